Context: an optimization exercise on an open-source flow, tuned for small area. The choices shown serve that exercise and are no tape-out recipe. RTL that was checked went through simulation tests only; none was proved equivalent to the original. Runs are listed by start time; runs that overlapped did not see each other's results, and the first one shown may already differ from the original design. Some runs may be left out. An edit can pass the tests and still lose a function that they never use. Function not checked in runs 1, 2 and 4: the RTL went through the layout flow alone. Power and IR drop assume default switching activity.

[design/flow/config.mk]
export PLATFORM = sky130hd
export DESIGN_NAME = calc_5
export DESIGN_NICKNAME = calc_5
export VERILOG_FILES = /design/flow/design.v
export SDC_FILE = /design/flow/constraint.sdc
export NUM_CORES = 4
export LEC_CHECK = 0
export CAP_MARGIN = 20
export CORE_MARGIN = 2
export CORE_UTILIZATION = 40
export SLEW_MARGIN = 20
[design/flow/constraint.sdc]
create_clock -name core_clock -period 10.0 [get_ports {clk16M}]
set_input_delay 2.0000 -clock core_clock [delete_from_list [all_inputs] [get_ports {clk16M}]]
set_output_delay 2.0000 -clock core_clock [all_outputs]
set_load 0.01 [all_outputs]
[design/flow/design.v]
`timescale 1ns / 1ps
module DFF(
    input d,
    input rst,
    input clk,
    output reg q
    );
always @ (posedge clk)
begin
    if(rst)
        q <= 0;
    else
        q <= d;
end
endmodule
`timescale 1ns / 1ps
module add #(parameter N=8)(
    input [N-1:0] a,
    input [N-1:0] b,
    output [2*N-1:0] out
    );
assign out = a + b;
endmodule
`timescale 1ns / 1ps
module sub #(parameter N=8)(
    input [N-1:0] a,
    input [N-1:0] b,
    output err,
    output [2*N-1:0] out
    );
assign out = a - b;
assign err = a < b ? 1 : 0;
endmodule
`timescale 1ns / 1ps
module mul #(parameter N=8)(
    input [N-1:0] a,
    input [N-1:0] b,
    output [2*N-1:0] out
    );
assign out = a * b;
endmodule
`timescale 1ns / 1ps
module cmp #(parameter N = 8)(
    input [N-1:0] a,
    input [N-1:0] b,
    output a_lt_b
    );
assign a_lt_b = (a < b);
endmodule
`timescale 1ns / 1ps
module sub_div #(parameter N = 8)(
    input [N-1:0] a,
    input [N-1:0] b,
    output [N-1:0] a_sub_b
    );
assign a_sub_b = a - b;
endmodule
`timescale 1ns / 1ps
module cnt #(parameter N = 8)(
    input en,
    output tc,
    input clk,
    output reg [N-1:0] q,
    input rst
    );
always @(posedge clk)
begin
	if(rst)
		q <= 0;
	else if(en)
		q <= q + 1;
end
assign tc = (q == (255));
endmodule
`timescale 1ns / 1ps
module reg12 #(parameter N = 8)(
    input [N-1:0] in,
    input clk,
    output [N-1:0] out,
    input rst
    );
reg [N-1:0] outreg;
always @(posedge clk)
	if(rst)
		outreg <= 0;
	else
		outreg <= in;
assign out = outreg;
endmodule
`timescale 1ns / 1ps
module reg3 #(parameter N=8)(
    input [N-1:0] i0,
    input [N-1:0] i1,
    input ldi0,
    input ldi1,
    output [N-1:0] q,
    input rst,
    input clk
    );
reg [N-1:0] outreg;
always @(posedge clk)
    if(rst)
        outreg <= 0;
    else if(ldi1)
        outreg <= i1;
    else if(ldi0)
        outreg <= i0;
    else;
assign q = outreg;
endmodule
`timescale 1ns / 1ps
module reg4 #(parameter N=8)(
    input [N-1:0] D,
    output [N-1:0] q,
    input init,
    input rst,
    input clk
    );
reg [N-1:0] outreg;
always @(posedge clk)
    if(rst)
        outreg <= 1;
    else if (init)
        outreg <= D;
assign q = outreg;		  
endmodule
`timescale 1ns / 1ps
module reg56 #(parameter N = 8)(
    input [N-1:0] d,
    output [N-1:0] q,
    input ld,
    input rst,
	 input clk
    );
reg [N-1:0] outreg;
always @(posedge clk)
begin
	if(rst)
		outreg <= 0;
	else if (ld)
		outreg <= d;
end
assign q = outreg;
endmodule
`timescale 1ns / 1ps
module reg7(
    input d0,
    input d1,
    output q0,
    output q1,
    input clk
    );
reg out0, out1;
always @(posedge clk)
begin
	out0 <= d0;
	out1 <= d1;
end
assign q0 = out0;
assign q1 = out1;
endmodule
`timescale 1ns / 1ps
module FSM(
    input start,
    input clk,
    input rst,
    output ini,
    output upd,
    input altb,
    input zero_b,
    output rdy,
    output err
    );
localparam IDLE = 1'b0, WORK = 1'b1;
reg state, next_state;
always@(posedge clk)
    if(rst) 
        state <= IDLE;
    else 
        state <= next_state;
always@(*)
    case(state)
        IDLE: if(start && !zero_b) next_state <= WORK;
                else next_state <= IDLE;
        WORK: if(!altb) next_state <= WORK;
                else next_state <= IDLE;
    endcase
assign ini = (state == IDLE)& start & ~zero_b;
assign upd = (state == WORK)& ~altb;
assign rdy = (state == WORK)& altb | (state == IDLE) & start & zero_b;
assign err = (state == IDLE)& zero_b;  
endmodule
`timescale 1ns / 1ps
module div #(parameter N=8)(
    input [N-1:0] a,
    input [N-1:0] b,
    output [N-1:0] out,
	 output [N-1:0] mod,
    input clk,
    input rst,
    output rdy,
    output err,
    input strt
    );
wire [N-1:0] i0, D, dvr, mod_i, div_i, diff;
wire upd, init, rdy_i, err_i, altb, zero_b, cnt_rst;
assign cnt_rst = (rst | init);
assign zero_b = &(~D);
reg12#(.N(N)) reg1(.in(a), .out(i0), .clk(clk), .rst(rst));
reg12#(.N(N)) reg2(.in(b), .out(D), .clk(clk), .rst(rst));
reg3#(.N(N)) reg3(.i1(diff), .i0(i0), .ldi1(upd), .ldi0(init), .q(mod_i), .rst(rst), .clk(clk));
reg4#(.N(N)) reg4(.D(D), .q(dvr), .init(init), .rst(rst), .clk(clk));
reg56#(.N(N)) reg5(.d(div_i), .q(out), .rst(rst), .clk(clk), .ld(rdy_i));
reg56#(.N(N)) reg6(.d(mod_i), .q(mod), .rst(rst), .clk(clk), .ld(rdy_i));
reg7 reg7(.d0(rdy_i), .d1(err_i), .q0(rdy), .q1(err), .clk(clk));
FSM FSM(.start(strt), .ini(init), .upd(upd), .altb(altb), .zero_b(zero_b), .rdy(rdy_i), .err(err_i), .rst(rst), .clk(clk));
cnt#(.N(N)) cnt(.en(upd), .q(div_i), .rst(cnt_rst), .clk(clk));
cmp#(.N(N)) cmp(.a(mod_i), .b(dvr), .a_lt_b(altb));
sub_div#(.N(N)) sub_div(.a(mod_i), .b(dvr), .a_sub_b(diff));
endmodule
`timescale 1ns / 1ps
module delay(
	input clk,
	input rst,
	input in,
	output reg out
    );
always @(posedge clk)
	if (rst)
		out <= 0;
	else
		out <= in;
endmodule
`timescale 1ns / 1ps
module negedge_obs(
    input in,
    input clk,
    output out,
    input rst
    );
reg [1:0] shr;
always @(posedge clk)
begin
    if(rst)
        shr <= 2'b00;
    else
        shr <= {shr[0],in};
end
assign out = ( shr == 2'b10);
endmodule
`timescale 1ns / 1ps
module shr10(
    input si,
    input en,
    input clk,
    input rst,
    input ld3ff,
    output [9:0] q
    );
reg [9:0] shr;
always @(posedge clk)
begin
    if(ld3ff | rst)
        shr <= 10'b1111111111;
    else if (en)
        shr <= {si, shr[9:1]};  
end
assign q = shr;
endmodule
`timescale 1ns / 1ps
module usrt_datareg(
    input clk,
    input rst,
    input ld,
    input [7:0] d,
    output reg [7:0] q
    );
always @ (posedge clk)
begin
    if(rst)
        q <= 0;
    else if(ld)
        q <= d;
end
endmodule
`timescale 1ns / 1ps
module usrt_rec(
    input rx,
    input usrt_clk,
    input clk,
    input rst,
	 output rdy,
    output [7:0] data
    );
wire pulse, rdy_i, rstlog;
wire [9:0] shiftdata;
assign rstlog = (rst | rdy_i);
negedge_obs negedge_obs(.in(usrt_clk),.clk(clk),.rst(rst),.out(pulse));
shr10 shr10(.si(rx),.en(pulse),.clk(clk),.rst(rst),.ld3ff(rstlog),.q(shiftdata));
assign rdy_i = (~shiftdata[0] & shiftdata[9]);
usrt_datareg usrt_datareg(.clk(clk),.rst(rst),.ld(rdy_i),.d(shiftdata[8:1]),.q(data));
DFF DFF(.d(rdy_i),.q(rdy),.clk(clk),.rst(rst));
endmodule
`timescale 1ns / 1ps
module cmd_interp(
    input clk,
    input strt,
    input rst,
    input [7:0] data,
    output reg [7:0] op_A,
    output reg [7:0] op_B,
    output [3:0] cmd,
    output [7:0] debug,
    output rdy
    );
localparam OPA = 3'b000, OPA2 = 3'b001, OP = 3'b010, OPB = 3'b011, OPB2 = 3'b100, EQU = 3'b101;
reg [2:0] state, next_state;
assign debug = data;
wire operator, equsymbol, number, escape;
assign operator = ((data == 8'h2B) || (data == 8'h2D ) || (data == 8'h2A ) || (data == 8'h2F));
assign equsymbol = ((data == 8'h3D) || (data == 8'h0D));
assign number = ((data >= 8'h30) && (data <= 8'h39));
assign escape = (data == 8'h1B);
reg [3:0] command_code, cmd_out;
assign cmd = rst ? 4'b0000 : cmd_out;
always @(posedge clk)
	if (rst)
		command_code <= 4'b0000;
	else if(operator && ((state == OP) || (state == OPA2)))
		case(data)
			8'h2B:	command_code <= 4'b0001;
			8'h2D:	command_code <= 4'b0010;
			8'h2A:	command_code <= 4'b0100;
			8'h2F:	command_code <= 4'b1000;
			default: command_code <= 4'b0000;
		endcase
wire [3:0] in_num;
assign in_num = {data[3:0]};	
assign rdy = (((state == OPB2) || (state == EQU)) && (equsymbol));
wire strt_d;
delay d_cmd(.in(strt), .clk(clk), .rst(rst), .out(strt_d));
always @(posedge clk)
	if (rst)
	begin
		state <= OPA;
	end
	else
	begin
		state <= next_state;
	end
wire strt_rise;
assign strt_rise = strt & ~strt_d;
always @(posedge clk)
begin
	if (rst)
	begin
		next_state <= OPA;
		op_A <= 8'd0;
		op_B <= 8'd0;
		cmd_out <= 4'b0000;
	end
	else if (!strt_rise)
		;
	else if (escape)
		next_state <= OPA;
	else
		case(state)
			OPA:	if (number)
					begin
						next_state <= OPA2;
						op_A <= {4'b0000, in_num};
						cmd_out <= 4'b0000;
					end
					else
						next_state <= OPA;
			OPA2:	if (number)
					begin
						next_state <= OP;
						op_A <= (op_A * 4'd10) + in_num;
					end
					else if (operator)
					begin
						next_state <= OPB;
					end
					else
						next_state <= OPA2;
			OP:	if (operator)
					begin
						next_state <= OPB;
					end
					else
						next_state <= OP;
			OPB:	if (number)
					begin
						next_state <= OPB2;
						op_B <= {4'b0000, in_num};
					end
					else
						next_state <= OPB;
			OPB2:	if (number)
					begin
						next_state <= EQU;
						op_B <= (op_B * 4'd10) + in_num;
					end
					else if (equsymbol)
					begin
						next_state <= OPA;
						cmd_out <= command_code;
					end
					else
						next_state <= OPB2;
			EQU:	if(equsymbol)
					begin
						next_state <= OPA;
						cmd_out <= command_code;
					end
					else
						next_state <= EQU;
		endcase
end
endmodule
`timescale 1ns / 1ps
module mpx #(parameter N=8)(
    input [N-1:0] i0,
    input [N-1:0] i1,
    input [N-1:0] i2,
    input [N-1:0] i3,
    input [3:0] sel,
    output reg [N-1:0] out
    );
always @(*)
	case (sel)
		4'b0001: out <= i0;
		4'b0010: out <= i1;
		4'b0100: out <= i2;
		4'b1000: out <= i3;
		default: out <= 0;
	endcase
endmodule
`timescale 1ns / 1ps
module bin2bcd(
    input clk,
    input rst,
	 input [15:0] in,
	 input strt_bcd,
	 output [3:0] bcd_ones,
	 output [3:0] bcd_tens,
	 output [3:0] bcd_hundreds,
	 output [3:0] bcd_thousands
    );
wire ready1, ready2, ready1_d, ready2_d;
wire [15:0] result1, result2, bcd_res0, bcd_res1, bcd_res2, bcd_res3;
div#(.N(16)) div_bcd1(.a(in), .b(16'd1000), .strt(strt_bcd), .rst(rst), .clk(clk), .out(bcd_res3), .mod(result1), .rdy(ready1));
div#(.N(16)) div_bcd2(.a(result1), .b(16'd100), .strt(ready1_d), .rst(rst), .clk(clk), .out(bcd_res2), .mod(result2), .rdy(ready2));
div#(.N(16)) div_bcd3(.a(result2), .b(16'd10), .strt(ready2_d), .rst(rst), .clk(clk), .out(bcd_res1), .mod(bcd_res0));
delay d1(.clk(clk), .rst(rst), .in(ready1), .out(ready1_d));
delay d2(.clk(clk), .rst(rst), .in(ready2), .out(ready2_d));
assign bcd_ones      = bcd_res0[3:0];
assign bcd_tens      = bcd_res1[3:0];
assign bcd_hundreds  = bcd_res2[3:0];
assign bcd_thousands = bcd_res3[3:0];
endmodule
`timescale 1ns / 1ps
module mpx16_2_1(
    input [15:0] l0,
    input [15:0] l1,
    input s,
    output reg [15:0] out
    );
always @(*)
    case (s)
        0: out <= l0;
        1: out <= l1;
        default: out <= l1;
    endcase
endmodule
`timescale 1ns / 1ps
module tst(
    input sw,
    input [3:0] cmd,
    output selout
    );
assign selout = (sw | (cmd == 4'b0000));
endmodule
`timescale 1ns / 1ps
module err_logic(
    input err_in_sub,
    input err_in_div,
    input subcmd,
	 input divcmd,
    output [3:0] out
    );
assign out = ((subcmd & err_in_sub) | (divcmd & err_in_div)) ? 4'b1111 : 4'b0000;
endmodule
`timescale 1ns / 1ps
module blank_logic(
    input [3:0] cmd,
    input sw,
    output reg [3:0] out
    );
always @ (*)
	begin
		 if ((sw == 0) & (cmd == 0))
			  out <= 4'b1111;
		 else
			  out <= 0;
	end
endmodule
`timescale 1ns / 1ps
module dp_logic(
   input [3:0] cmd,
   input sw,
   output reg [3:0] out
    );
always @(*)
	begin
		 if( (sw == 0) & (cmd == 4'b1000))
			  out <= 4'b0100;
		 else if ((sw == 0) & (cmd == 4'b0000))
					out <= 4'b1111;
			  else
			  out <= 0;
	end
endmodule
`timescale 1ns / 1ps
module mpx6_4_1(
	 input [6:0] di3,
	 input [6:0] di2,
	 input [6:0] di1,
	 input [6:0] di0,
	 input [3:0] sel,
	 output reg [6:0] out
    );
always @(*)
begin
	case (sel)
		4'b1110: out <= di0;
		4'b1101: out <= di1;
		4'b1011: out <= di2;
		4'b0111: out <= di3;
		default: out <= 0;
	endcase
end
endmodule
`timescale 1ns / 1ps
module hex_to_7seg(
	 input err,
	 input inh,
	 input [3:0] in,
	 output reg [6:0] seg_n
    );
   always @(*)
	begin
		if (inh)
			seg_n <= 7'b1111111;
		else if (err)
			seg_n <= 7'b0000110;
		else
		begin
			case (in)
				 4'b0001 : seg_n <= 7'b1111001;    
				 4'b0010 : seg_n <= 7'b0100100;    
				 4'b0011 : seg_n <= 7'b0110000;    
				 4'b0100 : seg_n <= 7'b0011001;    
				 4'b0101 : seg_n <= 7'b0010010;    
				 4'b0110 : seg_n <= 7'b0000010;    
				 4'b0111 : seg_n <= 7'b1111000;    
				 4'b1000 : seg_n <= 7'b0000000;    
				 4'b1001 : seg_n <= 7'b0010000;    
				 4'b1010 : seg_n <= 7'b0001000;    
				 4'b1011 : seg_n <= 7'b0000011;    
				 4'b1100 : seg_n <= 7'b1000110;    
				 4'b1101 : seg_n <= 7'b0100001;    
				 4'b1110 : seg_n <= 7'b0000110;    
				 4'b1111 : seg_n <= 7'b0001110;    
				 default : seg_n <= 7'b1000000;    
			endcase
		end
	end
endmodule
`timescale 1ns / 1ps
module cnt_40k(
    input rst,
    input clk,
    output tc
    );
reg [15:0] q;
always @(posedge clk)
begin
    if(rst | q == 0 )
        q <= 39999;
    else
        q <= q-1;
end
assign tc = (q == 0);
endmodule
`timescale 1ns / 1ps
module shr4(
    input en,
    input rst,
    input clk,
    input si,
    output reg [3:0] q
    );
always @(posedge clk)
begin
    if(rst)
        q <= 4'b1110;
    else if(en)
        q <= {q[2:0], si};  
end    
endmodule
`timescale 1ns / 1ps
module kijelzo(
    input [3:0] err,
    input [3:0] dp,
    input [3:0] blank,
	 input [3:0] num0,
	 input [3:0] num1,
	 input [3:0] num2,
	 input [3:0] num3,
    input clk,
    input rst,
	 output out100hz,
	 output [7:0] seg_n,
	 output [3:0] dig_n
    );
wire [6:0] di3, di2, di1, di0, mpx_out, seg7_out;
wire err_i, inh, tc_en, shift_input;
wire [3:0] dcba, shr_out, mpx_sel;
assign di3 = {err[3], blank[3], dp[3], num3[3:0]};
assign di2 = {err[2], blank[2], dp[2], num2[3:0]};
assign di1 = {err[1], blank[1], dp[1], num1[3:0]};
assign di0 = {err[0], blank[0], dp[0], num0[3:0]};
assign dcba = mpx_out[3:0];
assign err_i = mpx_out[6];
assign inh = mpx_out[5];
assign seg_n = {(~mpx_out[4]), seg7_out[6:0]};
assign dig_n = shr_out;
assign mpx_sel = shr_out;
assign shift_input = shr_out[3];
assign out100hz = (shift_input & tc_en);
mpx6_4_1 mpx6(.di0(di0), .di1(di1), .di2(di2), .di3(di3), .sel(mpx_sel), .out(mpx_out));
hex_to_7seg ht7(.in(dcba), .err(err_i), .inh(inh), .seg_n(seg7_out));
cnt_40k cnt_40k(.clk(clk), .rst(rst), .tc(tc_en));
shr4 shr4(.clk(clk), .rst(rst), .en(tc_en), .si(shift_input), .q(shr_out));
endmodule
`timescale 1ns / 1ps
module calc_5(
	 input [0:0] sw,  
	 input rst,
	 input clk16M,
	 input clk,				 
	 input mosi,			 
	 output [7:0] seg_n,
	 output [3:0] dig_n,
	 output [4:0] col_n,
	 output [7:0] ld
    );
assign col_n = 5'h1f;
wire [7:0] a, b;
wire [15:0] add_a_b, sub_a_b, mul_a_b, div_result_full;
wire [7:0] div_a_b, mod_a_b;
wire [15:0] mpx_out, mpx2_out, bin2bcd_out_con;
wire [7:0] data;
wire sub_err, div_err, usrt_rdy, cmd_interp_rdy, tst_out, bcd_tick;
wire [3:0] err_out, dp_out, blank_out, cmd;
wire [3:0] bcd0, bcd1, bcd2, bcd3;
assign bin2bcd_out_con = {bcd3, bcd2, bcd1, bcd0};
wire [15:0] a_times_hundred;
mul#(.N(8)) mul100(.a(a), .b(8'd100), .out(a_times_hundred));
add#(.N(8)) add(.a(a), .b(b), .out(add_a_b));
sub#(.N(8)) sub(.a(a), .b(b), .out(sub_a_b), .err(sub_err));
mul#(.N(8)) mul(.a(a), .b(b), .out(mul_a_b));
div#(.N(16)) div(.a(a_times_hundred), .b(b), .strt(cmd_interp_rdy), .rst(rst), .clk(clk16M), .err(div_err), .out(div_result_full));
err_logic err_logic(.err_in_sub(sub_err), .err_in_div(div_err),. subcmd(cmd[1]), .divcmd(cmd[3]), .out(err_out));
blank_logic blank_logic(.cmd(cmd), .sw(sw), .out(blank_out));
dp_logic dp_logic(.cmd(cmd), .sw(sw), .out(dp_out));
usrt_rec usrt_rec(.rx(mosi), .usrt_clk(clk), .clk(clk16M), .rst(rst), .rdy(usrt_rdy), .data(data));
cmd_interp cmd_interp(.clk(clk16M), .strt(usrt_rdy), .rst(rst), .data(data), .op_A(a), .op_B(b),.debug(ld), .cmd(cmd), .rdy(cmd_interp_rdy));
mpx#(.N(16)) mpx16_4_1(.sel(cmd), .i0(add_a_b), .i1(sub_a_b), .i2(mul_a_b), .i3(div_result_full), .out(mpx_out));
bin2bcd bin2bcd(.clk(clk16M), .rst(rst), .in(mpx_out), .strt_bcd(bcd_tick), .bcd_ones(bcd0), .bcd_tens(bcd1), .bcd_hundreds(bcd2), .bcd_thousands(bcd3));
mpx16_2_1 mpx16_2_1(.l0(bin2bcd_out_con), .l1({a,b}), .s(tst_out), .out(mpx2_out));
tst tst(.cmd(cmd), .sw(sw), .selout(tst_out));
kijelzo kijelzo(.err(err_out), .dp(dp_out), .blank(blank_out), .num0(mpx2_out[3:0]), .num1(mpx2_out[7:4]), .num2(mpx2_out[11:8]), .num3(mpx2_out[15:12]), .clk(clk16M),
					.rst(rst), .out100hz(bcd_tick), .seg_n(seg_n), .dig_n(dig_n));
endmodule
[design/flow/run.sh]
#!/bin/bash
# synth_recipe.tcl (not shown) runs the flow's synth.tcl, then flattens the netlist and writes it again
# the make line also repeats each setting of config.mk as NAME=value (left out here)
make -C /OpenROAD-flow-scripts/flow DESIGN_CONFIG=/design/flow/config.mk WORK_HOME=/design/flow/orfs CLKGATE_MAP_FILE= SYNTH_SCRIPT=/design/flow/synth_recipe.tcl finish
==> flow_metrics.py, run 1 <==
metrics = {
    "run_status": {
        "status": "timing/DRC/antenna clean",
    },
    "timing": {
        "slew_violations": 0,
        "fmax_mhz": 132,
        "tightest_slew_ns": 1.08,
        "grt_setup_unrepaired": "no",
        "layout_min_cycle_time_ns": 7.60,
        "hold_violations": 0,
        "slew_headroom_pct": 27.8,
        "finalClockSkew_ns": 0.0227,
        "tns_ns": 0,
        "setup_viol": 0,
        "post-route-period-util_pct": 76.0,
    },
    "power": {
        "vdd_drop_max_mv": 0.126,
        "powerDensity_nw_per_um2": 133,
        "total_leakage_power_nw": 8.50,
    },
    "logic_synthesis": {
        "async_flop_share_pct": 0,
        "synthTopCellsByArea": "dfxtp_1, ha_1, fa_1",
        "synth_cells": 2020,
        "synth_most_common_cell": "dfxtp_1",
        "synth.avg_cell_area_um2": 8.83,
        "ys_types": 87,
        "ys_warn_count": 22,
        "synth_common_cells": "dfxtp_1, nor2_1, nand2_1, ha_1, inv_1",
        "yosysTopAreaCellShare_pct": 36.0,
        "yosys.area.top_type": "dfxtp_1",
        "synth_area_um2": 17800,
        "synth_seq_cells": 321,
        "yosysSeqAreaShare_pct": 36.0,
        "ys.flop_type": "dfxtp_1",
        "synth_edf_count": 0,
    },
    "final_layout": {
        "layout.cells.non_filler": 2627,
        "diodes": 0,
        "drive_gt1_share_pct": 5.11,
        "fillers": 4430,
        "syn_to_final_growth_pct": 10.3,
        "final_nets": 2197,
        "postLayoutCellArea_um2": 19700,
    },
    "detailed_routing": {
        "viasPerCell": 5.40,
        "wl_met3_um": 1660,
        "drt_iter0_markers": 846,
        "vias": 14185,
        "dr.pass1.iters": 5,
        "dr_wl_met2_um": 20700,
        "drc": 0,
        "drt-total-wl_um": 43000,
        "wl_per_cell_um": 16.4,
        "ant_nets": 0,
        "maxUsedRoutingLayer": "met4",
        "wl_met1_um": 19600,
    },
    "clocking": {
        "cts_setup_buffers": 0,
        "cts_max_level": 2,
        "cts_inserted_buffers": 35,
        "clkTransAtPathRegs_ns": 0.06,
        "clkLatencyLatePin_ns": 0.54,
        "cts_resized": 0,
        "cts.sinks": 321,
        "root_buffer": "clkbuf_16",
        "ctsHoldBuffers": 0,
        "clockBufferDepth": 3,
        "cts_tree": "yes",
    },
    "worst_setup_path": {
        "start_kind": "primary input",
        "arrival_ns": 5.60,
        "critPathSlowestCell": "nor3_2",
        "setup.worst_path.end_class": "primary output",
        "crit_buf_inv": 4,
        "path_class": "primary input to primary output",
        "critPathRequiredTime_ns": 8.00,
        "crit_chain": "clkdlybuf4s50_1 > nor3_2 > mux2i_1 > o221ai_1 > inv_1 > ha_1 > inv_1 > mux4_2 > nand2_1 > nand2_1 > clkdlybuf4s50_1",
        "cp_slowest_stage_delay_ns": 0.71,
        "path_max_fanout": 13,
        "cpLargestDelayFamily": "buffers and inverters",
    },
    "placement": {
        "hpwl_um": 30700,
        "place_area_um2": 18500,
        "gp_congestion": 0.878,
        "dp_cells": 2564,
        "portBuffers": 24,
    },
    "grt": {
        "track_usage_pct": 18.4,
        "grt-ovfl-total": 0,
        "grt_max_degree": 104,
        "antenna_found_initial": 0,
        "grt_pass1_wl_um": 70800,
        "grt_pass1_vias": 13978,
    },
    "floorplan": {
        "rows": 77,
        "dieArea_um2": 46300,
        "ios": 30,
        "initial_core_util_pct": 40.4,
        "die_y_um": 215,
        "core_region_area_um2": 44100,
        "die_w_um": 215,
    },
    "worst_hold_path": {
        "hold_path.class": "flop to flop",
    },
    "run": {
        "timing.max_cap.violations": 0,
    },
}
-- kinds of logic after synthesis --
family          share of synthesized area (%)
buf+inv                                  5.16
compound gates                           15.4
mux                                      5.04
simple gates                             19.6
fa+ha+maj                                14.8
xor+xnor                                 3.98
flops                                    36.0
other cells                            0.0210
-- cell usage in the layout, fill, tap and decap left out, types with 47 or more instances in the layout --
| cell type | n |
|---|---|
| dfxtp_1 | 321 |
| nor2_1 | 249 |
| nand2_1 | 157 |
| ha_1 | 136 |
| inv_1 | 122 |
| a21oi_1 | 116 |
| mux2i_1 | 82 |
| nor2b_1 | 71 |
| nand3_1 | 56 |
| o21ai_0 | 51 |
| xnor2_1 | 49 |
| fa_1 | 47 |
-- layer usage --
layer | vias up | track usage [%]
met1 | 6827 | 23.6
li1 | 7018 | -
met3 | 70 | 2.68
met5 | - | 0
met4 | 0 | 6.14
met2 | 270 | 31.5
-- power by group --
| group | switching, mW | leakage (nW) | internal [mW] | total, mW |
|---|---|---|---|---|
| combinational | 0.0339 | 5.36 | 0.0160 | 0.0500 |
| clock | 0.540 | 0.561 | 0.740 | 1.28 |
| sequential | 0.00736 | 2.59 | 1.28 | 1.29 |
| total | 0.582 | 8.50 | 2.04 | 2.62 |
-- stage by stage --
stage | hold slack [ns] | worst slack [ns] | total power, mW | util (%)
5_1_grt | 0.444 | 2.21 | 2.71 | 44.6
3_5_place_dp | 0.405 | 2.45 | 1.37 | 41.9
6_report | 0.420 | 2.40 | 2.62 | 44.6
3_3_place_gp | 0.405 | 2.63 | 1.37 | 41.9
2_1_floorplan | 0.385 | 3.54 | 1.35 | -
4_1_cts | 0.420 | 2.45 | 2.65 | 44.6
-- flip-flops by register name, indices dropped and copies added (netlist names), 10 cells and up --
register	cells
bin2bcd.div_bcd2.reg1.outreg	16
bin2bcd.div_bcd3.reg3.outreg	16
bin2bcd.div_bcd2.reg6.outreg	16
kijelzo.cnt_40k.q	16
bin2bcd.div_bcd1.reg1.outreg	16
div.reg5.outreg	16
usrt_rec.shr10.shr	10
div.cnt.q	16
bin2bcd.div_bcd1.reg6.outreg	16
div.reg1.outreg	13
bin2bcd.div_bcd1.reg3.outreg	16
div.reg3.outreg	16
bin2bcd.div_bcd2.reg3.outreg	16
bin2bcd.div_bcd3.reg1.outreg	16
-- path summary, 6_finish.rpt --
check | start | endpoint | slack (ns) | depth (start not counted)
setup / recovery | sw[0] | seg_n[3] | 2.40 | 11
hold / removal | kijelzo.cnt_40k.q[0] | kijelzo.cnt_40k.q[0] | 0.42 | 1
setup reg to reg | cmd_interp.op_A[1] | bin2bcd.div_bcd1.reg1.outreg[15] | 4.53 | 16
hold reg to reg | kijelzo.cnt_40k.q[0] | kijelzo.cnt_40k.q[0] | 0.42 | 1
-- area by class of cell --
cell class | instances | area (um2) | area share [%]
Timing Repair Buffer | 37 | 339 | 1.72
Clock buffer | 49 | 1010 | 5.13
Sequential cell | 321 | 6430 | 32.7
Clock inverter | 14 | 146 | 0.744
Inverter | 126 | 473 | 2.40
Tap cell | 592 | 741 | 3.77
Multi-Input combinational cell | 1488 | 10500 | 53.6
==> run 2, diff against run 1 <==
==> design/flow/design.v (replaced) <==
`timescale 1ns / 1ps
module calc_5(
	 input [0:0] sw,
	 input rst,
	 input clk16M,
	 input clk,
	 input mosi,
	 output [7:0] seg_n,
	 output [3:0] dig_n,
	 output [4:0] col_n,
	 output [7:0] ld
    );
assign col_n = 5'h1f;
reg [1:0] ce;
always @(posedge clk16M)
	if (rst) ce <= 2'b00;
	else     ce <= {ce[0], clk};
wire pulse = ce[1] & ~ce[0];
reg [9:0] shr;
wire rdy = ~shr[0] & shr[9];
always @(posedge clk16M)
	if (rst | rdy) shr <= 10'h3ff;
	else if (pulse) shr <= {mosi, shr[9:1]};
reg [7:0] data;
always @(posedge clk16M)
	if (rst) data <= 8'd0;
	else if (rdy) data <= shr[8:1];
assign ld = data;
wire [7:0] c = shr[8:1];
wire is_op  = (c == 8'h2B) | (c == 8'h2D) | (c == 8'h2A) | (c == 8'h2F);
wire is_eq  = (c == 8'h3D) | (c == 8'h0D);
wire is_num = (c[7:4] == 4'h3) & (c[3:0] <= 4'd9);
wire is_esc = (c == 8'h1B);
localparam OPA = 3'd0, OPA2 = 3'd1, OP = 3'd2, OPB = 3'd3, OPB2 = 3'd4, EQU = 3'd5;
reg [2:0] st;
reg [6:0] A, B;
reg [1:0] opc;       
reg valid;           
reg busy;            
wire go = rdy & ~is_esc;
wire ld_a1 = go & is_num & (st == OPA);
wire ld_a2 = go & is_num & (st == OPA2);
wire ld_b1 = go & is_num & (st == OPB);
wire ld_b2 = go & is_num & (st == OPB2);
wire set_op = go & is_op & ((st == OPA2) | (st == OP));
wire start = go & is_eq & ((st == OPB2) | (st == EQU));
always @(posedge clk16M)
	if (rst) st <= OPA;
	else if (rdy) begin
		if (is_esc) st <= OPA;
		else case (st)
			OPA:  if (is_num) st <= OPA2;
			OPA2: if (is_num) st <= OP; else if (is_op) st <= OPB;
			OP:   if (is_op) st <= OPB;
			OPB:  if (is_num) st <= OPB2;
			OPB2: if (is_num) st <= EQU; else if (is_eq) st <= OPA;
			EQU:  if (is_eq) st <= OPA;
			default: st <= OPA;
		endcase
	end
always @(posedge clk16M)
	if (rst) A <= 7'd0;
	else if (ld_a1) A <= {3'b000, c[3:0]};
	else if (ld_a2) A <= A[3:0] * 4'd10 + c[3:0];
always @(posedge clk16M)
	if (rst) B <= 7'd0;
	else if (ld_b1) B <= {3'b000, c[3:0]};
	else if (ld_b2) B <= B[3:0] * 4'd10 + c[3:0];
always @(posedge clk16M)
	if (set_op) opc <= {c[1] & (~c[0] | c[2]), c[2]};
always @(posedge clk16M)
	if (rst | ld_a1) valid <= 1'b0;
	else if (start) valid <= 1'b1;
reg [6:0] x, r, y;
reg [15:0] res;
wire xa = (x == A);
wire rb = (r == B);
wire y99 = (y == 7'd99);
wire is_add = (opc == 2'd0);
wire is_sub = (opc == 2'd1);
wire is_mul = (opc == 2'd2);
wire is_div = (opc == 2'd3);
reg x_inc, r_inc, r_clr, y_inc, y_clr, res_inc, done;
always @(*) begin
	x_inc = 0; r_inc = 0; r_clr = 0; y_inc = 0; y_clr = 0; res_inc = 0; done = 0;
	case (opc)
		2'd0: begin  
			if (!xa) begin x_inc = 1; res_inc = 1; end
			else if (!rb) begin r_inc = 1; res_inc = 1; end
			else done = 1;
		end
		2'd1: begin  
			if (xa) done = rb;
			else begin x_inc = 1; if (rb) res_inc = 1; else r_inc = 1; end
		end
		2'd2: begin  
			if (xa) done = 1;
			else if (rb) begin r_clr = 1; x_inc = 1; end
			else begin r_inc = 1; res_inc = 1; end
		end
		2'd3: begin  
			if (rb) begin r_clr = 1; res_inc = 1; end
			else if (xa) done = 1;
			else begin
				r_inc = 1;
				if (y99) begin y_clr = 1; x_inc = 1; end
				else y_inc = 1;
			end
		end
	endcase
end
always @(posedge clk16M)
	if (rst | ld_a1) busy <= 1'b0;
	else if (start) busy <= 1'b1;
	else if (done) busy <= 1'b0;
always @(posedge clk16M)
	if (~busy) begin
		x <= 7'd0; r <= 7'd0; y <= 7'd0;
	end else begin
		if (x_inc) x <= x + 7'd1;
		if (r_clr) r <= 7'd0; else if (r_inc) r <= r + 7'd1;
		if (y_clr) y <= 7'd0; else if (y_inc) y <= y + 7'd1;
	end
wire [3:0] r0 = res[3:0], r1 = res[7:4], r2 = res[11:8], r3 = res[15:12];
wire c0 = res_inc & (r0 == 4'd9);
wire c1 = c0 & (r1 == 4'd9);
wire c2 = c1 & (r2 == 4'd9);
always @(posedge clk16M)
	if (rst | start) res <= 16'd0;
	else if (busy & res_inc) begin
		res[3:0]   <= c0 ? 4'd0 : r0 + 4'd1;
		if (c0) res[7:4]   <= c1 ? 4'd0 : r1 + 4'd1;
		if (c1) res[11:8]  <= c2 ? 4'd0 : r2 + 4'd1;
		if (c2) res[15:12] <= r3 + 4'd1;
	end
reg [15:0] q40;
wire tc = (q40 == 16'd0);
always @(posedge clk16M)
	if (rst | tc) q40 <= 16'd39999;
	else q40 <= q40 - 16'd1;
reg [3:0] dg;
always @(posedge clk16M)
	if (rst) dg <= 4'b1110;
	else if (tc) dg <= {dg[2:0], dg[3]};
assign dig_n = dg;
reg [3:0] hexd, bcdd;
always @(*)
	case (dg)
		4'b1110: begin hexd = B[3:0];         bcdd = r0; end
		4'b1101: begin hexd = {1'b0, B[6:4]}; bcdd = r1; end
		4'b1011: begin hexd = A[3:0];         bcdd = r2; end
		default: begin hexd = {1'b0, A[6:4]}; bcdd = r3; end
	endcase
wire s = sw[0];
wire blank = ~s & ~valid;
wire dp = ~s & (~valid | (is_div & ~dg[2]));
wire [3:0] nib = busy ? 4'hE : ((s | ~valid) ? hexd : bcdd);
reg [6:0] seg;
always @(*)
	if (blank) seg = 7'b1111111;
	else case (nib)
		4'h1: seg = 7'b1111001;
		4'h2: seg = 7'b0100100;
		4'h3: seg = 7'b0110000;
		4'h4: seg = 7'b0011001;
		4'h5: seg = 7'b0010010;
		4'h6: seg = 7'b0000010;
		4'h7: seg = 7'b1111000;
		4'h8: seg = 7'b0000000;
		4'h9: seg = 7'b0010000;
		4'hA: seg = 7'b0001000;
		4'hB: seg = 7'b0000011;
		4'hC: seg = 7'b1000110;
		4'hD: seg = 7'b0100001;
		4'hE: seg = 7'b0000110;
		4'hF: seg = 7'b0001110;
		default: seg = 7'b1000000;
	endcase
assign seg_n = {~dp, seg};
endmodule
==> flow_metrics.py, run 2 <==
metrics = {
    "timing": {
        "layout_min_cycle_time_ns": 6.98,
        "finalWorstSetupSlack_ns": 3.02,
        "finalClockSkew_ns": 0.00647,
        "tns_ns": 0,
        "post-route-period-util_pct": 69.8,
        "slew_headroom_pct": 32.8,
        "grt_setup_unrepaired": "no",
        "tightest_slew_ns": 1.00,
        "hold_violations": 0,
        "slew_violations": 0,
        "hold_ws_ns": 0.418,
        "setup_viol": 0,
        "fmax_mhz": 143,
    },
    "logic_synthesis": {
        "async_flop_share_pct": 0,
        "synth_cells": 713,
        "ys_warn_count": 1,
        "synth_area_um2": 5850,
        "synth_common_cells": "nand2_1, dfxtp_1, nor2_1, a21oi_1, ha_1",
        "yosysSeqAreaShare_pct": 33.9,
        "ys_types": 66,
        "synth_edf_count": 2,
        "yosysTopAreaCellShare_pct": 32.9,
        "synth_most_common_cell": "nand2_1",
        "synth.avg_cell_area_um2": 8.20,
        "yosys.area.top_type": "dfxtp_1",
        "synth_seq_cells": 98,
        "synthTopCellsByArea": "dfxtp_1, nand2_1, ha_1",
        "ys.flop_type": "dfxtp_1",
    },
    "final_layout": {
        "final_nets": 758,
        "syn_to_final_growth_pct": 10.8,
        "drive_gt1_share_pct": 5.54,
        "reg_top3": "q40 (16), res (16), shr (10)",
        "postLayoutCellArea_um2": 6470,
        "layout_commonest_cell": "nand2_1",
        "diodes": 0,
        "final_cell_mix": "nand2_1, dfxtp_1, nor2_1",
    },
    "clocking": {
        "cts_tree": "yes",
        "clkTransAtPathRegs_ns": 0.07,
        "clockBufferDepth": 2,
        "root_buffer": "clkbuf_16",
        "clkLatencyLatePin_ns": 0.36,
        "ctsHoldBuffers": 0,
        "cts_setup_buffers": 0,
        "cts_inserted_buffers": 9,
        "cts_max_level": 3,
        "cts_resized": 0,
        "cts.sinks": 98,
    },
    "detailed_routing": {
        "wl_per_cell_um": 14.8,
        "dr.pass1.iters": 5,
        "drc": 0,
        "drt_iter0_markers": 254,
        "vias": 4914,
        "drt-total-wl_um": 13400,
        "ant_nets": 0,
        "viasPerCell": 5.42,
    },
    "worst_setup_path": {
        "cp_common_cell": "clkdlybuf4s50_1",
        "start_kind": "primary input",
        "crit_chain": "clkdlybuf4s50_1 > nor2b_1 > a2111oi_0 > a2111o_1 > inv_1 > ha_1 > nand2_1 > o21ai_0 > a221o_1 > clkdlybuf4s50_1",
        "r2r_start": "opc[0]",
        "crit_path_start": "sw[0]",
        "cp_slowest_stage_delay_ns": 0.56,
        "path_max_fanout": 9,
        "setup.worst_path.end_class": "primary output",
        "crit_end": "seg_n[6]",
        "worst-r2r-cell-count": 8,
        "worstReg2RegEnd": "res[12]",
        "critPathRequiredTime_ns": 8.00,
        "critPathSlowestCell": "clkdlybuf4s50_1",
        "r2r_slack_ns": 7.08,
        "path_class": "primary input to primary output",
        "arrival_ns": 4.98,
    },
    "placement": {
        "gp_congestion": 0.923,
        "portBuffers": 24,
        "preCtsSetupSlack_ns": 3.15,
        "place_area_um2": 6170,
        "hpwl_um": 9580,
    },
    "floorplan": {
        "core_region_area_um2": 14400,
        "ios": 30,
        "die_w_um": 125,
        "initial_core_util_pct": 40.5,
        "die_y_um": 125,
        "rows": 44,
        "dieArea_um2": 15600,
    },
    "power": {
        "powerDensity_nw_per_um2": 123,
        "p_total_mw": 0.795,
        "total_leakage_power_nw": 2.46,
        "vdd_drop_max_mv": 0.117,
    },
    "grt": {
        "track_usage_pct": 17.8,
        "grt_pass1_wl_um": 23000,
        "grt_max_degree": 41,
        "antenna_found_initial": 0,
        "grt-ovfl-total": 0,
        "grt_pass1_vias": 4823,
    },
    "run_status": {
        "status": "timing/DRC/antenna clean",
    },
    "run": {
        "timing.max_cap.violations": 0,
    },
    "worst_hold_path": {
        "hold_path.class": "flop to flop",
    },
}
==> run 2: final cells by class <==
class / count / area (um2)
fillers: 1431 / 7950
flip-flops and latches: 98 / 1980
inverters: 24 / 90.1
repair buffers: 25 / 248
clock buffers: 9 / 225
well taps: 184 / 230
clock inverters: 7 / 76.3
multi-input cells: 559 / 3620
==> run 2: cells by family (layout without fill, tap and decap cells) <==
logic type,Yosys count,in the layout,synth area share (%)
mux,15,15,2.68
buf+inv,60,65,4.37
fa+ha+maj,36,36,8.22
flops,98,98,33.9
simple gates,321,321,27.9
compound gates,126,126,14.5
other cells,1,5,0.0642
xor+xnor,56,56,8.39
==> run 2: critical path, delay by kind of cell <==
kind	cells	cell delay, ns
buffers and inverters	3	1.15
adder cells (fa/ha/maj)	1	0.24
AO/OA/AOI/OAI	4	1.33
AND/OR/NAND/NOR	2	0.25
==> run 2: metal layers <==
layer  global-route usage [%]  vias to the layer above  routed length, um
met1                     22.1                     2336               6320
met2                     30.6                       74               6380
li1                         -                     2483                  -
met4                     6.73                        0                314
met5                        0                        -                  0
met3                     3.48                       21                392
==> run 2: stage by stage <==
stage	std cells	utilization, %
after floorplan	717	-
after detailed placement	890	42.8
after CTS	906	44.9
after global placement	890	42.8
after global routing	906	44.9
final	906	44.9
==> run 2: worst min path at each step <==
stage	from	endpoint	slack, ns	depth (start not counted)
final	q40[0]	q40[0]	0.42	1
after global routing	q40[0]	q40[0]	0.45	1
after CTS	q40[0]	q40[0]	0.42	1
after detailed placement	q40[0]	q40[0]	0.40	1
after global placement	q40[0]	q40[0]	0.40	1
after floorplan	q40[0]	q40[0]	0.38	1
==> run 2: power breakdown <==
group	total (mW)	internal [mW]	leakage [nW]	switching (mW)
Sequential	0.402	0.396	0.794	0.00594
Clock	0.359	0.197	0.153	0.162
Combinational	0.0338	0.0154	1.51	0.0184
Total	0.795	0.609	2.46	0.186
==> run 3, diff against run 2 <==
--- a/design/flow/design.v
+++ b/design/flow/design.v
@@ -134,26 +134,27 @@
 		if (c2) res[15:12] <= r3 + 4'd1;
 	end
 reg [15:0] q40;
-wire tc = (q40 == 16'd0);
+wire tc = &q40;
 always @(posedge clk16M)
-	if (rst | tc) q40 <= 16'd39999;
-	else q40 <= q40 - 16'd1;
-reg [3:0] dg;
+	if (rst | tc) q40 <= 16'h2b03;
+	else q40 <= {q40[14:0], q40[15] ^ q40[14] ^ q40[12] ^ q40[3]};
+reg [1:0] dsel;      
 always @(posedge clk16M)
-	if (rst) dg <= 4'b1110;
-	else if (tc) dg <= {dg[2:0], dg[3]};
+	if (rst) dsel <= 2'd0;
+	else if (tc) dsel <= dsel + 2'd1;
+wire [3:0] dg = ~(4'b0001 << dsel);
 assign dig_n = dg;
 reg [3:0] hexd, bcdd;
 always @(*)
-	case (dg)
-		4'b1110: begin hexd = B[3:0];         bcdd = r0; end
-		4'b1101: begin hexd = {1'b0, B[6:4]}; bcdd = r1; end
-		4'b1011: begin hexd = A[3:0];         bcdd = r2; end
+	case (dsel)
+		2'd0: begin hexd = B[3:0];         bcdd = r0; end
+		2'd1: begin hexd = {1'b0, B[6:4]}; bcdd = r1; end
+		2'd2: begin hexd = A[3:0];         bcdd = r2; end
 		default: begin hexd = {1'b0, A[6:4]}; bcdd = r3; end
 	endcase
 wire s = sw[0];
 wire blank = ~s & ~valid;
-wire dp = ~s & (~valid | (is_div & ~dg[2]));
+wire dp = ~s & (~valid | (is_div & (dsel == 2'd2)));
 wire [3:0] nib = busy ? 4'hE : ((s | ~valid) ? hexd : bcdd);
 reg [6:0] seg;
 always @(*)
==> flow_metrics.py, run 3 <==
metrics = {
    "clocking": {
        "clkTransAtPathRegs_ns": 0.06,
        "cts_max_level": 3,
        "cts_resized": 0,
        "ctsHoldBuffers": 0,
        "clkLatencyLatePin_ns": 0.35,
        "clockBufferDepth": 2,
        "cts_setup_buffers": 0,
        "cts.sinks": 96,
        "cts_inserted_buffers": 9,
        "root_buffer": "clkbuf_16",
        "cts_tree": "yes",
    },
    "detailed_routing": {
        "vias": 4387,
        "drc": 0,
        "ant_nets": 0,
        "drt-total-wl_um": 11900,
        "wl_per_cell_um": 14.3,
        "dr.pass1.iters": 5,
        "drt_iter0_markers": 208,
        "viasPerCell": 5.29,
    },
    "grt": {
        "grt_max_degree": 41,
        "grt_pass1_vias": 4281,
        "track_usage_pct": 17.3,
        "grt-ovfl-total": 0,
        "grt_pass1_wl_um": 20400,
        "antenna_found_initial": 0,
    },
    "timing": {
        "grt_setup_unrepaired": "no",
        "post-route-period-util_pct": 74.4,
        "hold_violations": 0,
        "tightest_slew_ns": 0.888,
        "finalClockSkew_ns": 0.00837,
        "slew_violations": 0,
        "layout_min_cycle_time_ns": 7.44,
        "setup_viol": 0,
        "tns_ns": 0,
        "finalWorstSetupSlack_ns": 2.56,
        "fmax_mhz": 134,
        "hold_ws_ns": 0.446,
        "slew_headroom_pct": 40.3,
    },
    "placement": {
        "gp_congestion": 0.826,
        "preCtsSetupSlack_ns": 2.59,
        "portBuffers": 24,
        "hpwl_um": 8520,
        "place_area_um2": 5800,
    },
    "final_layout": {
        "diodes": 0,
        "syn_to_final_growth_pct": 11.1,
        "postLayoutCellArea_um2": 6090,
        "final_nets": 695,
        "utilization_pct": 45.8,
        "final_cell_mix": "dfxtp_1, nand2_1, nor2_1",
        "reg_top3": "q40 (16), res (16), shr (10)",
        "drive_gt1_share_pct": 4.90,
        "layout_commonest_cell": "dfxtp_1",
    },
    "logic_synthesis": {
        "synth_seq_cells": 96,
        "yosysTopAreaCellShare_pct": 34.3,
        "synth_area_um2": 5480,
        "yosys.area.top_type": "dfxtp_1",
        "synth_most_common_cell": "dfxtp_1",
        "ys_warn_count": 1,
        "yosysSeqAreaShare_pct": 35.4,
        "synth_edf_count": 2,
        "ys_types": 67,
        "async_flop_share_pct": 0,
        "synth_common_cells": "dfxtp_1, nand2_1, nor2_1, a21oi_1, ha_1",
        "synth_cells": 644,
        "synth.avg_cell_area_um2": 8.51,
        "synthTopCellsByArea": "dfxtp_1, ha_1, nand2_1",
        "ys.flop_type": "dfxtp_1",
    },
    "worst_setup_path": {
        "crit_path_start": "sw[0]",
        "setup.worst_path.end_class": "primary output",
        "start_kind": "primary input",
        "critPathRequiredTime_ns": 8.00,
        "r2r_start": "shr[3]",
        "arrival_ns": 5.44,
        "path_class": "primary input to primary output",
        "path_max_fanout": 13,
    },
    "worst_hold_path": {
        "hold_start": "q40[10]",
        "hold_path.class": "flop to flop",
    },
    "floorplan": {
        "dieArea_um2": 14700,
        "die_w_um": 121,
        "rows": 42,
        "initial_core_util_pct": 41.2,
        "core_region_area_um2": 13300,
        "ios": 30,
        "die_y_um": 121,
    },
    "run": {
        "timing.max_cap.violations": 0,
    },
    "power": {
        "total_leakage_power_nw": 2.30,
        "vdd_drop_max_mv": 0.105,
        "powerDensity_nw_per_um2": 127,
    },
    "run_status": {
        "status": "timing/DRC/antenna clean",
    },
}
-- run 3: cell types whose count changed in the layout (fill, tap and decap cells not counted), sizes merged, moves of 6 or more --
cell    before  now
nand2      108   75
mux2i       10   16
nand3b      17    0
nor4         8    2
xor2        28   20
and2         6   15
nor2        69   51
o21ai       16   22
-- run 3: path summary, 6_finish.rpt --
path	endpoint	slack, ns	cells after the start
min reg2reg	q40[11]	0.45	1
max reg2reg	res[2]	7.31	6
min	q40[11]	0.45	1
max	seg_n[3]	2.56	9
-- run 3: cells by family after synthesis --
logic type | share of synthesized area (%)
other cells | 0.0684
flops | 35.4
simple gates | 24.1
buf+inv | 4.75
xor+xnor | 7.51
fa+ha+maj | 9.90
mux | 4.36
compound gates | 13.9
-- run 3: per-layer routing --
metal,GRT usage (%),part of all wire [%],vias up
met1,22.5,49,2063
met5,0,0,-
li1,-,-,2251
met4,5.31,1.2,0
met2,28.1,47,61
met3,4.61,3.5,12
-- run 3: final cells by class --
type | count | area (um2)
clock buffers | 12 | 268
clock inverters | 3 | 23.8
fillers | 1301 | 7200
inverters | 25 | 93.8
multi-input cells | 492 | 3300
flip-flops and latches | 96 | 1940
well taps | 176 | 220
repair buffers | 25 | 248
-- run 3: power by group --
group / switching [mW] / total [mW] / internal [mW]
Combinational: 0.0182 / 0.0347 / 0.0165
Clock: 0.147 / 0.337 / 0.190
Sequential: 0.00753 / 0.399 / 0.392
-- run 3: through the flow --
step | std cells | power (mW)
3_5_place_dp | 814 | 0.443
3_3_place_gp | 814 | 0.442
6_report | 829 | 0.771
5_1_grt | 829 | 0.804
2_1_floorplan | 648 | 0.431
4_1_cts | 829 | 0.782
-- run 3: worst max-delay path, stage by stage --
cell	delay [ns]
clkdlybuf4s50_1	0.52
nand2b_1	0.46
mux4_2	0.56
nor2_1	0.30
inv_1	0.14
ha_1	0.32
mux4_2	0.45
or2_1	0.21
clkdlybuf4s50_1	0.47
==> run 4, diff against run 3 <==
--- a/design/flow/design.v
+++ b/design/flow/design.v
@@ -58,14 +58,15 @@
 			default: st <= OPA;
 		endcase
 	end
+wire [6:0] two = (st == OPA2 ? A[3:0] : B[3:0]) * 4'd10 + c[3:0];
 always @(posedge clk16M)
 	if (rst) A <= 7'd0;
 	else if (ld_a1) A <= {3'b000, c[3:0]};
-	else if (ld_a2) A <= A[3:0] * 4'd10 + c[3:0];
+	else if (ld_a2) A <= two;
 always @(posedge clk16M)
 	if (rst) B <= 7'd0;
 	else if (ld_b1) B <= {3'b000, c[3:0]};
-	else if (ld_b2) B <= B[3:0] * 4'd10 + c[3:0];
+	else if (ld_b2) B <= two;
 always @(posedge clk16M)
 	if (set_op) opc <= {c[1] & (~c[0] | c[2]), c[2]};
 always @(posedge clk16M)
==> design/flow/flow/run.sh (new file) <==
#!/bin/bash
# Own layout flow: the standard flow (standard.sh) with three area changes.
#  2. Port buffers: buffer_ports with the smallest buffer (every port still gets a buffer).
#  3. CTS: settings from flow/cts_args.txt (no dummy loads, smaller clock buffers).
# Every tool's output goes to a log file of its own in the work folder.
set -euo pipefail
W=$PWD
R=$W/orfs/results/$FLOW_PLATFORM/calc_5/base
HERE=$(cd "$(dirname "${BASH_SOURCE[0]}")" && pwd)

bash standard.sh synth > $W/log_std_synth.txt 2>&1
flops() { grep -oE '^ *sky130_fd_sc_hd__(df|edf|sdf|dl)[a-z0-9_]+ +[^ ]+' "$1" | sed -E 's/_[0-9]+ +/ /; s/^ *//' | sort; }
flops $R/1_2_yosys.v > $W/flops_std.txt
mkdir -p $W/std_synth
cp $R/1_2_yosys.v $R/1_2_yosys.sdc $R/1_synth.odb $R/1_synth.sdc $W/std_synth/

# 1b. own synthesis: same script with the ABC call replaced
{ cat "$HERE/abc_override.tcl"; cat $W/synth_recipe.tcl; } > $W/own_synth.tcl
rm -f $R/1_2_yosys.v $R/1_2_yosys.sdc $R/1_synth.odb $R/1_synth.sdc
MAKECMD=$(grep -E '^make ' standard.sh | sed -E 's#"\$\{@:-finish\}"##; s#SYNTH_SCRIPT=[^ ]+#SYNTH_SCRIPT='"$W"'/own_synth.tcl#')
if eval "$MAKECMD ADDER_MAP_FILE= synth" > $W/log_own_synth.txt 2>&1; then
  flops $R/1_2_yosys.v > $W/flops_own.txt
else
  : > $W/flops_own.txt
fi
if ! cmp -s $W/flops_std.txt $W/flops_own.txt; then
  echo "own synthesis registers differ from the standard synthesis: using the standard netlist" | tee $W/log_fallback.txt
  cp $W/std_synth/* $R/
fi
touch $R/1_synth.odb $R/1_synth.sdc

# 2-3. the rest of the standard flow
export BUFFER_PORTS_ARGS="-buffer_cell sky130_fd_sc_hd__buf_1"
if [[ -s "$HERE/cts_args.txt" ]]; then export CTS_ARGS="$(cat "$HERE/cts_args.txt")"; fi
bash standard.sh > $W/log_std_finish.txt 2>&1
==> design/flow/flow/abc_override.tcl (new file) <==
# Final technology mapping with Yosys's default ABC script: drop ORFS's -script, -constr and -D.
proc abc {args} {
  set out {}
  set i 0
  while {$i < [llength $args]} {
    set a [lindex $args $i]
    if {$a in {-script -constr -D}} { incr i 2; continue }
    lappend out $a
    incr i
  }
  puts "own flow: abc $out"
  yosys abc {*}$out
}
==> design/flow/flow/cts_args.txt (new file) <==
-sink_clustering_enable -repair_clock_nets -dont_use_dummy_load -buf_list sky130_fd_sc_hd__clkbuf_8
==> design/flow/standard.sh (new file) <==
#!/bin/bash
# synth_recipe.tcl (not shown) runs the flow's synth.tcl, then flattens the netlist and writes it again
# the make line also repeats each setting of config.mk as NAME=value (left out here)
make -C /OpenROAD-flow-scripts/flow DESIGN_CONFIG=/design/flow/config.mk WORK_HOME=/design/flow/orfs CLKGATE_MAP_FILE= SYNTH_SCRIPT=/design/flow/synth_recipe.tcl "${@:-finish}"
removed: design/flow/run.sh
==> flow_metrics.py, run 4 <==
metrics = {
    "worst_setup_path": {
        "crit_path_start": "sw[0]",
        "worst-r2r-cell-count": 9,
        "critPathRequiredTime_ns": 8.00,
        "r2r_start": "B[6]",
        "crit_end": "seg_n[0]",
        "setup.worst_path.end_class": "primary output",
        "r2r_slack_ns": 6.69,
        "start_kind": "primary input",
        "worstReg2RegEnd": "res[14]",
        "path_max_fanout": 11,
        "arrival_ns": 4.10,
        "path_class": "primary input to primary output",
    },
    "placement": {
        "preCtsSetupSlack_ns": 3.98,
        "portBuffers": 24,
        "hpwl_um": 7380,
        "gp_congestion": 0.818,
    },
    "grt": {
        "track_usage_pct": 18.0,
        "grt_pass1_wl_um": 17100,
        "grt-ovfl-total": 0,
        "grt_pass1_vias": 3648,
        "antenna_found_initial": 0,
        "grt_max_degree": 35,
    },
    "detailed_routing": {
        "vias": 4006,
        "drt-total-wl_um": 10200,
        "drc": 0,
        "dr.pass1.iters": 7,
        "ant_nets": 0,
        "drt_iter0_markers": 281,
        "wl_per_cell_um": 14.0,
        "viasPerCell": 5.52,
    },
    "final_layout": {
        "syn_to_final_growth_pct": 8.47,
        "drive_gt1_share_pct": 1.88,
        "reg_top3": "q40 (16), res (16), shr (10)",
        "final_cell_mix": "dfxtp_1, nor2_1, nand2_1",
        "diodes": 0,
        "final_nets": 593,
        "layout_commonest_cell": "dfxtp_1",
        "utilization_pct": 44.7,
    },
    "logic_synthesis": {
        "yosysTopAreaCellShare_pct": 41.7,
        "synth_cells": 552,
        "ys_warn_count": 1,
        "synth.avg_cell_area_um2": 8.17,
        "synth_most_common_cell": "dfxtp_1",
        "synth_seq_cells": 96,
        "synthTopCellsByArea": "dfxtp_1, nor2_1, a21oi_1",
        "synth_area_um2": 4510,
        "ys_types": 54,
        "yosys.area.top_type": "dfxtp_1",
        "ys.flop_type": "dfxtp_1",
        "yosysSeqAreaShare_pct": 43.1,
        "async_flop_share_pct": 0,
        "synth_edf_count": 2,
        "synth_common_cells": "dfxtp_1, nor2_1, nand2_1, a21oi_1, o21ai_0",
    },
    "clocking": {
        "cts_max_level": 3,
        "cts_resized": 0,
        "clkTransAtPathRegs_ns": 0.10,
        "cts_inserted_buffers": 9,
        "clkLatencyLatePin_ns": 0.37,
        "cts.sinks": 96,
        "cts_setup_buffers": 0,
        "clockBufferDepth": 2,
        "ctsHoldBuffers": 0,
        "cts_tree": "yes",
        "root_buffer": "clkbuf_8",
    },
    "timing": {
        "finalClockSkew_ns": 0.0276,
        "hold_violations": 0,
        "slew_headroom_pct": 31.6,
        "setup_viol": 0,
        "slew_violations": 0,
        "grt_setup_unrepaired": "no",
        "tns_ns": 0,
        "hold_ws_ns": 0.438,
        "fmax_mhz": 164,
        "tightest_slew_ns": 1.02,
        "layout_min_cycle_time_ns": 6.10,
        "post-route-period-util_pct": 61.0,
        "finalWorstSetupSlack_ns": 3.90,
    },
    "floorplan": {
        "core_region_area_um2": 10900,
        "die_w_um": 110,
        "initial_core_util_pct": 41.2,
        "rows": 38,
        "die_y_um": 110,
        "ios": 30,
        "dieArea_um2": 12100,
    },
    "power": {
        "pwr-share-clk_pct": 31.9,
        "seq_power_share_pct": 64.0,
        "powerDensity_nw_per_um2": 126,
        "switching_share_pct": 22.2,
        "switching_power_mw": 0.137,
        "total_leakage_power_nw": 1.65,
        "p_int_mw": 0.480,
        "vdd_drop_max_mv": 0.0946,
        "combPwrFrac_pct": 4.1,
    },
    "worst_hold_path": {
        "hold_path.class": "flop to flop",
    },
    "run_status": {
        "status": "timing/DRC/antenna clean",
    },
    "run": {
        "timing.max_cap.violations": 0,
    },
}
-- run 4: cell types whose count changed after synthesis, sizes merged, moves of 17 or more --
| cell | before | now |
|---|---|---|
| inv | 25 | 0 |
| clkinv | 0 | 22 |
| ha | 37 | 0 |
| clkbuf | 20 | 0 |
| nand2 | 75 | 58 |
| nor2 | 51 | 74 |
| nand3 | 28 | 10 |
-- run 4: area by class of cell --
| type | count | area (um2) |
|---|---|---|
| tap | 140 | 175 |
| inverter | 22 | 82.6 |
| clock buffer | 9 | 124 |
| sequential | 96 | 1940 |
| multi-input combinational | 433 | 2460 |
| timing repair buffer | 26 | 105 |
| fill | 1127 | 6050 |
-- run 4: kinds of logic (layout without fill, tap and decap cells) --
logic type | count (synthesis) | in the layout | share of synthesized area, %
simple gates | 261 | 261 | 28.6
fa+ha+maj | 1 | 1 | 0.222
xor+xnor | 31 | 31 | 6.02
flops | 96 | 96 | 43.1
other cells | 1 | 5 | 0.0832
mux | 4 | 4 | 0.888
buf+inv | 27 | 57 | 2.66
compound gates | 131 | 131 | 18.4
-- run 4: power by group through the flow --
stage               Clock [mW]  Combinational [mW]  Sequential (mW)
finish                   0.197              0.0251            0.395
global route             0.219              0.0284            0.396
CTS                      0.206              0.0253            0.395
detailed placement           0              0.0251            0.404
global placement             0              0.0246            0.403
floorplan                    0              0.0171            0.403
-- run 4: metal layers --
layer | routed length (um) | vias up | global-route usage [%]
li1 | - | 2033 | -
met1 | 4900 | 1859 | 23.2
met2 | 4710 | 100 | 30.2
met3 | 453 | 14 | 4.64
met4 | 119 | 0 | 4.29
met5 | 0 | - | 0
-- run 4: worst min-delay path by stage --
stage                     startpoint  cells past startpoint      end
after floorplan               q40[7]                      1   q40[8]
after global placement        q40[0]                      1   q40[1]
after detailed placement      q40[8]                      1   q40[9]
after CTS                    q40[11]                      1  q40[12]
after global routing          q40[4]                      1   q40[5]
final                        q40[11]                      1  q40[12]
-- run 4: metrics by stage --
stage / instances / power [mW] / instance area, um2
3_5_place_dp: 717 / 0.429 / 4770
5_1_grt: 726 / 0.643 / 4890
3_3_place_gp: 717 / 0.428 / 4770
6_report: 726 / 0.617 / 4890
2_1_floorplan: 556 / 0.420 / 4520
4_1_cts: 726 / 0.626 / 4890
-- run 4: worst max-delay path, cell delays in order --
cell     delay (ns)
buf_1          0.12
nor2b_1        0.32
nor2_1         0.09
nor3_1         0.79
nor2_1         0.17
a21oi_1        0.24
nand2_1        0.09
a21o_1         0.17
buf_1          0.12
==> run 5, diff against run 4 <==
--- a/design/flow/design.v
+++ b/design/flow/design.v
@@ -31,7 +31,7 @@
 wire is_eq  = (c == 8'h3D) | (c == 8'h0D);
 wire is_num = (c[7:4] == 4'h3) & (c[3:0] <= 4'd9);
 wire is_esc = (c == 8'h1B);
-localparam OPA = 3'd0, OPA2 = 3'd1, OP = 3'd2, OPB = 3'd3, OPB2 = 3'd4, EQU = 3'd5;
+localparam OPA = 3'b000, OPA2 = 3'b001, OP = 3'b011, OPB = 3'b100, OPB2 = 3'b101, EQU = 3'b111;
 reg [2:0] st;
 reg [6:0] A, B;
 reg [1:0] opc;       
@@ -58,15 +58,14 @@
 			default: st <= OPA;
 		endcase
 	end
-wire [6:0] two = (st == OPA2 ? A[3:0] : B[3:0]) * 4'd10 + c[3:0];
+wire [3:0] prev = (st == OPA2) ? A[3:0] : (st == OPB2) ? B[3:0] : 4'd0;
+wire [6:0] two = prev * 4'd10 + c[3:0];
 always @(posedge clk16M)
 	if (rst) A <= 7'd0;
-	else if (ld_a1) A <= {3'b000, c[3:0]};
-	else if (ld_a2) A <= two;
+	else if (ld_a1 | ld_a2) A <= two;
 always @(posedge clk16M)
 	if (rst) B <= 7'd0;
-	else if (ld_b1) B <= {3'b000, c[3:0]};
-	else if (ld_b2) B <= two;
+	else if (ld_b1 | ld_b2) B <= two;
 always @(posedge clk16M)
 	if (set_op) opc <= {c[1] & (~c[0] | c[2]), c[2]};
 always @(posedge clk16M)
--- a/design/flow/flow/run.sh
+++ b/design/flow/flow/run.sh
@@ -15,7 +15,7 @@
 cp $R/1_2_yosys.v $R/1_2_yosys.sdc $R/1_synth.odb $R/1_synth.sdc $W/std_synth/
 
 # 1b. own synthesis: same script with the ABC call replaced
-{ cat "$HERE/abc_override.tcl"; cat $W/synth_recipe.tcl; } > $W/own_synth.tcl
+{ echo "set own_abc_script $HERE/area.abc"; sed "s/^set own_abc_script.*//" "$HERE/abc_override.tcl"; cat $W/synth_recipe.tcl; } > $W/own_synth.tcl
 rm -f $R/1_2_yosys.v $R/1_2_yosys.sdc $R/1_synth.odb $R/1_synth.sdc
 MAKECMD=$(grep -E '^make ' standard.sh | sed -E 's#"\$\{@:-finish\}"##; s#SYNTH_SCRIPT=[^ ]+#SYNTH_SCRIPT='"$W"'/own_synth.tcl#')
 if eval "$MAKECMD ADDER_MAP_FILE= synth" > $W/log_own_synth.txt 2>&1; then
==> design/flow/flow/abc_override.tcl (replaced) <==
# Final technology mapping for area: ABC with flow/area.abc instead of ORFS's script, and
# without ORFS's -constr and -D (no delay target, no buffering or upsizing in ABC).
set own_abc_script [file join [file dirname [info script]] area.abc]
proc abc {args} {
  global own_abc_script
  set out [list -script $own_abc_script]
  set i 0
  while {$i < [llength $args]} {
    set a [lindex $args $i]
    if {$a in {-script -constr -D}} { incr i 2; continue }
    lappend out $a
    incr i
  }
  puts "own flow: abc $out"
  yosys abc {*}$out
}
==> design/flow/flow/area.abc (new file) <==
strash
dch -f
amap
topo
==> flow_metrics.py, run 5 <==
metrics = {
    "final_layout": {
        "drive_gt1_share_pct": 1.82,
        "final_nets": 611,
        "reg_top3": "q40 (16), res (16), shr (10)",
        "syn_to_final_growth_pct": 8.74,
        "diodes": 0,
        "final_cell_mix": "nor2_1, dfxtp_1, clkinv_1",
        "layout_commonest_cell": "nor2_1",
        "layout.cells.non_filler": 744,
    },
    "run": {
        "timing.max_cap.violations": 0,
    },
    "worst_setup_path": {
        "worstReg2RegEnd": "res[15]",
        "setup.worst_path.end_class": "primary output",
        "cp_slowest_stage_delay_ns": 0.63,
        "worst-r2r-cell-count": 14,
        "critPathRequiredTime_ns": 8.00,
        "cp_num_cells": 12,
        "arrival_ns": 4.52,
        "r2r_start": "B[5]",
        "path_class": "primary input to primary output",
        "start_kind": "primary input",
        "crit_chain": "buf_1 > nor2b_1 > clkinv_1 > a221oi_1 > clkinv_1 > nor2_1 > clkinv_1 > nor2_1 > a31oi_1 > nor2_1 > a311o_1 > buf_1",
        "r2r_slack_ns": 5.89,
        "path_max_fanout": 6,
        "crit_buf_inv": 5,
        "critPathSlowestCell": "a221oi_1",
        "crit_path_start": "sw[0]",
        "cpLargestDelayFamily": "simple AND/OR/NAND/NOR gates",
        "crit_end": "seg_n[0]",
    },
    "logic_synthesis": {
        "async_flop_share_pct": 0,
        "synth_common_cells": "nor2_1, dfxtp_1, clkinv_1, nand2_1, a21oi_1",
        "yosysSeqAreaShare_pct": 44.5,
        "synth_edf_count": 2,
        "yosysTopAreaCellShare_pct": 43.1,
        "ys_warn_count": 1,
        "synth_most_common_cell": "nor2_1",
        "yosys.area.top_type": "dfxtp_1",
        "ys.flop_type": "dfxtp_1",
        "ys_types": 40,
        "synthTopCellsByArea": "dfxtp_1, nor2_1, clkinv_1",
        "synth_seq_cells": 96,
        "synth_cells": 570,
        "synth.avg_cell_area_um2": 7.66,
        "synth_area_um2": 4360,
    },
    "power": {
        "switching_share_pct": 22.8,
        "powerDensity_nw_per_um2": 132,
        "pwr-share-clk_pct": 32.1,
        "total_leakage_power_nw": 1.50,
        "switching_power_mw": 0.143,
        "vdd_drop_max_mv": 0.0614,
        "p_int_mw": 0.482,
        "seq_power_share_pct": 63.5,
        "combPwrFrac_pct": 4.5,
    },
    "timing": {
        "slew_headroom_pct": 44.3,
        "tightest_slew_ns": 0.834,
        "slew_violations": 0,
        "setup_viol": 0,
        "hold_violations": 0,
        "tns_ns": 0,
        "fmax_mhz": 153,
        "post-route-period-util_pct": 65.2,
        "layout_min_cycle_time_ns": 6.52,
        "grt_setup_unrepaired": "no",
        "finalClockSkew_ns": 0.0243,
    },
    "grt": {
        "track_usage_pct": 18.2,
        "antenna_found_initial": 0,
        "grt-ovfl-total": 0,
        "grt_max_degree": 36,
        "grt_pass1_vias": 3685,
        "grt_pass1_wl_um": 17100,
    },
    "clocking": {
        "cts_max_level": 3,
        "cts.sinks": 96,
        "cts_resized": 0,
        "clkLatencyLatePin_ns": 0.36,
        "ctsHoldBuffers": 0,
        "cts_setup_buffers": 0,
        "root_buffer": "clkbuf_8",
        "cts_tree": "yes",
        "clockBufferDepth": 2,
        "clkTransAtPathRegs_ns": 0.09,
        "cts_inserted_buffers": 9,
    },
    "placement": {
        "dp_cells": 735,
        "hpwl_um": 7780,
        "gp_congestion": 0.805,
        "portBuffers": 24,
    },
    "floorplan": {
        "initial_core_util_pct": 40.6,
        "core_region_area_um2": 10700,
        "die_w_um": 108,
        "rows": 38,
        "die_y_um": 108,
        "ios": 30,
        "dieArea_um2": 11800,
    },
    "detailed_routing": {
        "viasPerCell": 5.53,
        "drt_iter0_markers": 293,
        "vias": 4113,
        "drc": 0,
        "dr.pass1.iters": 6,
        "drt-total-wl_um": 10400,
        "wl_per_cell_um": 13.9,
        "ant_nets": 0,
    },
    "run_status": {
        "status": "timing/DRC/antenna clean",
    },
    "worst_hold_path": {
        "hold_path.class": "flop to flop",
    },
}
[run 5: kinds of logic (layout without fill, tap and decap cells)]
logic type             after synthesis  count (layout)  share of synthesized area [%]
buffers and inverters               81             111                           7.40
AO/OA/AOI/OAI                      156             156                           23.9
flip-flops                          96              96                           44.5
AND/OR/NAND/NOR                    236             236                           24.1
other                                1               5                         0.0859
[run 5: through the flow]
stage	worst slack [ns]	area, um2	hold WS [ns]	total power, mW	utilization (%)
floorplan	4.23	4380	0.398	0.424	-
global placement	3.84	4620	0.404	0.432	43.0
detailed placement	3.52	4620	0.415	0.433	43.0
CTS	3.51	4750	0.429	0.632	44.2
global route	3.18	4750	0.431	0.651	44.2
finish	3.48	4750	0.423	0.624	44.2
[run 5: worst reg2reg max path, cell delays in order, from the launching register on]
cell and delay [ns]:
dfxtp_1 0.38, clkinv_1 0.11, a221oi_1 0.30, o221ai_1 0.17, nor4_1 0.53, clkinv_1 0.35
a21oi_1 0.22, o31ai_1 0.13, or4_1 0.44, nor4_1 0.40, nand3_1 0.21, nor3_1 0.30
and2_0 0.23, nor2_1 0.05, a211oi_1 0.19
[run 5: power by group through the flow]
stage | clock (mW) | sequential, mW | combinational [mW]
6_report | 0.200 | 0.396 | 0.0280
5_1_grt | 0.222 | 0.397 | 0.0323
3_3_place_gp | 0 | 0.405 | 0.0274
3_5_place_dp | 0 | 0.405 | 0.0280
4_1_cts | 0.208 | 0.396 | 0.0282
2_1_floorplan | 0 | 0.405 | 0.0194
[run 5: worst min path at each step]
stage	from	to	slack, ns	depth (start not counted)
after floorplan	ce[0]	ce[1]	0.40	2
after global placement	ce[0]	ce[1]	0.40	2
after detailed placement	ce[0]	ce[1]	0.42	2
after CTS	q40[7]	q40[8]	0.43	1
after global routing	q40[7]	q40[8]	0.43	1
final	ce[0]	ce[1]	0.42	2
[run 5: layout make-up]
| type | count | area [um2] |
|---|---|---|
| multi-input combinational | 397 | 2110 |
| sequential | 96 | 1940 |
| inverter | 76 | 285 |
| timing repair buffer | 26 | 105 |
| clock buffer | 9 | 124 |
| fill | 1133 | 6000 |
| tap | 140 | 175 |
[run 5: metal layers]
metal / global-route usage [%] / part of all wire, % / up-vias
met5: 0 / 0 / -
met4: 8.42 / 2.1 / 0
met3: 2.53 / 3.9 / 23
met2: 30.0 / 47 / 110
met1: 23.6 / 47 / 1906
li1: - / - / 2074
==> run 6, diff against run 5 <==
--- a/design/flow/design.v
+++ b/design/flow/design.v
@@ -59,30 +59,42 @@
 		endcase
 	end
 wire [3:0] prev = (st == OPA2) ? A[3:0] : (st == OPB2) ? B[3:0] : 4'd0;
-wire [6:0] two = prev * 4'd10 + c[3:0];
+wire [6:0] two = rst ? 7'd0 : prev * 4'd10 + c[3:0];
 always @(posedge clk16M)
-	if (rst) A <= 7'd0;
-	else if (ld_a1 | ld_a2) A <= two;
+	if (rst | ld_a1 | ld_a2) A <= two;
 always @(posedge clk16M)
-	if (rst) B <= 7'd0;
-	else if (ld_b1 | ld_b2) B <= two;
+	if (rst | ld_b1 | ld_b2) B <= two;
 always @(posedge clk16M)
 	if (set_op) opc <= {c[1] & (~c[0] | c[2]), c[2]};
 always @(posedge clk16M)
 	if (rst | ld_a1) valid <= 1'b0;
 	else if (start) valid <= 1'b1;
-reg [6:0] x, r, y;
+reg [6:0] p;
+reg [8:0] q;
+wire p100 = (p == 7'h34);
+wire tc = p100 & (q == 9'h057);
+always @(posedge clk16M)
+	if (rst | p100) p <= 7'h7f;
+	else p <= {p[5:0], p[6] ^ p[5]};
+always @(posedge clk16M)
+	if (rst | tc) q <= 9'h1ff;
+	else if (p100) q <= {q[7:0], q[8] ^ q[4]};
+reg [1:0] dsel;      
+always @(posedge clk16M)
+	if (rst) dsel <= 2'd0;
+	else if (tc) dsel <= dsel + 2'd1;
+wire [3:0] dg = ~(4'b0001 << dsel);
+assign dig_n = dg;
+reg [6:0] x, r;
 reg [15:0] res;
 wire xa = (x == A);
 wire rb = (r == B);
-wire y99 = (y == 7'd99);
-wire is_add = (opc == 2'd0);
-wire is_sub = (opc == 2'd1);
-wire is_mul = (opc == 2'd2);
+wire bz = (B == 7'd0);
+wire aligned = ~&x;      
 wire is_div = (opc == 2'd3);
-reg x_inc, r_inc, r_clr, y_inc, y_clr, res_inc, done;
+reg x_inc, r_inc, r_clr, res_inc, done;
 always @(*) begin
-	x_inc = 0; r_inc = 0; r_clr = 0; y_inc = 0; y_clr = 0; res_inc = 0; done = 0;
+	x_inc = 0; r_inc = 0; r_clr = 0; res_inc = 0; done = 0;
 	case (opc)
 		2'd0: begin  
 			if (!xa) begin x_inc = 1; res_inc = 1; end
@@ -99,12 +111,13 @@
 			else begin r_inc = 1; res_inc = 1; end
 		end
 		2'd3: begin  
-			if (rb) begin r_clr = 1; res_inc = 1; end
-			else if (xa) done = 1;
-			else begin
+			x_inc = p100 & ~xa;
+			if (xa) begin
+				if (rb) begin r_clr = 1; res_inc = 1; end
+				else done = ~bz;
+			end else if (aligned) begin
 				r_inc = 1;
-				if (y99) begin y_clr = 1; x_inc = 1; end
-				else y_inc = 1;
+				if (rb) begin r_clr = 1; res_inc = 1; end
 			end
 		end
 	endcase
@@ -115,35 +128,23 @@
 	else if (done) busy <= 1'b0;
 always @(posedge clk16M)
 	if (~busy) begin
-		x <= 7'd0; r <= 7'd0; y <= 7'd0;
+		x <= {7{is_div}}; r <= 7'd0;
 	end else begin
 		if (x_inc) x <= x + 7'd1;
-		if (r_clr) r <= 7'd0; else if (r_inc) r <= r + 7'd1;
-		if (y_clr) y <= 7'd0; else if (y_inc) y <= y + 7'd1;
+		r <= (r_clr ? 7'd0 : r) + {6'd0, r_inc};
 	end
 wire [3:0] r0 = res[3:0], r1 = res[7:4], r2 = res[11:8], r3 = res[15:12];
 wire c0 = res_inc & (r0 == 4'd9);
 wire c1 = c0 & (r1 == 4'd9);
 wire c2 = c1 & (r2 == 4'd9);
 always @(posedge clk16M)
-	if (rst | start) res <= 16'd0;
+	if (start) res <= 16'd0;
 	else if (busy & res_inc) begin
 		res[3:0]   <= c0 ? 4'd0 : r0 + 4'd1;
 		if (c0) res[7:4]   <= c1 ? 4'd0 : r1 + 4'd1;
 		if (c1) res[11:8]  <= c2 ? 4'd0 : r2 + 4'd1;
 		if (c2) res[15:12] <= r3 + 4'd1;
 	end
-reg [15:0] q40;
-wire tc = &q40;
-always @(posedge clk16M)
-	if (rst | tc) q40 <= 16'h2b03;
-	else q40 <= {q40[14:0], q40[15] ^ q40[14] ^ q40[12] ^ q40[3]};
-reg [1:0] dsel;      
-always @(posedge clk16M)
-	if (rst) dsel <= 2'd0;
-	else if (tc) dsel <= dsel + 2'd1;
-wire [3:0] dg = ~(4'b0001 << dsel);
-assign dig_n = dg;
 reg [3:0] hexd, bcdd;
 always @(*)
 	case (dsel)
==> design/flow/flow/area.abc (replaced) <==
strash
&get -n
&deepsyn -J 200
&put
&get -n
&st
&dch -f
&nf -R 1000
&put
topo
==> flow_metrics.py, run 6 <==
metrics = {
    "grt": {
        "grt_pass1_vias": 3275,
        "grt_max_degree": 26,
        "grt-ovfl-total": 0,
        "grt_pass1_wl_um": 15600,
        "antenna_found_initial": 0,
        "track_usage_pct": 17.4,
    },
    "timing": {
        "grt_setup_unrepaired": "no",
        "slew_violations": 0,
        "layout_min_cycle_time_ns": 6.08,
        "tightest_slew_ns": 0.994,
        "setup_viol": 0,
        "slew_headroom_pct": 33.1,
        "fmax_mhz": 165,
        "hold_ws_ns": 0.444,
        "tns_ns": 0,
        "finalClockSkew_ns": 0.0202,
        "hold_violations": 0,
        "post-route-period-util_pct": 60.8,
    },
    "logic_synthesis": {
        "ys.flop_type": "dfxtp_1",
        "yosysTopAreaCellShare_pct": 32.1,
        "synth_cells": 449,
        "yosysSeqAreaShare_pct": 48.9,
        "synth_edf_count": 23,
        "synthTopCellsByArea": "dfxtp_1, edfxtp_1, a21oi_1",
        "synth_area_um2": 4110,
        "synth_most_common_cell": "dfxtp_1",
        "synth_common_cells": "dfxtp_1, nor2_1, nand2_1, a21oi_1, nor3_1",
        "yosys.area.top_type": "dfxtp_1",
        "ys_warn_count": 1,
        "async_flop_share_pct": 0,
        "synth_seq_cells": 89,
        "ys_types": 47,
        "synth.avg_cell_area_um2": 9.16,
    },
    "power": {
        "total_leakage_power_nw": 1.59,
        "powerDensity_nw_per_um2": 136,
        "p_int_mw": 0.470,
        "seq_power_share_pct": 62.0,
        "switching_power_mw": 0.141,
        "vdd_drop_max_mv": 0.0651,
        "pwr-share-clk_pct": 31.1,
        "combPwrFrac_pct": 6.8,
        "switching_share_pct": 23.1,
    },
    "detailed_routing": {
        "dr.pass1.iters": 5,
        "ant_nets": 0,
        "wl_per_cell_um": 14.4,
        "viasPerCell": 5.47,
        "drt-total-wl_um": 8930,
        "vias": 3388,
        "drt_iter0_markers": 253,
        "drc": 0,
    },
    "final_layout": {
        "layout_commonest_cell": "dfxtp_1",
        "final_nets": 490,
        "top_register": "res",
        "syn_to_final_growth_pct": 9.28,
        "largest_reg_flops": 16,
        "diodes": 0,
        "reg_top3": "res (16), shr (10), q (9)",
        "drive_gt1_share_pct": 2.48,
        "final_cell_mix": "dfxtp_1, nor2_1, nand2_1",
    },
    "floorplan": {
        "die_y_um": 105,
        "ios": 30,
        "initial_core_util_pct": 40.6,
        "rows": 37,
        "core_region_area_um2": 10100,
        "die_w_um": 105,
        "dieArea_um2": 11100,
    },
    "worst_hold_path": {
        "hold_end": "p[1]",
        "hold_start": "p[0]",
        "hold_path_depth": 1,
        "hold_path.class": "flop to flop",
    },
    "placement": {
        "portBuffers": 24,
        "hpwl_um": 6550,
        "gp_congestion": 0.967,
    },
    "clocking": {
        "cts_inserted_buffers": 9,
        "ctsHoldBuffers": 0,
        "cts_setup_buffers": 0,
        "cts.sinks": 89,
        "clkLatencyLatePin_ns": 0.35,
        "root_buffer": "clkbuf_8",
        "cts_tree": "yes",
        "clockBufferDepth": 2,
        "clkTransAtPathRegs_ns": 0.07,
        "cts_resized": 0,
        "cts_max_level": 3,
    },
    "worst_setup_path": {
        "start_kind": "primary input",
        "worstReg2RegEnd": "res[15]",
        "r2r_start": "A[0]",
        "arrival_ns": 4.08,
        "path_class": "primary input to primary output",
        "worst-r2r-cell-count": 16,
        "setup.worst_path.end_class": "primary output",
        "critPathRequiredTime_ns": 8.00,
        "r2r_slack_ns": 5.06,
        "path_max_fanout": 10,
    },
    "run_status": {
        "status": "timing/DRC/antenna clean",
    },
    "run": {
        "timing.max_cap.violations": 0,
    },
}
-- run 6: cell count changes in the layout (fill, tap and decap cells not counted), moves of 10 or more --
cell      previous run  this run
and3_1               0        17
nor2_1             109        46
dfxtp_1             94        66
a22oi_1             21         4
xor2_1               0        12
xnor2_1              0        10
o21ai_0             32        17
clkinv_1            76        25
edfxtp_1             2        23
a211oi_1            16         0
and2_0               3        13
o22a_1               5        18
-- run 6: logic make-up after synthesis --
kind of cell | after synthesis | synth area share [%]
AOI/OAI and AO/OA | 118 | 19.6
xor gates and xnor gates | 22 | 4.69
buffers and inverters | 30 | 3.20
DFF | 89 | 48.9
muxes | 4 | 1.00
other | 1 | 0.0912
and+or+nand+nor | 185 | 22.5
-- run 6: how the worst max path moves through the flow --
stage | startpoint | endpoint | slack (ns) | depth (start not counted)
after global routing | sw[0] | seg_n[0] | 3.61 | 12
after detailed placement | sw[0] | seg_n[0] | 3.95 | 12
after CTS | sw[0] | seg_n[0] | 3.95 | 12
final | sw[0] | seg_n[0] | 3.92 | 12
after floorplan | sw[0] | seg_n[0] | 4.36 | 9
after global placement | sw[0] | seg_n[0] | 4.10 | 12
-- run 6: metal layers --
metal	global-route usage (%)	share of wire [%]	vias up
li1	-	-	1706
met1	23.5	47	1582
met2	26.2	45	79
met3	4.14	5.0	21
met4	8.48	2.8	0
met5	0	0	-
-- run 6: per-stage QoR --
| step | utilization [%] | setup WS [ns] | power [mW] | instances | area [um2] |
|---|---|---|---|---|---|
| 2_1_floorplan | - | 4.36 | 0.417 | 453 | 4130 |
| 3_3_place_gp | 43.0 | 4.10 | 0.428 | 610 | 4360 |
| 3_5_place_dp | 43.0 | 3.95 | 0.429 | 610 | 4360 |
| 4_1_cts | 44.3 | 3.95 | 0.619 | 619 | 4490 |
| 5_1_grt | 44.3 | 3.61 | 0.639 | 619 | 4490 |
| 6_report | 44.3 | 3.92 | 0.611 | 619 | 4490 |
-- run 6: layout make-up --
cell class	count	area [um2]
Multi-Input combinational cell	334	1990
Sequential cell	89	2010
Clock buffer	9	124
Inverter	25	93.8
Fill cell	1011	5650
Timing Repair Buffer	26	105
Tap cell	136	170
-- run 6: power groups by stage --
| stage | sequential [mW] | combinational (mW) | clock (mW) |
|---|---|---|---|
| 3_3_place_gp | 0.387 | 0.0404 | 0 |
| 6_report | 0.379 | 0.0418 | 0.190 |
| 5_1_grt | 0.380 | 0.0478 | 0.211 |
| 3_5_place_dp | 0.387 | 0.0414 | 0 |
| 2_1_floorplan | 0.385 | 0.0323 | 0 |
| 4_1_cts | 0.379 | 0.0416 | 0.198 |
-- run 6: worst max-delay path: stages --
cell	delay [ns]
buf_1	0.30
nor2_1	0.10
a21oi_1	0.29
clkinv_1	0.15
a21oi_1	0.32
and3_1	0.25
clkinv_1	0.07
a21oi_1	0.15
nor2_1	0.06
a21boi_0	0.16
o21ai_0	0.10
buf_1	0.13
==> run 7, diff against run 6 <==
==> design/flow/flow/cts_args.txt (replaced) <==
-sink_clustering_enable -repair_clock_nets -dont_use_dummy_load -buf_list {sky130_fd_sc_hd__clkbuf_2 sky130_fd_sc_hd__clkbuf_4 sky130_fd_sc_hd__clkbuf_8}
==> flow_metrics.py, run 7 <==
metrics = {
    "worst_setup_path": {
        "path_class": "primary input to primary output",
        "critPathSlowestCell": "a21oi_1",
        "path_max_fanout": 10,
        "arrival_ns": 4.08,
        "setup.worst_path.end_class": "primary output",
        "cp_common_cell": "a21oi_1",
        "start_kind": "primary input",
        "cp_slowest_stage_delay_ns": 0.32,
        "crit_chain": "buf_1 > nor2_1 > a21oi_1 > clkinv_1 > a21oi_1 > and3_1 > clkinv_1 > a21oi_1 > nor2_1 > a21boi_0 > o21ai_0 > buf_1",
        "critPathRequiredTime_ns": 8.00,
    },
    "timing": {
        "slew_headroom_pct": 33.1,
        "hold_violations": 0,
        "finalClockSkew_ns": 0.0202,
        "tns_ns": 0,
        "layout_min_cycle_time_ns": 6.08,
        "setup_viol": 0,
        "tightest_slew_ns": 0.994,
        "post-route-period-util_pct": 60.8,
        "fmax_mhz": 165,
        "grt_setup_unrepaired": "no",
        "slew_violations": 0,
    },
    "run": {
        "timing.max_cap.violations": 0,
    },
    "placement": {
        "portBuffers": 24,
        "hpwl_um": 6550,
        "dp_cells": 610,
        "gp_congestion": 0.967,
    },
    "clocking": {
        "clockBufferDepth": 2,
        "cts_max_level": 3,
        "cts.sinks": 89,
        "ctsHoldBuffers": 0,
        "cts_tree": "yes",
        "cts_setup_buffers": 0,
        "cts_resized": 0,
        "root_buffer": "clkbuf_8",
        "cts_inserted_buffers": 9,
        "clkTransAtPathRegs_ns": 0.07,
        "clkLatencyLatePin_ns": 0.35,
    },
    "grt": {
        "grt-ovfl-total": 0,
        "antenna_found_initial": 0,
        "grt_pass1_wl_um": 15600,
        "grt_max_degree": 26,
        "track_usage_pct": 17.4,
        "grt_pass1_vias": 3275,
    },
    "logic_synthesis": {
        "async_flop_share_pct": 0,
        "yosys.area.top_type": "dfxtp_1",
        "yosysTopAreaCellShare_pct": 32.1,
        "synth_common_cells": "dfxtp_1, nor2_1, nand2_1, a21oi_1, nor3_1",
        "synth_cells": 449,
        "ys_types": 47,
        "synthTopCellsByArea": "dfxtp_1, edfxtp_1, a21oi_1",
        "synth_area_um2": 4110,
        "synth_seq_cells": 89,
        "ys.flop_type": "dfxtp_1",
        "ys_warn_count": 1,
        "yosysSeqAreaShare_pct": 48.9,
        "synth_most_common_cell": "dfxtp_1",
        "synth_edf_count": 23,
        "synth.avg_cell_area_um2": 9.16,
    },
    "floorplan": {
        "die_y_um": 105,
        "ios": 30,
        "dieArea_um2": 11100,
        "rows": 37,
        "core_region_area_um2": 10100,
        "initial_core_util_pct": 40.6,
        "die_w_um": 105,
    },
    "detailed_routing": {
        "viasPerCell": 5.47,
        "ant_nets": 0,
        "dr.pass1.iters": 5,
        "wl_per_cell_um": 14.4,
        "vias": 3388,
        "drc": 0,
        "drt-total-wl_um": 8930,
        "drt_iter0_markers": 253,
    },
    "final_layout": {
        "reg_top3": "res (16), shr (10), q (9)",
        "fillers": 1011,
        "top_register": "res",
        "layout_commonest_cell": "dfxtp_1",
        "final_cell_mix": "dfxtp_1, nor2_1, nand2_1",
        "drive_gt1_share_pct": 2.48,
        "largest_reg_flops": 16,
        "layout.cells.non_filler": 619,
        "final_nets": 490,
        "diodes": 0,
        "syn_to_final_growth_pct": 9.28,
    },
    "power": {
        "p_total_mw": 0.611,
        "powerDensity_nw_per_um2": 136,
        "total_leakage_power_nw": 1.59,
        "vdd_drop_max_mv": 0.0651,
    },
    "worst_hold_path": {
        "hold_path.class": "flop to flop",
    },
    "run_status": {
        "status": "timing/DRC/antenna clean",
    },
}
[run 7: cell counts in the layout (fill, tap and decap cells not counted)]
No cell type changed its count.
[run 7: final cells by class]
class | count | area (um2) | share of cell area [%]
Sequential cell | 89 | 2010 | 44.8
Multi-Input combinational cell | 334 | 1990 | 44.2
Tap cell | 136 | 170 | 3.79
Clock buffer | 9 | 124 | 2.76
Timing Repair Buffer | 26 | 105 | 2.34
Inverter | 25 | 93.8 | 2.09
[run 7: per-stage QoR]
step / worst slack [ns] / cell area (um2) / util [%] / hold WS [ns]
floorplan: 4.36 / 4130 / - / 0.406
global placement: 4.10 / 4360 / 43.0 / 0.419
detailed placement: 3.95 / 4360 / 43.0 / 0.425
CTS: 3.95 / 4490 / 44.3 / 0.446
global route: 3.61 / 4490 / 44.3 / 0.454
finish: 3.92 / 4490 / 44.3 / 0.444
[run 7: report_power, final]
part / leakage (nW) / internal [mW] / switching (mW)
combinational: 0.756 / 0.0156 / 0.0262
clock: 0.0647 / 0.0807 / 0.109
sequential: 0.773 / 0.374 / 0.00558
[run 7: cells by family after synthesis]
family                    Yosys count  synth area share (%)
muxes                               4                  1.00
xor gates and xnor gates           22                  4.69
other                               1                0.0912
and+or+nand+nor                   185                  22.5
AOI/OAI and AO/OA                 118                  19.6
buffers and inverters              30                  3.20
DFF                                89                  48.9
[run 7: routing by layer]
layer  part of all wire (%)  track usage, %  vias to the layer above
li1                       -               -                     1706
met1                     47            23.5                     1582
met2                     45            26.2                       79
met3                    5.0            4.14                       21
met4                    2.8            8.48                        0
met5                      0               0                        -
[run 7: final timing paths]
check / to / slack, ns / cells past startpoint / start
min reg2reg: p[1] / 0.44 / 1 / p[0]
max: seg_n[0] / 3.92 / 12 / sw[0]
max reg2reg: res[15] / 5.06 / 16 / A[0]
min: p[1] / 0.44 / 1 / p[0]
[run 7: critical path: cells and delay by family]
family | cells | cell delay, ns
buf+inv | 4 | 0.65
compound gates | 5 | 1.02
simple gates | 3 | 0.41
==> run 8, diff against run 7 <==
--- a/design/flow/design.v
+++ b/design/flow/design.v
@@ -31,14 +31,17 @@
 wire is_eq  = (c == 8'h3D) | (c == 8'h0D);
 wire is_num = (c[7:4] == 4'h3) & (c[3:0] <= 4'd9);
 wire is_esc = (c == 8'h1B);
-localparam OPA = 3'b000, OPA2 = 3'b001, OP = 3'b011, OPB = 3'b100, OPB2 = 3'b101, EQU = 3'b111;
+localparam OPA = 3'b000, OPA2 = 3'b001, OP = 3'b011, RESD = 3'b010,
+           OPB = 3'b100, OPB2 = 3'b101, EQU = 3'b111, RESB = 3'b110;
 reg [2:0] st;
 reg [6:0] A, B;
 reg [1:0] opc;       
-reg valid;           
-reg busy;            
+wire valid = (st == RESD) | (st == RESB);    
+wire busy = (st == RESB);                    
+wire wait_a = (st == OPA) | valid;           
+wire done;
 wire go = rdy & ~is_esc;
-wire ld_a1 = go & is_num & (st == OPA);
+wire ld_a1 = go & is_num & wait_a;
 wire ld_a2 = go & is_num & (st == OPA2);
 wire ld_b1 = go & is_num & (st == OPB);
 wire ld_b2 = go & is_num & (st == OPB2);
@@ -47,17 +50,17 @@
 always @(posedge clk16M)
 	if (rst) st <= OPA;
 	else if (rdy) begin
-		if (is_esc) st <= OPA;
-		else case (st)
-			OPA:  if (is_num) st <= OPA2;
+		if (is_esc) begin
+			if (!valid) st <= OPA;
+		end else case (st)
+			OPA, RESD, RESB: if (is_num) st <= OPA2;
 			OPA2: if (is_num) st <= OP; else if (is_op) st <= OPB;
 			OP:   if (is_op) st <= OPB;
 			OPB:  if (is_num) st <= OPB2;
-			OPB2: if (is_num) st <= EQU; else if (is_eq) st <= OPA;
-			EQU:  if (is_eq) st <= OPA;
-			default: st <= OPA;
+			OPB2: if (is_num) st <= EQU; else if (is_eq) st <= RESB;
+			EQU:  if (is_eq) st <= RESB;
 		endcase
-	end
+	end else if (busy & done) st <= RESD;
 wire [3:0] prev = (st == OPA2) ? A[3:0] : (st == OPB2) ? B[3:0] : 4'd0;
 wire [6:0] two = rst ? 7'd0 : prev * 4'd10 + c[3:0];
 always @(posedge clk16M)
@@ -66,9 +69,6 @@
 	if (rst | ld_b1 | ld_b2) B <= two;
 always @(posedge clk16M)
 	if (set_op) opc <= {c[1] & (~c[0] | c[2]), c[2]};
-always @(posedge clk16M)
-	if (rst | ld_a1) valid <= 1'b0;
-	else if (start) valid <= 1'b1;
 reg [6:0] p;
 reg [8:0] q;
 wire p100 = (p == 7'h34);
@@ -92,21 +92,22 @@
 wire bz = (B == 7'd0);
 wire aligned = ~&x;      
 wire is_div = (opc == 2'd3);
-reg x_inc, r_inc, r_clr, res_inc, done;
+reg x_inc, r_inc, r_clr, res_inc, done_c;
+assign done = done_c;
 always @(*) begin
-	x_inc = 0; r_inc = 0; r_clr = 0; res_inc = 0; done = 0;
+	x_inc = 0; r_inc = 0; r_clr = 0; res_inc = 0; done_c = 0;
 	case (opc)
 		2'd0: begin  
 			if (!xa) begin x_inc = 1; res_inc = 1; end
 			else if (!rb) begin r_inc = 1; res_inc = 1; end
-			else done = 1;
+			else done_c = 1;
 		end
 		2'd1: begin  
-			if (xa) done = rb;
+			if (xa) done_c = rb;
 			else begin x_inc = 1; if (rb) res_inc = 1; else r_inc = 1; end
 		end
 		2'd2: begin  
-			if (xa) done = 1;
+			if (xa) done_c = 1;
 			else if (rb) begin r_clr = 1; x_inc = 1; end
 			else begin r_inc = 1; res_inc = 1; end
 		end
@@ -114,7 +115,7 @@
 			x_inc = p100 & ~xa;
 			if (xa) begin
 				if (rb) begin r_clr = 1; res_inc = 1; end
-				else done = ~bz;
+				else done_c = ~bz;
 			end else if (aligned) begin
 				r_inc = 1;
 				if (rb) begin r_clr = 1; res_inc = 1; end
@@ -122,10 +123,6 @@
 		end
 	endcase
 end
-always @(posedge clk16M)
-	if (rst | ld_a1) busy <= 1'b0;
-	else if (start) busy <= 1'b1;
-	else if (done) busy <= 1'b0;
 always @(posedge clk16M)
 	if (~busy) begin
 		x <= {7{is_div}}; r <= 7'd0;
@@ -138,7 +135,7 @@
 wire c1 = c0 & (r1 == 4'd9);
 wire c2 = c1 & (r2 == 4'd9);
 always @(posedge clk16M)
-	if (start) res <= 16'd0;
+	if (~valid) res <= 16'd0;
 	else if (busy & res_inc) begin
 		res[3:0]   <= c0 ? 4'd0 : r0 + 4'd1;
 		if (c0) res[7:4]   <= c1 ? 4'd0 : r1 + 4'd1;
==> design/flow/flow/cts_args.txt (replaced) <==
-sink_clustering_enable -repair_clock_nets -dont_use_dummy_load -buf_list sky130_fd_sc_hd__clkbuf_8
==> flow_metrics.py, run 8 <==
metrics = {
    "run_status": {
        "status": "timing/DRC/antenna clean",
    },
    "placement": {
        "portBuffers": 24,
        "gp_congestion": 0.882,
        "hpwl_um": 6820,
        "dp_cells": 596,
        "preCtsSetupSlack_ns": 3.85,
        "place_area_um2": 4310,
    },
    "timing": {
        "hold_ws_ns": 0.463,
        "setup_viol": 0,
        "hold_violations": 0,
        "slew_violations": 0,
        "tightest_slew_ns": 0.832,
        "slew_headroom_pct": 44.0,
        "tns_ns": 0,
        "finalClockSkew_ns": 0.0259,
        "layout_min_cycle_time_ns": 6.23,
        "grt_setup_unrepaired": "no",
        "post-route-period-util_pct": 62.3,
        "fmax_mhz": 160,
        "finalWorstSetupSlack_ns": 3.77,
    },
    "logic_synthesis": {
        "synth_common_cells": "dfxtp_1, nor2_1, nand2_1, o21ai_0, a21oi_1",
        "yosys.area.top_type": "dfxtp_1",
        "synthTopCellsByArea": "dfxtp_1, edfxtp_1, o22a_1",
        "ys_types": 50,
        "synth.avg_cell_area_um2": 9.27,
        "synth_edf_count": 23,
        "ys.flop_type": "dfxtp_1",
        "synth_seq_cells": 87,
        "yosysTopAreaCellShare_pct": 31.5,
        "yosysSeqAreaShare_pct": 48.5,
        "synth_cells": 439,
        "async_flop_share_pct": 0,
        "synth_area_um2": 4070,
        "ys_warn_count": 1,
        "synth_most_common_cell": "dfxtp_1",
    },
    "clocking": {
        "cts_inserted_buffers": 9,
        "cts_setup_buffers": 0,
        "clkLatencyLatePin_ns": 0.35,
        "cts_resized": 0,
        "cts.sinks": 87,
        "cts_max_level": 3,
        "root_buffer": "clkbuf_8",
        "clockBufferDepth": 2,
        "clkTransAtPathRegs_ns": 0.09,
        "cts_tree": "yes",
        "ctsHoldBuffers": 0,
    },
    "final_layout": {
        "largest_reg_flops": 16,
        "layout_commonest_cell": "dfxtp_1",
        "final_cell_mix": "dfxtp_1, nor2_1, nand2_1",
        "top_register": "res",
        "diodes": 0,
        "utilization_pct": 45.2,
        "reg_top3": "res (16), shr (10), q (9)",
        "drive_gt1_share_pct": 2.33,
        "layout.cells.non_filler": 606,
        "final_nets": 480,
        "syn_to_final_growth_pct": 9.10,
        "postLayoutCellArea_um2": 4440,
    },
    "grt": {
        "grt_max_degree": 28,
        "grt_pass1_wl_um": 15900,
        "track_usage_pct": 17.5,
        "grt-ovfl-total": 0,
        "antenna_found_initial": 0,
        "grt_pass1_vias": 3269,
    },
    "power": {
        "p_total_mw": 0.586,
        "powerDensity_nw_per_um2": 132,
        "total_leakage_power_nw": 1.51,
        "p_int_mw": 0.455,
        "pwr-share-clk_pct": 31.9,
        "switching_share_pct": 22.3,
        "seq_power_share_pct": 63.0,
        "vdd_drop_max_mv": 0.0858,
        "combPwrFrac_pct": 5.0,
        "switching_power_mw": 0.130,
    },
    "worst_setup_path": {
        "r2r_start": "B[3]",
        "path_max_fanout": 10,
        "arrival_ns": 4.23,
        "worst-r2r-cell-count": 15,
        "setup.worst_path.end_class": "primary output",
        "crit_end": "seg_n[0]",
        "r2r_slack_ns": 5.35,
        "critPathRequiredTime_ns": 8.00,
        "crit_path_start": "sw[0]",
        "worstReg2RegEnd": "res[15]",
        "start_kind": "primary input",
        "path_class": "primary input to primary output",
    },
    "floorplan": {
        "rows": 36,
        "dieArea_um2": 11000,
        "core_region_area_um2": 9820,
        "initial_core_util_pct": 41.4,
        "die_y_um": 105,
        "die_w_um": 105,
        "ios": 30,
    },
    "detailed_routing": {
        "ant_nets": 0,
        "wl_per_cell_um": 15.4,
        "vias": 3485,
        "drc": 0,
        "drt-total-wl_um": 9350,
        "viasPerCell": 5.75,
        "drt_iter0_markers": 182,
        "dr.pass1.iters": 5,
    },
    "run": {
        "timing.max_cap.violations": 0,
    },
    "worst_hold_path": {
        "hold_path.class": "flop to flop",
    },
}
==> run 8: cell count changes after synthesis, sizes merged, moves of 5 or more <==
| cell | before | now |
|---|---|---|
| nor2 | 46 | 40 |
| nor3 | 26 | 15 |
| a21oi | 36 | 27 |
| a31o | 0 | 6 |
| and3 | 17 | 11 |
| o21ai | 18 | 32 |
| a211oi | 0 | 5 |
==> run 8: how the worst min path moves through the flow <==
stage / startpoint / depth (start not counted) / end
2_1_floorplan: p[2] / 1 / p[3]
5_1_grt: p[4] / 1 / p[5]
3_5_place_dp: p[2] / 1 / p[3]
6_report: p[1] / 1 / p[2]
3_3_place_gp: p[4] / 1 / p[5]
4_1_cts: p[4] / 1 / p[5]
==> run 8: per-layer routing <==
| metal | up-vias | routed length [um] | GRT usage (%) |
|---|---|---|---|
| li1 | 1701 | - | - |
| met2 | 95 | 4300 | 27.4 |
| met3 | 12 | 456 | 3.99 |
| met1 | 1677 | 4450 | 23.9 |
| met4 | 0 | 137 | 5.52 |
| met5 | - | 0 | 0 |
==> run 8: cell type report <==
cell class / count / area, um2
Multi-Input combinational cell: 328 / 1990
Clock buffer: 9 / 124
Fill cell: 1007 / 5380
Timing Repair Buffer: 26 / 103
Sequential cell: 87 / 1970
Tap cell: 133 / 166
Inverter: 23 / 86.3
==> run 8: power groups by stage <==
stage | clock (mW) | combinational, mW | sequential [mW]
after detailed placement | 0 | 0.0290 | 0.377
after floorplan | 0 | 0.0213 | 0.375
after global routing | 0.206 | 0.0331 | 0.370
after CTS | 0.193 | 0.0291 | 0.369
after global placement | 0 | 0.0277 | 0.377
final | 0.187 | 0.0293 | 0.369
==> run 8: critical path, cell delays in order <==
cell and delay, ns:
buf_1 0.36, o221ai_1 0.20, o21ai_0 0.54, clkinv_1 0.23
nor2_1 0.20, o21ai_0 0.11, o21ai_0 0.13, nand2_1 0.13
o311ai_0 0.13, buf_1 0.19
==> run 8: cells by family after synthesis <==
family | share of synthesized area, %
flops | 48.5
xor+xnor | 3.01
fa+ha+maj | 0.492
other cells | 0.0922
buf+inv | 3.04
compound gates | 24.8
simple gates | 20.1
==> run 9, diff against run 8 <==
--- a/design/flow/design.v
+++ b/design/flow/design.v
@@ -31,8 +31,8 @@
 wire is_eq  = (c == 8'h3D) | (c == 8'h0D);
 wire is_num = (c[7:4] == 4'h3) & (c[3:0] <= 4'd9);
 wire is_esc = (c == 8'h1B);
-localparam OPA = 3'b000, OPA2 = 3'b001, OP = 3'b011, RESD = 3'b010,
-           OPB = 3'b100, OPB2 = 3'b101, EQU = 3'b111, RESB = 3'b110;
+localparam OPA = 3'b000, OPA2 = 3'b001, OP = 3'b010, RESD = 3'b011,
+           OPB = 3'b100, OPB2 = 3'b101, EQU = 3'b110, RESB = 3'b111;
 reg [2:0] st;
 reg [6:0] A, B;
 reg [1:0] opc;       
==> flow_metrics.py, run 9 <==
metrics = {
    "timing": {
        "fmax_mhz": 155,
        "slew_headroom_pct": 35.0,
        "setup_viol": 0,
        "finalClockSkew_ns": 0.0240,
        "slew_violations": 0,
        "layout_min_cycle_time_ns": 6.43,
        "grt_setup_unrepaired": "no",
        "tightest_slew_ns": 0.965,
        "tns_ns": 0,
        "hold_violations": 0,
        "post-route-period-util_pct": 64.3,
    },
    "logic_synthesis": {
        "ys.flop_type": "dfxtp_1",
        "synthTopCellsByArea": "dfxtp_1, edfxtp_1, nor2_1",
        "async_flop_share_pct": 0,
        "synth_cells": 432,
        "ys_warn_count": 1,
        "yosysTopAreaCellShare_pct": 31.9,
        "yosys.area.top_type": "dfxtp_1",
        "synth.avg_cell_area_um2": 9.30,
        "yosysSeqAreaShare_pct": 49.1,
        "synth_area_um2": 4020,
        "synth_edf_count": 23,
        "synth_common_cells": "dfxtp_1, nor2_1, nand2_1, o21ai_0, edfxtp_1",
        "synth_seq_cells": 87,
        "ys_types": 47,
        "synth_most_common_cell": "dfxtp_1",
    },
    "detailed_routing": {
        "dr.pass1.iters": 4,
        "drt_iter0_markers": 195,
        "vias": 3326,
        "drc": 0,
        "ant_nets": 0,
        "wl_per_cell_um": 14.7,
        "drt-total-wl_um": 8830,
        "viasPerCell": 5.54,
    },
    "final_layout": {
        "final_nets": 474,
        "layout.cells.non_filler": 600,
        "layout_commonest_cell": "dfxtp_1",
        "final_cell_mix": "dfxtp_1, nor2_1, nand2_1",
        "utilization_pct": 45.0,
        "syn_to_final_growth_pct": 9.46,
        "fillers": 998,
        "top_register": "res",
        "reg_top3": "res (16), shr (10), q (9)",
        "largest_reg_flops": 16,
        "diodes": 0,
        "drive_gt1_share_pct": 2.57,
    },
    "worst_setup_path": {
        "path_max_fanout": 7,
        "critPathRequiredTime_ns": 8.00,
        "arrival_ns": 4.43,
        "start_kind": "primary input",
        "setup.worst_path.end_class": "primary output",
        "path_class": "primary input to primary output",
    },
    "grt": {
        "grt-ovfl-total": 0,
        "track_usage_pct": 16.8,
        "grt_pass1_vias": 3127,
        "grt_max_degree": 27,
        "grt_pass1_wl_um": 14900,
        "antenna_found_initial": 0,
    },
    "placement": {
        "gp_congestion": 0.874,
        "dp_cells": 591,
        "portBuffers": 24,
        "hpwl_um": 6400,
    },
    "clocking": {
        "cts_setup_buffers": 0,
        "clockBufferDepth": 2,
        "cts_inserted_buffers": 9,
        "cts_tree": "yes",
        "clkLatencyLatePin_ns": 0.35,
        "cts_resized": 0,
        "clkTransAtPathRegs_ns": 0.07,
        "cts_max_level": 3,
        "root_buffer": "clkbuf_8",
        "cts.sinks": 87,
        "ctsHoldBuffers": 0,
    },
    "power": {
        "powerDensity_nw_per_um2": 133,
        "vdd_drop_max_mv": 0.0749,
        "total_leakage_power_nw": 1.50,
    },
    "run": {
        "timing.max_cap.violations": 0,
    },
    "floorplan": {
        "die_y_um": 104,
        "ios": 30,
        "dieArea_um2": 10900,
        "core_region_area_um2": 9770,
        "rows": 36,
        "die_w_um": 104,
        "initial_core_util_pct": 41.1,
    },
    "worst_hold_path": {
        "hold_path.class": "flop to flop",
    },
    "run_status": {
        "status": "timing/DRC/antenna clean",
    },
}
==> run 9: cell types whose count changed in the layout (fill, tap and decap cells not counted), moves of 3 or more <==
cell / change
a31o_1: -6
o21ai_0: -7
nor3b_1: -3
nor2b_1: +6
or3_1: +3
nor3_1: +3
a21oi_1: -7
xor2_1: +3
nand2b_1: +3
a211oi_1: -5
==> run 9: critical path: stages <==
cell and delay, ns:
buf_1 0.29, o221ai_1 0.19, nor2_1 0.10, o21ai_0 0.08
o21ai_0 0.21, xor2_1 0.19, or2_0 0.33, nor2b_1 0.19
a31oi_1 0.29, o21a_1 0.24, nand2_1 0.07, o211ai_1 0.08
buf_1 0.17
==> run 9: final cells by class <==
type	count	area (um2)	share of cell area, %
well taps	133	166	3.78
inverters	22	82.6	1.88
multi-input cells	322	1940	44.1
repair buffers	27	113	2.56
clock buffers	9	124	2.82
flip-flops and latches	87	1970	44.8
==> run 9: path summary, 6_finish.rpt <==
| path | slack (ns) | end | cells past startpoint | start |
|---|---|---|---|---|
| setup / recovery | 3.57 | seg_n[1] | 13 | sw[0] |
| hold / removal | 0.45 | p[4] | 1 | p[3] |
| setup reg to reg | 5.92 | res[15] | 17 | x[3] |
| hold reg to reg | 0.45 | p[4] | 1 | p[3] |
==> run 9: cell families (layout without fill, tap and decap cells) <==
logic type,Yosys count,count (layout),share of synthesized area [%]
AOI/OAI and AO/OA,125,125,21.7
xor gates and xnor gates,18,18,3.92
buffers and inverters,27,58,2.99
DFF,87,87,49.1
muxes,2,2,0.498
other,1,5,0.0933
and+or+nand+nor,172,172,21.7
==> run 9: stage by stage <==
step / area [um2] / hold slack, ns / power [mW] / setup slack [ns]
floorplan: 4030 / 0.406 / 0.398 / 4.27
global placement: 4280 / 0.424 / 0.406 / 3.80
detailed placement: 4280 / 0.422 / 0.407 / 3.64
CTS: 4400 / 0.448 / 0.593 / 3.63
global route: 4400 / 0.491 / 0.609 / 3.38
finish: 4400 / 0.446 / 0.586 / 3.57
==> run 9: where the power goes <==
group          switching [mW]  leakage [nW]  total (mW)  internal (mW)
clock                   0.106        0.0647       0.187         0.0807
sequential            0.00414         0.756       0.369          0.365
combinational          0.0197         0.676      0.0306         0.0109
total                   0.130          1.50       0.586          0.456
==> run 9: routing by layer <==
| layer | share of wire (%) | GRT usage [%] | vias to the layer above |
|---|---|---|---|
| met5 | 0 | 0 | - |
| met4 | 1.5 | 7.24 | 0 |
| met3 | 4.3 | 2.63 | 10 |
| met2 | 45 | 27.2 | 84 |
| met1 | 49 | 22.3 | 1575 |
| li1 | - | - | 1657 |
==> run 10, diff against run 9 <==
--- a/design/flow/design.v
+++ b/design/flow/design.v
@@ -71,13 +71,13 @@
 	if (set_op) opc <= {c[1] & (~c[0] | c[2]), c[2]};
 reg [6:0] p;
 reg [8:0] q;
-wire p100 = (p == 7'h34);
-wire tc = p100 & (q == 9'h057);
+wire p100 = ((p & 7'b1110101) == (7'h5d & 7'b1110101));
+wire tc = p100 & ((q & 9'b110011111) == (9'h0f8 & 9'b110011111));
 always @(posedge clk16M)
-	if (rst | p100) p <= 7'h7f;
+	if (rst | p100) p <= 7'h01;
 	else p <= {p[5:0], p[6] ^ p[5]};
 always @(posedge clk16M)
-	if (rst | tc) q <= 9'h1ff;
+	if (rst | tc) q <= 9'h001;
 	else if (p100) q <= {q[7:0], q[8] ^ q[4]};
 reg [1:0] dsel;      
 always @(posedge clk16M)
@@ -130,17 +130,20 @@
 		if (x_inc) x <= x + 7'd1;
 		r <= (r_clr ? 7'd0 : r) + {6'd0, r_inc};
 	end
+function [3:0] bcd_inc(input [3:0] d);
+	bcd_inc = {d[3] ? ~d[0] : &d[2:0], d[2] ^ (d[1] & d[0]), d[0] ? ~d[1] & ~d[3] : d[1], ~d[0]};
+endfunction
 wire [3:0] r0 = res[3:0], r1 = res[7:4], r2 = res[11:8], r3 = res[15:12];
-wire c0 = res_inc & (r0 == 4'd9);
-wire c1 = c0 & (r1 == 4'd9);
-wire c2 = c1 & (r2 == 4'd9);
+wire c0 = res_inc & r0[3] & r0[0];
+wire c1 = c0 & r1[3] & r1[0];
+wire c2 = c1 & r2[3] & r2[0];
 always @(posedge clk16M)
 	if (~valid) res <= 16'd0;
 	else if (busy & res_inc) begin
-		res[3:0]   <= c0 ? 4'd0 : r0 + 4'd1;
-		if (c0) res[7:4]   <= c1 ? 4'd0 : r1 + 4'd1;
-		if (c1) res[11:8]  <= c2 ? 4'd0 : r2 + 4'd1;
-		if (c2) res[15:12] <= r3 + 4'd1;
+		res[3:0] <= bcd_inc(r0);
+		if (c0) res[7:4]   <= bcd_inc(r1);
+		if (c1) res[11:8]  <= bcd_inc(r2);
+		if (c2) res[15:12] <= bcd_inc(r3);
 	end
 reg [3:0] hexd, bcdd;
 always @(*)
==> flow_metrics.py, run 10 <==
metrics = {
    "worst_setup_path": {
        "path_max_fanout": 8,
        "cp_slowest_stage_delay_ns": 0.52,
        "arrival_ns": 3.77,
        "critPathSlowestCell": "a211oi_1",
        "crit_path_start": "sw[0]",
        "cpLargestDelayFamily": "buffers and inverters",
        "r2r_slack_ns": 5.85,
        "critPathRequiredTime_ns": 8.00,
        "worstReg2RegEnd": "res[14]",
        "start_kind": "primary input",
        "r2r_start": "A[1]",
        "crit_end": "seg_n[1]",
        "crit_chain": "buf_1 > clkinv_1 > a211oi_1 > nor2_1 > nand2_1 > mux2i_1 > nand2_1 > buf_1",
        "setup.worst_path.end_class": "primary output",
        "path_class": "primary input to primary output",
        "cp_num_cells": 8,
        "crit_buf_inv": 3,
        "worst-r2r-cell-count": 14,
    },
    "final_layout": {
        "drive_gt1_share_pct": 2.78,
        "reg_top3": "res (16), shr (10), q (9)",
        "final_nets": 475,
        "postLayoutCellArea_um2": 4380,
        "largest_reg_flops": 16,
        "syn_to_final_growth_pct": 9.61,
        "layout_commonest_cell": "dfxtp_1",
        "top_register": "res",
        "final_cell_mix": "dfxtp_1, nor2_1, a21oi_1",
        "diodes": 0,
        "fillers": 982,
    },
    "timing": {
        "grt_setup_unrepaired": "no",
        "hold_violations": 0,
        "slew_violations": 0,
        "finalClockSkew_ns": 0.0249,
        "setup_viol": 0,
        "slew_headroom_pct": 48.6,
        "tns_ns": 0,
        "fmax_mhz": 173,
        "post-route-period-util_pct": 57.7,
        "tightest_slew_ns": 0.769,
        "layout_min_cycle_time_ns": 5.77,
        "finalWorstSetupSlack_ns": 4.23,
    },
    "floorplan": {
        "core_region_area_um2": 9730,
        "rows": 36,
        "initial_core_util_pct": 41.1,
        "die_y_um": 104,
        "dieArea_um2": 10800,
        "die_w_um": 104,
        "ios": 30,
    },
    "detailed_routing": {
        "drt-total-wl_um": 9060,
        "drt_iter0_markers": 158,
        "drc": 0,
        "viasPerCell": 5.56,
        "wl_per_cell_um": 15.1,
        "ant_nets": 0,
        "dr.pass1.iters": 5,
        "vias": 3343,
    },
    "logic_synthesis": {
        "synth_most_common_cell": "dfxtp_1",
        "async_flop_share_pct": 0,
        "yosys.area.top_type": "dfxtp_1",
        "synth_edf_count": 23,
        "yosysSeqAreaShare_pct": 49.3,
        "synth.avg_cell_area_um2": 9.21,
        "yosysTopAreaCellShare_pct": 32.0,
        "synth_common_cells": "dfxtp_1, nor2_1, a21oi_1, nand2_1, o21ai_0",
        "synth_seq_cells": 87,
        "synthTopCellsByArea": "dfxtp_1, edfxtp_1, nor2_1",
        "synth_area_um2": 4000,
        "ys_types": 45,
        "ys_warn_count": 1,
        "ys.flop_type": "dfxtp_1",
        "synth_cells": 434,
    },
    "clocking": {
        "cts_inserted_buffers": 9,
        "root_buffer": "clkbuf_8",
        "cts_setup_buffers": 0,
        "clockBufferDepth": 2,
        "ctsHoldBuffers": 0,
        "clkLatencyLatePin_ns": 0.36,
        "cts.sinks": 87,
        "cts_tree": "yes",
        "cts_resized": 0,
        "cts_max_level": 3,
        "clkTransAtPathRegs_ns": 0.09,
    },
    "grt": {
        "antenna_found_initial": 0,
        "grt_max_degree": 22,
        "grt_pass1_vias": 3150,
        "track_usage_pct": 17.3,
        "grt_pass1_wl_um": 15300,
        "grt-ovfl-total": 0,
    },
    "placement": {
        "hpwl_um": 6600,
        "preCtsSetupSlack_ns": 4.27,
        "gp_congestion": 0.853,
        "place_area_um2": 4250,
        "portBuffers": 24,
    },
    "power": {
        "powerDensity_nw_per_um2": 135,
        "total_leakage_power_nw": 1.47,
        "vdd_drop_max_mv": 0.0819,
    },
    "run_status": {
        "status": "timing/DRC/antenna clean",
    },
    "run": {
        "timing.max_cap.violations": 0,
    },
    "worst_hold_path": {
        "hold_path.class": "flop to flop",
    },
}
==> run 10: changes by cell type in the layout (fill, tap and decap cells not counted), moves of 5 or more <==
cell      before  now
nand2_1       33   28
a22o_1        10   17
a22oi_1        6    1
and2_0        12   19
xor2_1        11    4
o22a_1        18   10
nand2b_1      12    4
or2_0          7    1
nor2_1        42   55
a21oi_1       20   31
xnor2_1        7   16
==> run 10: logic make-up after synthesis <==
| group | after synthesis | share of synthesized area, % |
|---|---|---|
| buf+inv | 23 | 2.63 |
| compound gates | 122 | 20.5 |
| mux | 6 | 1.53 |
| other cells | 1 | 0.0938 |
| xor+xnor | 20 | 4.38 |
| flops | 87 | 49.3 |
| simple gates | 175 | 21.6 |
==> run 10: report_power, final <==
| group | switching (mW) | internal, mW |
|---|---|---|
| combinational | 0.0228 | 0.0121 |
| sequential | 0.00428 | 0.365 |
| clock | 0.107 | 0.0806 |
| total | 0.134 | 0.458 |
==> run 10: stage by stage <==
step | util, % | power, mW | hold slack, ns | std cells
floorplan | - | 0.401 | 0.404 | 438
global placement | 43.7 | 0.410 | 0.415 | 592
detailed placement | 43.7 | 0.411 | 0.415 | 592
CTS | 44.9 | 0.601 | 0.448 | 601
global route | 45.0 | 0.617 | 0.451 | 601
finish | 45.0 | 0.592 | 0.440 | 601
==> run 10: area by class of cell <==
class                   instances  area [um2]  area share, %
well taps                     133         166           3.80
multi-input cells             328        1950           44.4
inverters                      18        67.6           1.54
flip-flops and latches         87        1970           45.0
repair buffers                 26         105           2.40
clock buffers                   9         124           2.83
==> run 10: how the worst min path moves through the flow <==
stage,startpoint,end,cells past startpoint
final,p[1],p[2],1
after global placement,p[1],p[2],1
after detailed placement,p[3],p[4],1
after floorplan,p[6],p[0],1
after CTS,p[3],p[4],1
after global routing,p[3],p[4],1
==> run 10: per-layer routing <==
metal / global-route usage (%) / up-vias / part of all wire (%)
met5: 0 / - / 0
met4: 6.76 / 0 / 1.7
li1: - / 1653 / -
met3: 4.01 / 15 / 5.7
met2: 28.1 / 105 / 47
met1: 22.3 / 1570 / 46
==> run 11, diff against run 10 <==
--- a/design/flow/design.v
+++ b/design/flow/design.v
@@ -90,7 +90,7 @@
 wire xa = (x == A);
 wire rb = (r == B);
 wire bz = (B == 7'd0);
-wire aligned = ~&x;      
+wire aligned = ~&x[6:4];  
 wire is_div = (opc == 2'd3);
 reg x_inc, r_inc, r_clr, res_inc, done_c;
 assign done = done_c;
==> flow_metrics.py, run 11 <==
metrics = {
    "grt": {
        "grt_max_degree": 22,
        "antenna_found_initial": 0,
        "grtUsageMet3_pct": 3.01,
        "grt_pass1_wl_um": 14500,
        "grt-busiest-layer": "met2",
        "grt_pass1_vias": 3056,
        "grt.met2_usage_pct": 25.5,
        "grt-ovfl-total": 0,
        "grt_use_met1_pct": 22.4,
        "track_usage_pct": 16.2,
    },
    "floorplan": {
        "dieArea_um2": 10800,
        "initial_core_util_pct": 41.0,
        "die_w_um": 104,
        "ios": 30,
        "die_y_um": 104,
        "core_region_area_um2": 9730,
        "rows": 36,
    },
    "timing": {
        "fmax_mhz": 167,
        "setup_viol": 0,
        "finalWorstSetupSlack_ns": 4.01,
        "layout_min_cycle_time_ns": 5.99,
        "tns_ns": 0,
        "post-route-period-util_pct": 59.9,
        "slew_headroom_pct": 25.9,
        "grt_setup_unrepaired": "no",
        "tightest_slew_ns": 1.10,
        "slew_violations": 0,
        "hold_violations": 0,
        "finalClockSkew_ns": 0.0265,
    },
    "logic_synthesis": {
        "yosysSeqAreaShare_pct": 49.4,
        "synth_area_um2": 3990,
        "synth_common_cells": "dfxtp_1, nor2_1, nand2_1, nor3_1, xnor2_1",
        "async_flop_share_pct": 0,
        "synth_seq_cells": 87,
        "ys_types": 46,
        "yosys.area.top_type": "dfxtp_1",
        "yosysTopAreaCellShare_pct": 32.1,
        "ys_warn_count": 1,
        "ys.flop_type": "dfxtp_1",
        "synth.avg_cell_area_um2": 9.39,
        "synth_cells": 425,
        "synthTopCellsByArea": "dfxtp_1, edfxtp_1, nor2_1",
        "synth_edf_count": 23,
        "synth_most_common_cell": "dfxtp_1",
    },
    "run": {
        "timing.max_cap.violations": 0,
    },
    "detailed_routing": {
        "drt_iter0_markers": 208,
        "vias": 3221,
        "ant_nets": 0,
        "drc": 0,
        "dr.pass1.iters": 5,
        "drt-total-wl_um": 8500,
        "viasPerCell": 5.45,
        "wl_per_cell_um": 14.4,
    },
    "final_layout": {
        "syn_to_final_growth_pct": 9.16,
        "fillers": 964,
        "layout_commonest_cell": "dfxtp_1",
        "reg_top3": "res (16), shr (10), q (9)",
        "drive_gt1_share_pct": 2.18,
        "final_cell_mix": "dfxtp_1, nor2_1, nand2_1",
        "diodes": 0,
        "layout.cells.non_filler": 591,
        "top_register": "res",
        "final_nets": 465,
        "largest_reg_flops": 16,
    },
    "clocking": {
        "clockBufferDepth": 2,
        "ctsHoldBuffers": 0,
        "clkLatencyLatePin_ns": 0.36,
        "cts_max_level": 3,
        "cts_tree": "yes",
        "cts_setup_buffers": 0,
        "root_buffer": "clkbuf_8",
        "cts_resized": 0,
        "cts.sinks": 87,
        "clkTransAtPathRegs_ns": 0.08,
        "cts_inserted_buffers": 9,
    },
    "power": {
        "powerDensity_nw_per_um2": 136,
        "total_leakage_power_nw": 1.46,
        "vdd_drop_max_mv": 0.0728,
    },
    "worst_hold_path": {
        "hold_path.class": "flop to flop",
    },
    "worst_setup_path": {
        "setup.worst_path.end_class": "primary output",
        "crit_path_start": "sw[0]",
        "critPathRequiredTime_ns": 8.00,
        "worst-r2r-cell-count": 12,
        "crit_end": "seg_n[5]",
        "r2r_slack_ns": 6.29,
        "r2r_start": "x[4]",
        "arrival_ns": 3.99,
        "start_kind": "primary input",
        "path_class": "primary input to primary output",
        "path_max_fanout": 10,
        "worstReg2RegEnd": "res[13]",
    },
    "placement": {
        "dp_cells": 582,
        "hpwl_um": 6300,
        "portBuffers": 24,
        "preCtsSetupSlack_ns": 4.08,
        "gp_congestion": 0.904,
    },
    "run_status": {
        "status": "timing/DRC/antenna clean",
    },
}
## run 11: changes by cell type in the layout (fill, tap and decap cells not counted), moves of 6 or more
| cell | change |
|---|---|
| a21oi_1 | -11 |
| nor3_1 | +6 |
| o21ai_0 | -11 |
| xnor2_1 | +8 |
## run 11: cell type report
| class | count | area, um2 | share of cell area (%) |
|---|---|---|---|
| inverter | 16 | 60.1 | 1.38 |
| tap | 133 | 166 | 3.82 |
| sequential | 87 | 1970 | 45.3 |
| timing repair buffer | 25 | 97.6 | 2.24 |
| clock buffer | 9 | 124 | 2.84 |
| multi-input combinational | 321 | 1930 | 44.4 |
## run 11: how the worst min path moves through the flow
stage | cells past startpoint | start | slack, ns | end
2_1_floorplan | 1 | p[6] | 0.40 | p[0]
3_3_place_gp | 1 | p[1] | 0.42 | p[2]
3_5_place_dp | 2 | p[5] | 0.42 | p[6]
4_1_cts | 1 | p[3] | 0.44 | p[4]
5_1_grt | 1 | p[0] | 0.47 | p[1]
6_report | 1 | p[3] | 0.44 | p[4]
## run 11: cells by family (layout without fill, tap and decap cells)
family | after synthesis | count (layout) | share of synthesized area, %
buffers and inverters | 21 | 50 | 2.45
XOR/XNOR | 31 | 31 | 6.81
flip-flops | 87 | 87 | 49.4
other | 1 | 5 | 0.0940
AND/OR/NAND/NOR | 180 | 180 | 22.0
AO/OA/AOI/OAI | 100 | 100 | 17.9
multiplexers | 4 | 4 | 1.00
adder cells (fa/ha/maj) | 1 | 1 | 0.251
## run 11: critical path, stage by stage
cell and delay, ns:
buf_1 0.31, o21ai_0 0.15, a211o_1 0.29, o21ai_0 0.30, nor2_1 0.08, a211oi_1 0.24
o21ai_0 0.16, nor2_1 0.16, xnor2_1 0.14, buf_1 0.17
## run 11: per-stage QoR
stage / cell area (um2) / hold WS, ns / power [mW] / util [%]
after global placement: 4230 / 0.416 / 0.410 / 43.5
after CTS: 4350 / 0.443 / 0.596 / 44.8
final: 4350 / 0.439 / 0.590 / 44.8
after detailed placement: 4230 / 0.424 / 0.411 / 43.5
after floorplan: 4000 / 0.404 / 0.401 / -
after global routing: 4350 / 0.474 / 0.613 / 44.8
## run 11: power breakdown
part           switching (mW)  total (mW)  internal, mW
clock network           0.106       0.187        0.0807
registers             0.00406       0.369         0.365
logic                  0.0218      0.0346        0.0128
## run 11: layer usage
layer	vias up	share of wire [%]
li1	1600	-
met1	1520	50
met2	85	44
met3	16	4.2
met4	0	1.8
met5	-	0
==> run 12, diff against run 11 <==
==> design/flow/flow/area.abc (replaced) <==
strash
&get -n
&deepsyn -J 1000
&put
&get -n
&st
&dch -f
&nf -R 1000
&put
topo
==> flow_metrics.py, run 12 <==
metrics = {
    "floorplan": {
        "initial_core_util_pct": 40.8,
        "die_y_um": 104,
        "die_w_um": 104,
        "core_region_area_um2": 9730,
        "dieArea_um2": 10700,
        "ios": 30,
        "rows": 36,
    },
    "power": {
        "powerDensity_nw_per_um2": 136,
        "vdd_drop_max_mv": 0.0671,
        "total_leakage_power_nw": 1.51,
    },
    "final_layout": {
        "seq_area_um2": 1970,
        "multiInputGateArea_um2": 1920,
        "diodes": 0,
        "final_nets": 464,
        "utilization_pct": 44.7,
        "syn_to_final_growth_pct": 9.45,
        "final_cell_mix": "dfxtp_1, nor2_1, a21oi_1",
        "fillers": 951,
        "drive_gt1_share_pct": 2.63,
        "layout.cells.non_filler": 590,
        "postLayoutCellArea_um2": 4350,
        "top_register": "res",
        "reg_top3": "res (16), shr (10), q (9)",
        "layout_commonest_cell": "dfxtp_1",
        "largest_reg_flops": 16,
    },
    "worst_hold_path": {
        "hold_path_depth": 1,
        "hold_start": "p[6]",
        "hold_end": "p[0]",
        "hold_path.class": "flop to flop",
    },
    "worst_setup_path": {
        "path_class": "primary input to primary output",
        "start_kind": "primary input",
        "path_max_fanout": 9,
        "r2r_slack_ns": 5.95,
        "arrival_ns": 4.76,
        "r2r_start": "x[1]",
        "worstReg2RegEnd": "res[13]",
        "worst-r2r-cell-count": 16,
        "setup.worst_path.end_class": "primary output",
        "critPathRequiredTime_ns": 8.00,
    },
    "timing": {
        "layout_min_cycle_time_ns": 6.76,
        "fmax_mhz": 148,
        "post-route-period-util_pct": 67.6,
        "setup_viol": 0,
        "finalClockSkew_ns": 0.0203,
        "grt_setup_unrepaired": "no",
        "slew_violations": 0,
        "tns_ns": 0,
        "tightest_slew_ns": 0.975,
        "slew_headroom_pct": 35.0,
        "finalWorstSetupSlack_ns": 3.24,
        "hold_violations": 0,
    },
    "run_status": {
        "status": "timing/DRC/antenna clean",
    },
    "logic_synthesis": {
        "synth.avg_cell_area_um2": 9.39,
        "ys.flop_type": "dfxtp_1",
        "synthTopCellsByArea": "dfxtp_1, edfxtp_1, a21oi_1",
        "synth_area_um2": 3970,
        "synth_edf_count": 23,
        "yosysSeqAreaShare_pct": 49.6,
        "synth_seq_cells": 87,
        "ys_types": 46,
        "synth_cells": 423,
        "yosysTopAreaCellShare_pct": 32.2,
        "synth_most_common_cell": "dfxtp_1",
        "ys_warn_count": 1,
        "yosys.area.top_type": "dfxtp_1",
        "async_flop_share_pct": 0,
        "synth_common_cells": "dfxtp_1, nor2_1, a21oi_1, nand2_1",
    },
    "placement": {
        "preCtsSetupSlack_ns": 3.29,
        "portBuffers": 24,
        "dp_cells": 580,
        "hpwl_um": 6280,
        "place_area_um2": 4220,
        "gp_congestion": 0.854,
    },
    "clocking": {
        "cts_inserted_buffers": 9,
        "cts_setup_buffers": 0,
        "root_buffer": "clkbuf_8",
        "cts.sinks": 87,
        "ctsHoldBuffers": 0,
        "cts_tree": "yes",
        "cts_max_level": 3,
        "clkLatencyLatePin_ns": 0.35,
        "clockBufferDepth": 2,
        "cts_resized": 0,
        "clkTransAtPathRegs_ns": 0.08,
    },
    "detailed_routing": {
        "drc": 0,
        "wl_per_cell_um": 14.8,
        "ant_nets": 0,
        "drt-total-wl_um": 8720,
        "dr.pass1.iters": 6,
        "viasPerCell": 5.53,
        "drt_iter0_markers": 196,
        "vias": 3262,
    },
    "grt": {
        "grt_max_degree": 24,
        "grt-ovfl-total": 0,
        "track_usage_pct": 16.9,
        "grt_pass1_wl_um": 14800,
        "grt_pass1_vias": 3114,
        "antenna_found_initial": 0,
    },
    "run": {
        "timing.max_cap.violations": 0,
    },
}
[run 12: critical path, stage by stage]
cell	delay, ns
buf_1	0.29
o221ai_1	0.18
nor2_1	0.10
o21ai_0	0.07
o21ai_0	0.25
nor3_1	0.16
nor3_1	0.24
o21ai_0	0.16
nor2_1	0.17
mux2_1	0.38
a21oi_1	0.15
or2_0	0.18
o21ba_1	0.17
a21oi_1	0.10
buf_1	0.16
[run 12: cell type report]
type / count / area share, %
timing repair buffer: 26 / 2.36
multi-input combinational: 319 / 44.2
tap: 133 / 3.83
clock buffer: 9 / 2.85
sequential: 87 / 45.3
inverter: 16 / 1.38
[run 12: layer usage]
| metal | wire [um] | share of wire [%] | up-vias | track usage, % |
|---|---|---|---|---|
| met5 | 0 | 0 | - | 0 |
| met4 | 121 | 1.4 | 0 | 8.69 |
| met3 | 336 | 3.9 | 11 | 2.83 |
| met2 | 3920 | 45 | 79 | 25.8 |
| met1 | 4340 | 50 | 1536 | 23.0 |
| li1 | - | - | 1636 | - |
[run 12: worst max-delay path by stage]
| stage | from | end | slack, ns |
|---|---|---|---|
| after floorplan | sw[0] | seg_n[0] | 3.67 |
| after global placement | sw[0] | seg_n[0] | 3.40 |
| after detailed placement | sw[0] | seg_n[0] | 3.29 |
| after CTS | sw[0] | seg_n[0] | 3.27 |
| after global routing | sw[0] | seg_n[0] | 2.81 |
| final | sw[0] | seg_n[0] | 3.24 |
[run 12: logic make-up (layout without fill, tap and decap cells)]
group / after synthesis / count (layout) / share of synthesized area [%]
AND/OR/NAND/NOR: 169 / 169 / 21.7
AO/OA/AOI/OAI: 122 / 122 / 20.9
flip-flops: 87 / 87 / 49.6
buffers and inverters: 21 / 51 / 2.46
XOR/XNOR: 17 / 17 / 3.75
multiplexers: 6 / 6 / 1.54
other: 1 / 5 / 0.0944
[run 12: metrics by stage]
| stage | hold slack [ns] | power [mW] |
|---|---|---|
| final | 0.431 | 0.591 |
| after global routing | 0.478 | 0.618 |
| after CTS | 0.433 | 0.599 |
| after detailed placement | 0.424 | 0.411 |
| after global placement | 0.414 | 0.410 |
| after floorplan | 0.404 | 0.402 |
[run 12: power breakdown]
group	internal, mW	switching [mW]	leakage, nW
clock network	0.0807	0.107	0.0647
registers	0.364	0.00352	0.755
logic	0.0127	0.0227	0.693
total	0.458	0.134	1.51

==> static timing again, ports no longer ideal <==
The flow's constraints put no driver on any port. The routed layouts listed below were extracted and timed again, unchanged, in two steps.
Step 1 sets driving cells, clkbuf_16 on the clock port and buf_2 on the other inputs (assumed; they add their load-dependent delay and slew).
Step 2 times the ports against the registers' clock, not the clock port: input delays grow and output delays shrink by t, the midpoint of the rising clock arrivals with the driver on.
Three values: ideal, step 1, step 2; two values: the first two.
run	t (ns)	setup WS [ns]	cell pins on the clock port's net
run 1	0.589	2.401 / 2.378 / 2.378	1
run 2	0.395	3.016 / 2.991 / 2.991	1
run 3	0.389	2.565 / 2.540 / 2.540	1
run 4	0.394	3.898 / 3.878 / 3.878	1
run 5	0.385	3.479 / 3.451 / 3.451	1
run 6	0.378	3.922 / 3.884 / 3.884	1
run 7	0.378	3.922 / 3.884 / 3.884	1
run 8	0.365	3.768 / 3.741 / 3.741	1
run 9	0.370	3.566 / 3.540 / 3.540	1
run 10	0.379	4.229 / 4.201 / 4.201	1
run 11	0.373	4.012 / 3.977 / 3.977	1
run 12	0.368	3.239 / 3.215 / 3.215	1
After both steps setup and hold are still met in every run listed.
